Background: an optimization exercise with open tools, aiming at small area, a short achievable clock period and few clock cycles. Do not read the settings as production practice. In this exercise RTL edits were held to simulation tests only and were not proved equivalent to the original. Order is by start time. A run may have started before the one above it ended, and the first run may already hold edits. Some runs may be left out. An edit can pass the tests and still lose a function that they never use. Power is estimated from default activity; no workload was simulated.

==> flow/design.v <==
`timescale 1ns / 1ps
module IFU(
        input [31:0] NPC,
        input clk,rst,
        output [31:0] INS,
        output [31:0] PC,
        output [31:0] ins_addr,
        input [31:0] ins_rd
    );
    reg [31:0] PC_reg;
    always @(posedge clk) begin
        if(rst) begin
            PC_reg = 32'h0000_3000;
        end else begin
            PC_reg <= NPC;
        end
    end
    assign PC = PC_reg;
    assign ins_addr = PC_reg;
    assign INS = ins_rd;
endmodule
`timescale 1ns / 1ps
module NPC(
    input [31:0] PC,
    input [31:0] C_PC, 
    input [15:0] IMM16,
    input [25:0] IMM26,
    input [31:0] IMM32,
    input [2:0] NPCOp,
    input EQ,LT,
    input [2:0] NPCCond,
    input stall,
    output [31:0] NPC
    );
    wire [31:0] _norm, _b, _j26, _j32;
    wire _cond, _uncond, _eq, _lt, _gt, _le, _ge, _ne;
    wire [31:0] _NPC, _NPC_temp;
    assign _norm = C_PC + 4,
           _b = PC + 4 + {{14{IMM16[15]}},IMM16,{2{1'b0}}},
           _j26 = {PC[31:28],IMM26,{2{1'b0}}},
           _j32 = IMM32;
    assign _uncond = 1'b1,
           _eq = EQ,
           _ne = !EQ,
           _lt = LT,
           _gt = !EQ & !LT,
           _le = LT | EQ,
           _ge = !LT;
    assign _cond = (NPCCond == 3'b101) ? _uncond : 
                   (NPCCond == 3'b110) ? _ne : 
                   (NPCCond == 3'b000) ? _eq : 
                   (NPCCond == 3'b001) ? _lt : 
                   (NPCCond == 3'b010) ? _gt : 
                   (NPCCond == 3'b011) ? _le : _ge;
    assign _NPC_temp = (NPCOp == 3'b000) ? _norm :
                 (NPCOp == 3'b001) ? _b :
                 (NPCOp == 3'b010) ? _j26 : _j32;
    assign _NPC = (_cond) ? _NPC_temp : _norm;
    assign NPC = (stall) ? C_PC : _NPC;
endmodule
`timescale 1ns / 1ps
module CMP(
    input [31:0] A1,A2,
    input CMPSigned,
    output EQ,
    output LT
    );
assign EQ = A1 == A2;
wire LT_signed = $signed(A1) < $signed(A2);
wire LT_unsigned = A1 < A2;
assign LT = (CMPSigned) ? LT_signed : LT_unsigned;
endmodule
`timescale 1ns / 1ps
module EXT(
    input [15:0] A,
    input EXTOp,  
    output [31:0] B
    );
    assign B = EXTOp ? {{16{A[15]}},A} : {{16{1'b0}},A};
endmodule
`timescale 1ns / 1ps
module GRF(
    input [4:0] A1,A2,A3,
    input [31:0] WD,
    input [31:0] PC,
    input GRFWe,
    input clk,rst,
    output [31:0] RD1,RD2
    );
    reg [31:0] GRF_REG [0:31]; 
    integer i;
    always @(posedge clk) begin
        if (rst) begin
            for (i = 0; i < 32; i = i + 1) begin
                GRF_REG[i] <= 32'd0;
            end
        end else if (GRFWe) begin
            GRF_REG[A3] <= (A3 == 5'b0) ? 32'b0 : WD;
        end
    end
    assign RD1 = GRF_REG[A1];
    assign RD2 = GRF_REG[A2];
endmodule
`timescale 1ns / 1ps
module ALU(
    input [31:0] A,B,
    input [4:0] SHAMT,
    input [3:0] ALUOp,
    output reg [31:0] C
    );
    always @(*) begin
        case(ALUOp) 
          4'b0000: C = A + B;
          4'b0001: C = A - B;
          4'b0010: C = A | B;
          4'b0011: C = B << SHAMT;
          4'b0100: C = A & B;
          default: C = A + B;
        endcase
    end
endmodule
`timescale 1ns / 1ps
module MD(
	input clk,rst,
	input start,
	output reg busy,
	input MDOp,
	input MDSigned,
	input MDOvrd,
	input MDOvrdDest,
	input [31:0] D1, D2,
	output [31:0] LO, HI,
	output ovrd_hi, ovrd_lo
    );
	reg [31:0] LO_reg, HI_reg;
	reg [3:0] timer;
	reg status;
	reg ovrd_hi_reg, ovrd_lo_reg;
	reg [63:0] calc_result_reg;
	wire [63:0] calc_result;
	wire [63:0] mul, div;
	wire [63:0] mul_signed, mul_unsigned;
	wire [63:0] div_signed, div_unsigned;
	wire [31:0] q_signed, q_unsigned, r_signed, r_unsigned;
	wire lo_ovrd, hi_ovrd;
	assign mul_signed = $signed(D1) * $signed(D2);
	assign mul_unsigned = D1 * D2;
	assign q_signed = $signed(D1) / $signed(D2);
	assign q_unsigned = D1 / D2;
	assign r_signed = $signed(D1) % $signed(D2);
	assign r_unsigned = D1 % D2;
	assign div_signed = {r_signed,q_signed};
	assign div_unsigned = {r_unsigned,q_unsigned};
	assign mul = (MDSigned) ? mul_signed : mul_unsigned;
	assign div = (MDSigned) ? div_signed : div_unsigned;
	assign calc_result = (MDOp) ? mul : div;
	assign lo_ovrd = MDOvrd & !MDOvrdDest,
		   hi_ovrd = MDOvrd & MDOvrdDest;
	always @(posedge clk) begin
		if(rst) begin
			LO_reg <= 32'b0;
			HI_reg <= 32'b0;
			timer <= 4'b0;
			status <= 1'b0;
			ovrd_hi_reg <= 1'b0;
			ovrd_lo_reg <= 1'b0;
			busy <= 1'b0;
			calc_result_reg <= 64'b0;
		end else begin
			if(lo_ovrd) begin
				LO_reg <= D1;
				ovrd_lo_reg <= 1'b1;
			end
			if(hi_ovrd) begin
				HI_reg <= D1;
				ovrd_hi_reg <= 1'b1;
			end
			if(start) begin
				timer <= (MDOp) ? 4'd4 : 4'd9;  
				status <= 1'b1;
				ovrd_hi_reg <= 1'b0;
				ovrd_lo_reg <= 1'b0;
				calc_result_reg <= calc_result;
				busy <= 1'b1;
			end else if(status) begin
				timer <= timer - 1;
				if(timer == 5'b0) begin
					busy <= 1'b0;
					status <= 1'b0;
					if(!hi_ovrd & !ovrd_hi_reg) HI_reg <= calc_result_reg[63:32];
					if(!lo_ovrd & !ovrd_lo_reg) LO_reg <= calc_result_reg[31:0];
				end
			end
		end
	end
	assign LO = LO_reg, 
		   HI = HI_reg;
	assign ovrd_hi = hi_ovrd | ovrd_hi_reg,
		   ovrd_lo = lo_ovrd | ovrd_lo_reg;
endmodule
`timescale 1ns / 1ps
module DM(
    input DMWe,
    input [1:0] DMOp,
    input DMEXTOp,
    input [31:0] ADDR,WD,
    input [31:0] PC,
    output [31:0] RD,
    output [31:0] data_addr,
    output [31:0] data_wd,
    output reg [3:0] data_byte_we,
    output [31:0] data_pc,
    input [31:0] data_rd
    );
assign data_addr = ADDR,
       data_wd = wd_temp,
       data_pc = PC;
always @(*) begin
    if (DMWe) begin
        case(DMOp)
            2'b00: begin
                data_byte_we = 4'b1111;
            end
            2'b01:begin
                case(ADDR[1])
                    1'b1: data_byte_we = 4'b1100;
                    1'b0: data_byte_we = 4'b0011;
                endcase
            end
            2'b10:begin
                case(ADDR[1:0])
                    2'b11: data_byte_we = 4'b1000;
                    2'b10: data_byte_we = 4'b0100;
                    2'b01: data_byte_we = 4'b0010;
                    2'b00: data_byte_we = 4'b0001;
                endcase
            end
            default: data_byte_we = 4'b0000;
        endcase
    end else begin
        data_byte_we = 4'b0000;
    end
end
wire [31:0] wd_temp;
wire [31:0] wd_half_temp;
wire [31:0] wd_byte_temp;
assign wd_half_temp = (ADDR[1] == 1'b1) ? {WD[15:0],{16{1'b0}}} :
                                          {{16{1'b0}},WD[15:0]};
assign wd_byte_temp = (ADDR[1:0] == 2'b11) ? {WD[7:0],{24{1'b0}}} : 
                      (ADDR[1:0] == 2'b10) ? {{8{1'b0}},WD[7:0],{16{1'b0}}} :
                      (ADDR[1:0] == 2'b01) ? {{16{1'b0}},WD[7:0],{8{1'b0}}} :
                      {{24{1'b0}},WD[7:0]};
assign wd_temp = (DMOp == 2'b00) ? WD :
                 (DMOp == 2'b01) ? wd_half_temp :
                 wd_byte_temp;
wire [15:0] data_rd_half_temp;
wire [7:0] data_rd_byte_temp;
wire [31:0] data_rd_half, data_rd_byte;
assign data_rd_half_temp = (ADDR[1] == 1'b1) ? data_rd[31:16] : 
                                               data_rd[15:0];
assign data_rd_byte_temp = (ADDR[1:0] == 2'b11) ? data_rd[31:24] :
                           (ADDR[1:0] == 2'b10) ? data_rd[23:16] :
                           (ADDR[1:0] == 2'b01) ? data_rd[15:8] :
                           data_rd[7:0];
assign data_rd_half = (DMEXTOp) ? {{16{data_rd_half_temp[15]}},data_rd_half_temp} : 
                                  {{16{1'b0}},data_rd_half_temp};
assign data_rd_byte = (DMEXTOp) ? {{24{data_rd_byte_temp[7]}},data_rd_byte_temp} :
                                  {{24{1'b0}},data_rd_byte_temp};
assign RD = (DMOp == 2'b00) ? data_rd : 
            (DMOp == 2'b01) ? data_rd_half :
                                 data_rd_byte ; 
endmodule
`timescale 1ns / 1ps
module CTRL(
    input [31:0] INS,
    output [4:0] rs,rt,rd,shamt,
    output [15:0] imm16,
    output [25:0] imm26,
    output [3:0] alu_op,
    output [2:0] npc_op,
                 npc_cond,
    output grf_we, 
           ext_signed,
           dm_we,
    output cmp_signed,
    output [1:0] dm_op,
    output dm_ext_signed,
    output [3:0] mgrfa3_c,
                 mgrfwd_c,
                 malub_c,
                 malusa_c,
    output [1:0] mcmpa2_c,
    output forward_e,
    output forward_m,
    output forward_w,
    output [4:0] target,
    output [2:0] forward_src_d,
    output [2:0] forward_src, 
    output [2:0] t_use_rd1, t_use_rd2, t_new,
    output [2:0] set_cond,
    output md_start, md_op, md_signed, md_ovrd, md_ovrd_dest,
    output read_hi, read_lo,
    output neo
    );
    wire [5:0] _opcode, _funct;
    wire [4:0] _rs, _rt, _rd, _shamt;
    wire [15:0] _imm16;
    wire [25:0] _imm26;
    assign _opcode = INS[31:26],  
           _rs = INS[25:21],
           _rt = INS[20:16],
           _rd = INS[15:11],
           _shamt = INS[10:6],
           _funct = INS[5:0];
    assign _imm16 = INS[15:0],  
           _imm26 = INS[25:0];  
       assign rs = _rs,
              rt = _rt,
              rd = _rd,
              shamt = _shamt,
              imm16 = _imm16,
              imm26 = _imm26;
    wire _special;
    wire _add, _sub, _jr, _sll;  
    wire _ori, _lw, _sw, _beq, _lui;  
    wire _jal;  
    wire _and, _andi, _addi, _or;
    wire _lb, _lh, _sb, _sh;
    wire _bne;
    wire _slt, _sltu;
    wire _mult, _multu, _div, _divu;
    wire _mfhi, _mflo, _mthi, _mtlo;
    wire _neo;  
    assign _special = !(|_opcode);
    assign _add = _special & (_funct == 6'b100000),
           _sub = _special & (_funct == 6'b100010),
           _jr = _special & (_funct == 6'b001000),
           _sll = _special & (_funct == 6'b000000);
    assign _ori = (_opcode == 6'b001101),
           _lw = (_opcode == 6'b100011),
           _sw = (_opcode == 6'b101011),
           _beq = (_opcode == 6'b000100),
           _lui = (_opcode == 6'b001111);
    assign _jal = (_opcode == 6'b000011);
    assign _and = _special & (_funct == 6'b100100);
    assign _andi = (_opcode == 6'b001100);
    assign _addi = (_opcode == 6'b001000);
    assign _or = _special & (_funct == 6'b100101);
    assign _lh = (_opcode == 6'b100001);
    assign _sh = (_opcode == 6'b101001);
    assign _lb = (_opcode == 6'b100000);
    assign _sb = (_opcode == 6'b101000);
    assign _slt = _special & (_funct == 6'b101010);
    assign _sltu = _special & (_funct == 6'b101011);
    assign _bne = (_opcode == 6'b000101);
    assign _mult = _special & (_funct == 6'b011000),
           _multu = _special & (_funct == 6'b011001),
           _div = _special & (_funct == 6'b011010),
           _divu = _special & (_funct == 6'b011011);
    assign _mfhi = _special & (_funct == 6'b010000),
           _mflo = _special & (_funct == 6'b010010),
           _mthi = _special & (_funct == 6'b010001),
           _mtlo = _special & (_funct == 6'b010011);
    assign _neo = (_opcode == 6'b111111) & (_funct == 6'b111111);
    assign neo = _neo;
              wire _no_reg_usage;
              assign _no_reg_usage = _lui | _md_read;
                     wire _branch;
                            assign _branch = _beq | _bne;
                     wire _jump;  
                            wire _jump_26, _jump_32;
                                   assign _jump = _jump_26 | _jump_32;
                                          assign _jump_26 = _jal,
                                                 _jump_32 = _jr;
                     wire _cond;
                            wire _cond_eq, _cond_lt, _cond_gt, _cond_le, _cond_ge, _cond_uncond, _cond_ne;
                                   assign _cond = _cond_uncond | _cond_eq | _cond_ne;
                                          assign _cond_uncond = _jal | _jr,
                                                 _cond_ne = _bne,
                                                 _cond_eq = _beq;
                     wire _link;
                            assign _link = _jal;
                     wire _cmp_signed;
                     assign _cmp_signed = _cond | (_set & !_set_unsigned);
                     assign cmp_signed = (_cmp_signed) ? 1'b1 : 1'b0;
                     wire _cmp_with_zero;
                            assign _cmp_with_zero = 1'b0;  
                     wire _cmp_with_signed_imm16;
                            assign _cmp_with_signed_imm16 = _set_imm16;
                     wire _set;
                            wire _set_lt;
                                   assign _set = _set_lt;
                                          assign _set_lt = _slt | _sltu;
                            wire _set_imm16;
                                   assign _set_imm16 = 1'b0;  
                            wire _set_unsigned;
                                   assign _set_unsigned = _sltu;
                     wire _calc;
                            wire _calc_and, _calc_add, _calc_sub, _calc_or, _calc_sll, _calc_imm16, _calc_shift;
                                   assign _calc = _calc_and | _calc_add | _calc_sub | _calc_or | _calc_sll;
                                          assign _calc_and = _and | _andi,
                                                 _calc_add = _add | _memory | _addi,
                                                 _calc_sub = _sub,
                                                 _calc_or = _or | _ori,
                                                 _calc_sll = _sll | _lui,
                                                 _calc_imm16 = _andi | _addi | _ori | _lui | _memory,
                                                 _calc_shift = _sll;
                            wire _calc_zero_ext, _calc_signed_ext;
                                   assign _calc_zero_ext = _andi | _ori,
                                          _calc_signed_ext = _addi;
                     wire _md;
                            assign _md = _md_mult | _md_div | _md_write | _md_read;
                                   wire _md_signed;
                                          assign _md_signed = _mult | _div;
                                   wire _md_mult, _md_div;
                                          assign _md_mult = _mult | _multu,
                                                 _md_div = _div | _divu;
                                   wire _md_write;
                                          wire _md_mthi, _md_mtlo;
                                          assign _md_write = _md_mthi | _md_mtlo;
                                                 assign _md_mthi = _mthi,
                                                        _md_mtlo = _mtlo;
                                   wire _md_read;
                                          wire _md_mfhi, _md_mflo;
                                          assign _md_read = _md_mfhi | _md_mflo;
                                                 assign _md_mfhi = _mfhi,
                                                        _md_mflo = _mflo;
                     wire _memory;
                            wire _memory_read, _memory_write;
                                   assign _memory = _memory_read | _memory_write;
                                          assign _memory_read = _lw | _lh | _lb,
                                                 _memory_write = _sw | _sh | _sb;
                            wire _memory_word, _memory_half, _memory_byte;
                                   assign _memory_word = _lw | _sw,
                                          _memory_half = _lh | _sh,
                                          _memory_byte = _lb | _sb;
                            wire _memory_ext_signed;
                                   assign _memory_ext_signed = _lb | _lh;
              assign forward_e = _set | _link;
              assign forward_m = (_calc & !_memory) | _link | _set | _md_read;
              assign forward_w = (_calc & !_memory_write) | _link | _set | _md_read;
              assign target = ( (_calc & !_calc_imm16) | (_set & !_set_imm16) | _md_read) ? _rd : 
                            ((_calc_imm16 & !_memory_write) | _set_imm16) ? _rt :
                            (_link) ? 5'd31 : 5'b0;
                     wire _src_d_set = _set;
                     wire _src_d_pc_8 = _link;
                     assign forward_src_d = (_src_d_set) ? 3'b000 :
                                            (_src_d_pc_8) ? 3'b001 :
                                            3'b000;
                     wire _src_alu;
                     wire _src_pc_8;
                     wire _src_set;
                     wire _src_hi, _src_lo;
                     assign _src_alu = (_calc & !_memory);
                     assign _src_pc_8 = _link;
                     assign _src_set = _set;
                     assign _src_hi = _md_mfhi;
                     assign _src_lo = _md_mflo;
                     assign forward_src = (_src_hi) ? 3'b011 :
                                          (_src_lo) ? 3'b100 :
                                          (_src_set) ? 3'b010 :
                                          (_src_alu) ? 3'b000 :
                                          (_src_pc_8) ? 3'b001 : 3'b000;  
              assign t_use_rd1 = (_no_reg_usage | _calc_shift) ? 3'd3 :     
                            ( (_calc & !_no_reg_usage & !_calc_shift) | _md_mult | _md_div | _md_write) ? 3'd1 :
                            (_set) ? 3'd0 :
                            3'd0;
              assign t_use_rd2 = (_memory_read | _no_reg_usage | _set_imm16 | _md_write) ? 3'd3 :         
                            (_memory_write) ? 3'd2 :
                            ((_calc & !_no_reg_usage & !_memory) | _md_mult | _md_div ) ? 3'd1 :
                            ((_set & !_set_imm16)) ? 3'd0 :
                            3'd0;
              assign t_new = (_memory_read) ? 3'd2 :
                            ((_calc & !_memory) | _md_read) ? 3'd1 : 
                            (_set) ? 3'd0 :
                            3'd0;
                     wire _npc_op_b, _npc_op_j26, _npc_op_j32;  
                     assign _npc_op_b = _branch,
                            _npc_op_j26 = _jump_26,
                            _npc_op_j32 = _jump_32;
                     wire _npc_cond_uncond, _npc_cond_eq, _npc_cond_lt, _npc_cond_gt, _npc_cond_le, _npc_cond_ge, _npc_cond_ne;
                     assign _npc_cond_uncond = _cond_uncond,
                            _npc_cond_ne = _cond_ne,
                            _npc_cond_eq = _cond_eq;
                            assign npc_op = (_npc_op_b) ? 3'b001 :
                                          (_npc_op_j26) ? 3'b010 :
                                          (_npc_op_j32) ? 3'b011 : 3'b000;
                            assign npc_cond = (_npc_cond_uncond) ? 3'b101 : 
                                              (_npc_cond_ne) ? 3'b110 : 
                                              (_npc_cond_eq) ? 3'b000 : 
                                                               3'b000;  
                     assign mcmpa2_c = (_cmp_with_zero) ? 2'b01 :
                                       (_cmp_with_signed_imm16) ? 2'b10 :
                                       2'b00;
                     wire _ext_signed; 
                     assign _ext_signed = _memory | _cmp_with_signed_imm16 | _calc_signed_ext;
                     assign ext_signed = (_ext_signed) ? 1'b1 : 1'b0;
                     assign set_cond = (_set_lt) ? 3'b00 :
                                       3'b00;
                     wire _alu_and, _alu_add, _alu_sub, _alu_or, _alu_sll;  
                     assign _alu_and = _calc_and,
                            _alu_add = _calc_add, 
                            _alu_sub = _calc_sub,
                            _alu_or = _calc_or,
                            _alu_sll = _calc_sll;
                     assign alu_op = (_alu_and) ? 4'b0100 : 
                                     (_alu_add) ? 4'b0000 :
                                     (_alu_sub) ? 4'b0001 :
                                     (_alu_or) ? 4'b0010 :
                                     (_alu_sll) ? 4'b0011 : 4'b0000;     
                            wire _malub_grf_a2, _malub_ext_b;  
                            assign _malub_grf_a2 = !_calc_imm16,
                                   _malub_ext_b = _calc_imm16;  
                            assign malub_c =  (_malub_grf_a2) ? 3'b000 :
                                              (_malub_ext_b) ? 3'b001 : 
                                              3'b000;
                            wire _malusa_5d16, _malusa_v;  
                            assign _malusa_5d16 = _lui;
                            assign malusa_c = (_malusa_5d16) ? 3'b001 : 3'b000; 
                     assign md_start = _md_mult | _md_div;
                     assign md_op = (_md_mult) ? 1'b1 : 1'b0;
                     assign md_signed = _md_signed;
                     assign md_ovrd = _md_write;
                     assign md_ovrd_dest = (_md_mthi) ? 1'b1 : 1'b0;
                     assign read_hi = _md_mfhi,
                            read_lo = _md_mflo;
                     wire _dm_we;
                     assign _dm_we = _memory_write;
                     assign dm_we = (_dm_we) ? 1'b1 : 1'b0;
                     wire _dm_op_word, _dm_op_half, _dm_op_byte;
                     assign _dm_op_word = _memory_word,
                            _dm_op_half = _memory_half,
                            _dm_op_byte = _memory_byte;
                     assign dm_op = (_dm_op_word) ? 2'b00 :
                                    (_dm_op_half) ? 2'b01 :
                                    2'b10;
                     wire _dm_ext_signed;
                     assign _dm_ext_signed = _memory_ext_signed;
                     assign dm_ext_signed = (_dm_ext_signed) ? 1'b1 : 1'b0;
                     wire _grf_we_n;
                     assign _grf_we_n = _memory_write | (_branch & !_link) | (_jump & !_link) | _md_mult | _md_div | _md_write;
                     assign grf_we = (!_grf_we_n) ? 1'b1 : 1'b0;
                            wire _mgrfa3_rd, _mgrfa3_rt, _mgrfa3_5d31;  
                            assign _mgrfa3_rd = (!_calc_imm16 & !_set_imm16) | _md_read,
                                   _mgrfa3_5d31 = _link,
                                   _mgrfa3_rt = _calc_imm16 | _set_imm16;  
                            assign mgrfa3_c = (_mgrfa3_5d31) ? 3'b010:  
                                          (_mgrfa3_rd) ? 3'b000 : 
                                          (_mgrfa3_rt) ? 3'b001 : 
                                          3'b000;
                            wire  _mgrfwd_dm_rd, _mgrfwd_pc_8, _mgrfwd_set;  
                            wire _mgrfwd_hi, _mgrfwd_lo;
                            assign _mgrfwd_dm_rd = _memory_read,
                                   _mgrfwd_pc_8 = _link,
                                   _mgrfwd_set = _set,
                                   _mgrfwd_hi = _md_mfhi,
                                   _mgrfwd_lo = _md_mflo;
                            assign mgrfwd_c = (_mgrfwd_hi) ? 3'b100 :
                                              (_mgrfwd_lo) ? 3'b101 :
                                              (_mgrfwd_dm_rd) ? 3'b001 :
                                              (_mgrfwd_pc_8) ? 3'b010 : 
                                              (_mgrfwd_set) ? 3'b011 :
                                              3'b000;
endmodule
`timescale 1ns / 1ps
module mips( 
    input clk,
    input reset,
    input [31:0] i_inst_rdata,
    output [31:0] i_inst_addr,
    input [31:0] m_data_rdata,
    output [31:0] m_data_addr, m_data_wdata, m_inst_addr,
    output [3:0] m_data_byteen,
    output w_grf_we,
    output [4:0] w_grf_addr,
    output [31:0] w_grf_wdata,
    output [31:0] w_inst_addr
    );
            wire [31:0] _IFU_NPC;
            wire [31:0] _IFU_INS, _IFU_PC;
        IFU Ifu (
            .NPC(_IFU_NPC),
            .clk(clk), .rst(reset),
            .INS(_IFU_INS),
            .PC(_IFU_PC),
            .ins_addr(i_inst_addr),
            .ins_rd(i_inst_rdata)
        );
            assign _IFU_NPC = _NPC_NPC;
        reg [31:0] C_IFU_INS, C_IFU_PC;
        reg [31:0] C_NPC_NPC;
        always @(posedge clk) begin
            if (reset | (_flush_CD & !_stall)) begin
                C_IFU_INS <= 32'b0;
                C_IFU_PC <= 32'b0;
                C_NPC_NPC <= 32'b0;
            end else begin
                if(!_stall) begin
                    C_IFU_INS <= _IFU_INS;
                    C_IFU_PC <= _IFU_PC;
                    C_NPC_NPC <= _NPC_NPC;
                end
            end
        end
            wire [31:0] _CTRL_D_INS;
            wire [4:0] _CTRL_D_RS, _CTRL_D_RT, _CTRL_D_RD, _CTRL_D_SHAMT; 
            wire [15:0] _CTRL_D_IMM16;
            wire [25:0] _CTRL_D_IMM26;
            wire [3:0] _CTRL_D_ALU_Op;
            wire [2:0] _CTRL_D_NPC_Op,_CTRL_D_NPC_Cond;
            wire _CTRL_D_GRF_We, _CTRL_D_EXT_Signed, _CTRL_D_DM_We;
            wire [3:0] _CTRL_D_MGRFA3_c, _CTRL_D_MGRFWD_c, _CTRL_D_MALUB_c, _CTRL_D_MALUSA_c;
            wire [2:0] _CTRL_D_t_use_rd1, _CTRL_D_t_use_rd2, _CTRL_D_t_new;
            wire _CTRL_D_neo;
            wire [1:0] _CTRL_D_MCMPA2_c;
            wire [2:0] _CTRL_D_SET_Cond;
            wire _CTRL_D_read_hi, _CTRL_D_read_lo;
            wire _CTRL_D_CMP_signed;
        CTRL Ctrl_D (
            .INS(_CTRL_D_INS),
            .rs(_CTRL_D_RS), .rt(_CTRL_D_RT), .rd(_CTRL_D_RD), .shamt(_CTRL_D_SHAMT),
            .imm16(_CTRL_D_IMM16), .imm26(_CTRL_D_IMM26),
            .alu_op(_CTRL_D_ALU_Op), .npc_op(_CTRL_D_NPC_Op), .npc_cond(_CTRL_D_NPC_Cond),
            .grf_we(_CTRL_D_GRF_We), .ext_signed(_CTRL_D_EXT_Signed), .dm_we(_CTRL_D_DM_We),
            .mgrfa3_c(_CTRL_D_MGRFA3_c), .mgrfwd_c(_CTRL_D_MGRFWD_c), .malub_c(_CTRL_D_MALUB_c), .malusa_c(_CTRL_D_MALUSA_c),
            .t_use_rd1(_CTRL_D_t_use_rd1), .t_use_rd2(_CTRL_D_t_use_rd2), .t_new(_CTRL_D_t_new),
            .neo(_CTRL_D_neo),
            .mcmpa2_c(_CTRL_D_MCMPA2_c),
            .set_cond(_CTRL_D_SET_Cond),
            .read_hi(_CTRL_D_read_hi), .read_lo(_CTRL_D_read_lo),
            .cmp_signed(_CTRL_D_CMP_signed)
        );
            assign _CTRL_D_INS = C_IFU_INS;
            wire [4:0] _GRF_A1, _GRF_A2;
            wire [4:0]  _GRF_A3;
            wire [31:0] _GRF_WD;
            wire _GRF_We;
            wire [31:0] _GRF_PC;
            wire [31:0] _GRF_RD1, _GRF_RD2;
        GRF Grf (
            .A1(_GRF_A1), .A2(_GRF_A2), .A3(_GRF_A3),
            .WD(_GRF_WD),
            .GRFWe(_GRF_We),
            .clk(clk), .rst(reset),
            .RD1(_GRF_RD1), .RD2(_GRF_RD2),
            .PC(_GRF_PC)
        );
            assign _GRF_A1 = _CTRL_D_RS,
                   _GRF_A2 = _CTRL_D_RT;
        wire _flush_CD;
        wire _flush_CD_cond;
        assign _flush_CD = 1'b0;  
        wire _stall;
        wire _stall_rd1, _stall_rd2;
        wire _stall_rd1_E, _stall_rd2_E;
        wire _stall_rd1_M, _stall_rd2_M;
        wire _stall_E_cond, _stall_M_cond;
        wire _stall_MD_HI, _stall_MD_LO;
        wire _stall_MD;
        assign _stall_rd1_E_cond = ( $signed(D_t_new) - $signed(_CTRL_D_t_use_rd1) > $signed(3'd0) );
        assign _stall_rd1_M_cond = ( $signed(E_t_new) - $signed(_CTRL_D_t_use_rd1) > $signed(3'd1) );
        assign _stall_rd2_E_cond = ( $signed(D_t_new) - $signed(_CTRL_D_t_use_rd2) > $signed(3'd0) );
        assign _stall_rd2_M_cond = ( $signed(E_t_new) - $signed(_CTRL_D_t_use_rd2) > $signed(3'd1) );
        assign _stall_rd1_E = (_target_E == _GRF_A1) & _stall_rd1_E_cond & (_GRF_A1 != 5'b0);
        assign _stall_rd2_E = (_target_E == _GRF_A2) & _stall_rd2_E_cond & (_GRF_A2 != 5'b0);
        assign _stall_rd1_M = (_target_M == _GRF_A1) & _stall_rd1_M_cond & (_GRF_A1 != 5'b0);
        assign _stall_rd2_M = (_target_M == _GRF_A2) & _stall_rd2_M_cond & (_GRF_A2 != 5'b0);
        assign _stall_rd1 = _stall_rd1_E | _stall_rd1_M;
        assign _stall_rd2 = _stall_rd2_E | _stall_rd2_M;
        assign _stall_MD_HI = (_CTRL_E_MD_Start | (_MD_Busy & !_MD_ovrd_hi)) & (_CTRL_D_read_hi);
        assign _stall_MD_LO = (_CTRL_E_MD_Start | (_MD_Busy & !_MD_ovrd_lo)) & (_CTRL_D_read_lo);
        assign _stall_MD = _stall_MD_HI | _stall_MD_LO;
        assign _stall = _stall_rd1 | _stall_rd2 | _stall_MD;
            wire [31:0] _GRF_RD1_F, _GRF_RD2_F;
            wire _forward_RD1_E_D = (_GRF_A1 == _target_E) & _forward_E & (_GRF_A1 != 5'b0);
            wire _forward_RD2_E_D = (_GRF_A2 == _target_E) & _forward_E & (_GRF_A2 != 5'b0);
            wire _forward_RD1_M_D = (_GRF_A1 == _target_M) & _forward_M & (_GRF_A1 != 5'b0);
            wire _forward_RD2_M_D = (_GRF_A2 == _target_M) & _forward_M & (_GRF_A2 != 5'b0);
            wire _forward_RD1_W_D = (_GRF_A1 == _target_W) & _forward_W & (_GRF_A1 != 5'b0);
            wire _forward_RD2_W_D = (_GRF_A2 == _target_W) & _forward_W & (_GRF_A2 != 5'b0);
            assign _GRF_RD1_F = (_forward_RD1_E_D) ? (_forward_data_E) :
                                (_forward_RD1_M_D) ? (_forward_data_M) :
                                (_forward_RD1_W_D) ? (_GRF_WD) :
                                _GRF_RD1;
            assign _GRF_RD2_F = (_forward_RD2_E_D) ? (_forward_data_E) :
                                (_forward_RD2_M_D) ? (_forward_data_M) :
                                (_forward_RD2_W_D) ? (_GRF_WD) :
                                _GRF_RD2;
            wire [31:0] _NPC_PC,_NPC_C_PC;
            wire [15:0] _NPC_IMM16;
            wire [25:0] _NPC_IMM26;
            wire [31:0] _NPC_IMM32;
            wire [2:0] _NPC_Op, _NPC_Cond;
            wire _NPC_EQ, _NPC_LT;
            wire [31:0] _NPC_NPC;
        NPC Npc (
            .PC(_NPC_PC), .C_PC(_NPC_C_PC),
            .IMM16(_NPC_IMM16), .IMM26(_NPC_IMM26), .IMM32(_NPC_IMM32),
            .NPCOp(_NPC_Op), .NPCCond(_NPC_Cond),
            .EQ(_NPC_EQ), .LT(_NPC_LT),
            .NPC(_NPC_NPC),
            .stall(_stall)
        );
            assign _NPC_PC = C_IFU_PC,
                _NPC_C_PC = _IFU_PC,
                _NPC_Op = _CTRL_D_NPC_Op,
                _NPC_Cond = _CTRL_D_NPC_Cond,
                _NPC_IMM16 = _CTRL_D_IMM16,
                _NPC_IMM26 = _CTRL_D_IMM26,
                _NPC_IMM32 = _GRF_RD1_F,  
                _NPC_EQ = _CMP_EQ,
                _NPC_LT = _CMP_LT;
            wire [15:0] _EXT_A;
            wire _EXT_Signed;
            wire [31:0] _EXT_B;
        EXT Ext (
            .A(_EXT_A),
            .EXTOp(_EXT_Signed),
            .B(_EXT_B)
        );
            assign _EXT_A = _CTRL_D_IMM16,
                _EXT_Signed = _CTRL_D_EXT_Signed;
            wire [31:0] _CMP_A1, _CMP_A2;
            wire _CMP_Signed;
            wire _CMP_EQ, _CMP_LT;
        CMP Cmp (
            .A1(_CMP_A1), .A2(_CMP_A2),
            .EQ(_CMP_EQ), .LT(_CMP_LT),
            .CMPSigned(_CMP_Signed)
        );
            wire [31:0] _MCMPA2;
            assign _MCMPA2 = (_CTRL_D_MCMPA2_c == 2'b01) ? 32'b0 : 
                             (_CTRL_D_MCMPA2_c == 2'b10) ? _EXT_B : 
                             (_CTRL_D_MCMPA2_c == 2'b00) ? _GRF_RD2_F :
                            _GRF_RD2_F;
            assign _CMP_A1 = _GRF_RD1_F,
                   _CMP_A2 = _MCMPA2,
                   _CMP_Signed = _CTRL_D_CMP_signed;
            wire _SET_CMP_EQ, _SET_CMP_LT;
            wire [31:0] _SET_RESULT;
            wire _SET_COND;
            wire _SET_LT;
            assign _SET_LT = _SET_CMP_LT;
            assign _SET_COND = (_CTRL_D_SET_Cond == 3'b00) ? _SET_LT : 
                                _SET_LT;
            assign _SET_RESULT = (_SET_COND) ? 32'd1 : 32'd0;
            assign _SET_CMP_LT = _CMP_LT,
                   _SET_CMP_EQ = _CMP_EQ;
        reg [31:0] D_IFU_INS, D_IFU_PC;
        reg [31:0] D_NPC_NPC;
        reg [31:0] D_EXT_B;
        reg [31:0] D_GRF_RD1, D_GRF_RD2;
        reg [4:0] D_GRF_A1, D_GRF_A2;
        reg D_CMP_EQ, D_CMP_LT;
        reg [2:0] D_t_new;
        reg [31:0] D_SET_RESULT;
        always @(posedge clk) begin
            if (reset | _stall) begin
                D_IFU_INS <= 32'b0;
                D_IFU_PC <= 32'b0;
                D_NPC_NPC <= 32'b0;
                D_EXT_B <= 32'b0;
                D_GRF_RD1 <= 32'b0;
                D_GRF_RD2 <= 32'b0;
                D_CMP_EQ <= 1'b0;
                D_CMP_LT <= 1'b0;
                D_GRF_A1 <= 5'b0;
                D_GRF_A2 <= 5'b0;
                D_t_new <= 3'b0;
                D_SET_RESULT <= 32'b0;
            end else begin
                D_IFU_INS <= C_IFU_INS;
                D_IFU_PC <= C_IFU_PC;
                D_NPC_NPC <= C_NPC_NPC;
                D_EXT_B <= _EXT_B;
                D_GRF_RD1 <= _GRF_RD1_F;
                D_GRF_RD2 <= _GRF_RD2_F;
                D_CMP_EQ <= _CMP_EQ;
                D_CMP_LT <= _CMP_LT;
                D_GRF_A1 <= _GRF_A1;
                D_GRF_A2 <= _GRF_A2;
                D_t_new <= _CTRL_D_t_new;
                D_SET_RESULT <= _SET_RESULT;
            end
        end
            wire [31:0] _CTRL_E_INS;
            wire [4:0] _CTRL_E_RS, _CTRL_E_RT, _CTRL_E_RD, _CTRL_E_SHAMT; 
            wire [15:0] _CTRL_E_IMM16;
            wire [25:0] _CTRL_E_IMM26;
            wire [3:0] _CTRL_E_ALU_Op;
            wire [2:0] _CTRL_E_NPC_Op,_CTRL_E_NPC_Cond;
            wire _CTRL_E_GRF_We, _CTRL_E_EXT_Signed, _CTRL_E_DM_We;
            wire [3:0] _CTRL_E_MGRFA3_c, _CTRL_E_MGRFWD_c, _CTRL_E_MALUB_c, _CTRL_E_MALUSA_c;
            wire [4:0] _target_E;
            wire _forward_E;
            wire [2:0] _forward_E_src;
            wire _CTRL_E_neo;
            wire _CTRL_E_forward_D;
            wire _CTRL_E_MD_Start, _CTRL_E_MD_Op, _CTRL_E_MD_Signed, _CTRL_E_MD_Ovrd, _CTRL_E_MD_Ovrd_Dest;
        CTRL Ctrl_E (
            .INS(_CTRL_E_INS),
            .rs(_CTRL_E_RS), .rt(_CTRL_E_RT), .rd(_CTRL_E_RD), .shamt(_CTRL_E_SHAMT),
            .imm16(_CTRL_E_IMM16), .imm26(_CTRL_E_IMM26),
            .alu_op(_CTRL_E_ALU_Op), 
            .npc_op(_CTRL_E_NPC_Op), .npc_cond(_CTRL_E_NPC_Cond),
            .grf_we(_CTRL_E_GRF_We), .ext_signed(_CTRL_E_EXT_Signed), .dm_we(_CTRL_E_DM_We),
            .mgrfa3_c(_CTRL_E_MGRFA3_c), .mgrfwd_c(_CTRL_E_MGRFWD_c), .malub_c(_CTRL_E_MALUB_c), .malusa_c(_CTRL_E_MALUSA_c),
            .target(_target_E), .forward_e(_forward_E), .forward_src_d(_forward_E_src),
            .neo(_CTRL_E_neo),
            .md_start(_CTRL_E_MD_Start), .md_op(_CTRL_E_MD_Op), .md_signed(_CTRL_E_MD_Signed), .md_ovrd(_CTRL_E_MD_Ovrd), .md_ovrd_dest(_CTRL_E_MD_Ovrd_Dest)
        );
            assign _CTRL_E_INS = D_IFU_INS;
            wire [31:0] _forward_data_E;
            assign _forward_data_E = (_forward_E_src == 3'b000) ? D_SET_RESULT : 
                                     (_forward_E_src == 3'b001) ? (D_IFU_PC + 8) :
                                     D_SET_RESULT; 
            wire [31:0] _D_GRF_RD1_F, _D_GRF_RD2_F;
            wire _forward_RD1_M_E = (D_GRF_A1 == _target_M) & _forward_M & (D_GRF_A1 != 5'b0); 
            wire _forward_RD2_M_E = (D_GRF_A2 == _target_M) & _forward_M & (D_GRF_A2 != 5'b0);
            wire _forward_RD1_W_E = (D_GRF_A1 == _target_W) & _forward_W & (D_GRF_A1 != 5'b0);
            wire _forward_RD2_W_E = (D_GRF_A2 == _target_W) & _forward_W & (D_GRF_A2 != 5'b0);
            assign _D_GRF_RD1_F = (_forward_RD1_M_E) ? (_forward_data_M) :
                                  (_forward_RD1_W_E) ? (_GRF_WD) :
                                  D_GRF_RD1;
            assign _D_GRF_RD2_F = (_forward_RD2_M_E) ? (_forward_data_M) :
                                  (_forward_RD2_W_E) ? (_GRF_WD) :
                                  D_GRF_RD2;
            wire [31:0] _ALU_A, _ALU_B;
            wire [4:0] _ALU_SHAMT;
            wire [3:0] _ALU_Op;
            wire [31:0] _ALU_C;
        ALU Alu (
            .A(_ALU_A), .B(_ALU_B),
            .SHAMT(_ALU_SHAMT),
            .ALUOp(_ALU_Op),
            .C(_ALU_C)
        );
            wire [31:0] _MALUB;
            wire [4:0] _MALUSA;
            assign _MALUB = (_CTRL_E_MALUB_c == 3'b000) ? _D_GRF_RD2_F : D_EXT_B;
            assign _MALUSA = (_CTRL_E_MALUSA_c == 3'b000) ? _CTRL_E_SHAMT : 5'd16;
            assign _ALU_A = _D_GRF_RD1_F,
                _ALU_B = _MALUB,
                _ALU_SHAMT = _MALUSA,
                _ALU_Op = _CTRL_E_ALU_Op;
            wire _MD_Start;
            wire _MD_Op;
            wire _MD_Signed;
            wire _MD_Ovrd, _MD_Ovrd_Dest;
            wire [31:0] _MD_D1, _MD_D2;
            wire _MD_Busy;
            wire [31:0] _MD_LO, _MD_HI;
            wire _MD_ovrd_hi, _MD_ovrd_lo;
        MD Md (
            .clk(clk), .rst(reset),
            .start(_MD_Start), 
            .MDOp(_MD_Op), .MDSigned(_MD_Signed),
            .MDOvrd(_MD_Ovrd), .MDOvrdDest(_MD_Ovrd_Dest),
            .D1(_MD_D1), .D2(_MD_D2),
            .busy(_MD_Busy),
            .LO(_MD_LO), .HI(_MD_HI),
            .ovrd_hi(_MD_ovrd_hi), .ovrd_lo(_MD_ovrd_lo)
        );
        assign _MD_D1 = _D_GRF_RD1_F,
               _MD_D2 = _D_GRF_RD2_F;
        assign _MD_Start = _CTRL_E_MD_Start,
               _MD_Op = _CTRL_E_MD_Op,
               _MD_Signed = _CTRL_E_MD_Signed,
               _MD_Ovrd = _CTRL_E_MD_Ovrd,
               _MD_Ovrd_Dest = _CTRL_E_MD_Ovrd_Dest;
        reg [31:0] E_IFU_INS, E_IFU_PC;
        reg [31:0] E_NPC_NPC;
        reg [31:0] E_EXT_B;
        reg [31:0] E_GRF_RD1, E_GRF_RD2;
        reg E_CMP_EQ, E_CMP_LT;
        reg [31:0] E_ALU_C;
        reg [4:0] E_GRF_A1, E_GRF_A2;
        reg [2:0] E_t_new;
        reg [31:0] E_SET_RESULT;
        reg [31:0] E_HI, E_LO;
        always @(posedge clk) begin
            if (reset) begin
                E_IFU_INS <= 32'b0;
                E_IFU_PC <= 32'b0;
                E_NPC_NPC <= 32'b0;
                E_EXT_B <= 32'b0;
                E_GRF_RD1 <= 32'b0;
                E_GRF_RD2 <= 32'b0;
                E_CMP_EQ <= 1'b0;
                E_CMP_LT <= 1'b0;
                E_ALU_C <= 32'b0;
                E_GRF_A1 <= 5'b0;
                E_GRF_A2 <= 5'b0;
                E_t_new <= 3'b0;
                E_SET_RESULT <= 32'b0;
                E_HI <= 32'b0;
                E_LO <= 32'b0;
            end else begin    
                E_IFU_INS <= D_IFU_INS;
                E_IFU_PC <= D_IFU_PC;
                E_NPC_NPC <= D_NPC_NPC;
                E_EXT_B <= D_EXT_B;
                E_GRF_RD1 <= _D_GRF_RD1_F;
                E_GRF_RD2 <= _D_GRF_RD2_F;
                E_CMP_EQ <= D_CMP_EQ;
                E_CMP_LT <= D_CMP_LT;
                E_ALU_C <= _ALU_C;
                E_GRF_A1 <= D_GRF_A1;
                E_GRF_A2 <= D_GRF_A2;
                E_t_new <= D_t_new;
                E_SET_RESULT <= D_SET_RESULT;
                E_HI <= _MD_HI;
                E_LO <= _MD_LO;
            end
        end
            wire [31:0] _CTRL_M_INS;
            wire [4:0] _CTRL_M_RS, _CTRL_M_RT, _CTRL_M_RD, _CTRL_M_SHAMT; 
            wire [15:0] _CTRL_M_IMM16;
            wire [25:0] _CTRL_M_IMM26;
            wire [3:0] _CTRL_M_ALU_Op;
            wire [2:0] _CTRL_M_NPC_Op,_CTRL_M_NPC_Cond;
            wire _CTRL_M_GRF_We, _CTRL_M_EXT_Signed, _CTRL_M_DM_We;
            wire [1:0] _CTRL_M_DM_Op;
            wire _CTRL_M_DM_EXT_Signed;
            wire [3:0] _CTRL_M_MGRFA3_c, _CTRL_M_MGRFWD_c, _CTRL_M_MALUB_c, _CTRL_M_MALUSA_c;
            wire _forward_M;
            wire [4:0] _target_M;
            wire [2:0] _forward_M_src;
            wire _CTRL_M_neo;
        CTRL Ctrl_M (
            .INS(_CTRL_M_INS),
            .rs(_CTRL_M_RS), .rt(_CTRL_M_RT), .rd(_CTRL_M_RD), .shamt(_CTRL_M_SHAMT),
            .imm16(_CTRL_M_IMM16), .imm26(_CTRL_M_IMM26),
            .alu_op(_CTRL_M_ALU_Op), .npc_op(_CTRL_M_NPC_Op), .npc_cond(_CTRL_M_NPC_Cond),
            .grf_we(_CTRL_M_GRF_We), .ext_signed(_CTRL_M_EXT_Signed), 
            .dm_we(_CTRL_M_DM_We), .dm_op(_CTRL_M_DM_Op), .dm_ext_signed(_CTRL_M_DM_EXT_Signed),
            .mgrfa3_c(_CTRL_M_MGRFA3_c), .mgrfwd_c(_CTRL_M_MGRFWD_c), .malub_c(_CTRL_M_MALUB_c), .malusa_c(_CTRL_M_MALUSA_c),
            .target(_target_M), .forward_m(_forward_M), .forward_src(_forward_M_src),
            .neo(_CTRL_M_neo)
        );
            assign _CTRL_M_INS = E_IFU_INS;
            wire [31:0] _forward_data_M;
            assign _forward_data_M = (_forward_M_src == 3'b011) ? E_HI :
                                     (_forward_M_src == 3'b100) ? E_LO :
                                     (_forward_M_src == 3'b010) ? E_SET_RESULT : 
                                     (_forward_M_src == 3'b000) ? E_ALU_C :
                                     (_forward_M_src == 3'b001) ? (E_IFU_PC + 8) :
                                     E_ALU_C;  
            wire [31:0] _E_GRF_RD1_F, _E_GRF_RD2_F;
            wire _forward_RD1_W_M = (E_GRF_A1 == _target_W) & _forward_W & (E_GRF_A1 != 5'b0);
            wire _forward_RD2_W_M = (E_GRF_A2 == _target_W) & _forward_W & (E_GRF_A2 != 5'b0);
            assign _E_GRF_RD1_F = (_forward_RD1_W_M) ? (_GRF_WD) :
                                E_GRF_RD1;
            assign _E_GRF_RD2_F =  (_forward_RD2_W_M) ? (_GRF_WD) :
                                E_GRF_RD2;
            wire _DM_We;
            wire [31:0] _DM_ADDR;
            wire [31:0] _DM_WD;
            wire [31:0] _DM_RD;
        DM Dm (
            .DMWe(_DM_We), .DMOp(_CTRL_M_DM_Op), .DMEXTOp(_CTRL_M_DM_EXT_Signed),
            .ADDR(_DM_ADDR), .WD(_DM_WD),
            .RD(_DM_RD),
            .PC(E_IFU_PC),
            .data_addr(m_data_addr), .data_wd(m_data_wdata), .data_byte_we(m_data_byteen), .data_pc(m_inst_addr),
            .data_rd(m_data_rdata)
        );
            assign _DM_ADDR = E_ALU_C,
                _DM_WD = _E_GRF_RD2_F,
                _DM_We = _CTRL_M_DM_We;
        reg [31:0] M_IFU_INS, M_IFU_PC;
        reg [31:0] M_NPC_NPC;
        reg [31:0] M_EXT_B;
        reg [31:0] M_GRF_RD1, M_GRF_RD2;
        reg M_CMP_EQ, M_CMP_LT;
        reg [31:0] M_ALU_C;
        reg [31:0] M_DM_RD;
        reg [31:0] M_SET_RESULT;
        reg [31:0] M_HI, M_LO;
        always @(posedge clk) begin
            if (reset) begin
                M_IFU_INS <= 32'b0;
                M_IFU_PC <= 32'b0;
                M_NPC_NPC <= 32'b0;
                M_EXT_B <= 32'b0;
                M_GRF_RD1 <= 32'b0;
                M_GRF_RD2 <= 32'b0;
                M_CMP_EQ <= 1'b0;
                M_CMP_LT <= 1'b0;
                M_ALU_C <= 32'b0;
                M_DM_RD <= 32'b0;
                M_SET_RESULT <= 32'b0;
                M_HI <= 32'b0;
                M_LO <= 32'b0;
            end else begin
                M_IFU_INS <= E_IFU_INS;
                M_IFU_PC <= E_IFU_PC;
                M_NPC_NPC <= E_NPC_NPC;
                M_EXT_B <= E_EXT_B;
                M_GRF_RD1 <= _E_GRF_RD1_F;
                M_GRF_RD2 <= _E_GRF_RD2_F;
                M_CMP_EQ <= E_CMP_EQ;
                M_CMP_LT <= E_CMP_LT;
                M_ALU_C <= E_ALU_C;
                M_DM_RD <= _DM_RD;
                M_SET_RESULT <= E_SET_RESULT;
                M_HI <= E_HI;
                M_LO <= E_LO;
            end
        end
            wire [31:0] _CTRL_W_INS;
            wire [4:0] _CTRL_W_RS, _CTRL_W_RT, _CTRL_W_RD, _CTRL_W_SHAMT; 
            wire [15:0] _CTRL_W_IMM16;
            wire [25:0] _CTRL_W_IMM26;
            wire [3:0] _CTRL_W_ALU_Op;
            wire [2:0] _CTRL_W_NPC_Op,_CTRL_W_NPC_Cond;
            wire _CTRL_W_GRF_We, _CTRL_W_EXT_Signed, _CTRL_W_DM_We;
            wire [3:0] _CTRL_W_MGRFA3_c, _CTRL_W_MGRFWD_c, _CTRL_W_MALUB_c, _CTRL_W_MALUSA_c;
            wire _forward_W;
            wire [4:0] _target_W;
            wire _CTRL_W_neo;
        CTRL Ctrl_W (
            .INS(_CTRL_W_INS),
            .rs(_CTRL_W_RS), .rt(_CTRL_W_RT), .rd(_CTRL_W_RD), .shamt(_CTRL_W_SHAMT),
            .imm16(_CTRL_W_IMM16), .imm26(_CTRL_W_IMM26),
            .alu_op(_CTRL_W_ALU_Op), .npc_op(_CTRL_W_NPC_Op), .npc_cond(_CTRL_W_NPC_Cond),
            .grf_we(_CTRL_W_GRF_We), .ext_signed(_CTRL_W_EXT_Signed), .dm_we(_CTRL_W_DM_We),
            .mgrfa3_c(_CTRL_W_MGRFA3_c), .mgrfwd_c(_CTRL_W_MGRFWD_c), .malub_c(_CTRL_W_MALUB_c), .malusa_c(_CTRL_W_MALUSA_c),
            .target(_target_W), .forward_w(_forward_W),
            .neo(_CTRL_W_neo)
        );
            assign _CTRL_W_INS = M_IFU_INS;
            wire [4:0] _MGRFA3;
            wire [31:0] _MGRFWD;
            assign _MGRFA3 = (_CTRL_W_MGRFA3_c == 3'b010) ? 5'd31 :
                             (_CTRL_W_MGRFA3_c == 3'b001) ? _CTRL_W_RT : _CTRL_W_RD;
            assign _MGRFWD = (_CTRL_W_MGRFWD_c == 3'b100) ? M_HI :
                             (_CTRL_W_MGRFWD_c == 3'b101) ? M_LO :
                             (_CTRL_W_MGRFWD_c == 3'b011) ? M_SET_RESULT :
                             (_CTRL_W_MGRFWD_c == 3'b000) ? M_ALU_C :
                             (_CTRL_W_MGRFWD_c == 3'b001) ? M_DM_RD : M_IFU_PC + 8;
            assign _GRF_A3 = _MGRFA3,
                   _GRF_We = _CTRL_W_GRF_We,
                   _GRF_WD = _MGRFWD,
                   _GRF_PC = M_IFU_PC;
            assign w_grf_addr = _GRF_A3,
                   w_grf_we = _GRF_We,
                   w_grf_wdata = _GRF_WD,
                   w_inst_addr = _GRF_PC;
endmodule
==> flow/run.sh <==
#!/bin/bash
# synth_recipe.tcl (not shown) runs the flow's synth.tcl, then flattens the netlist and writes it again
# the make line also repeats each setting of config.mk as NAME=value (left out here)
make -C /OpenROAD-flow-scripts/flow DESIGN_CONFIG=/design/flow/config.mk WORK_HOME=/design/flow/orfs CLKGATE_MAP_FILE= SYNTH_SCRIPT=/design/flow/synth_recipe.tcl finish
==> flow/config.mk <==
export PLATFORM = sky130hd
export DESIGN_NAME = mips
export DESIGN_NICKNAME = mips
export VERILOG_FILES = /design/flow/design.v
export SDC_FILE = /design/flow/constraint.sdc
export NUM_CORES = 4
export LEC_CHECK = 0
export CAP_MARGIN = 20
export CORE_MARGIN = 2
export CORE_UTILIZATION = 40
export SLEW_MARGIN = 20
==> flow/constraint.sdc <==
create_clock -name core_clock -period 100.0 [get_ports {clk}]
set_input_delay 20.0000 -clock core_clock [delete_from_list [all_inputs] [get_ports {clk}]]
set_output_delay 20.0000 -clock core_clock [all_outputs]
set_load 0.01 [all_outputs]
==> flow_metrics.tcl, run 1 <==
set metrics [dict create \
    slew_headroom 0.0928 \
    synth_edf_count 1024 \
    ys_dominant_reg_cell "edfxtp_1" \
    die_w_um 716 \
    first_global_vias 186000 \
    drt-vias-per-instance 6.17 \
    cpMaxStageDelayCell "xnor2_1" \
    ys_top_cells_by_area "edfxtp_1 15%, fa_1 15%, ha_1 9.8%" \
    multi_input_area_mm2 0.147 \
    cp_max_fo 30 \
    die_h_um 716 \
    die_area_mm2 0.513 \
    grt_pass1_wl_um 1370000 \
    synth_top_cell_area_share 0.152 \
    r2r-start "M_IFU_PC[3]$_SDFF_PP0_" \
    route.met2.wl_um 426000 \
    io_buffer_count 267 \
    hold_viol_final 0 \
    clock_sinks 1766 \
    drt_wl_total_um 982000 \
    hold_depth 2 \
    routedWlPerCell_um 31.6 \
    cts_hold_buf 0 \
    layout.cells.non_filler 31000 \
    cpMostUsedCell "o21a_1" \
    cap_violations 0 \
    syn_area_per_cell_um2 8.80 \
    tns_ns 0 \
    syn_inst 23000 \
    end_kind "flip-flop" \
    wl_met3_um 106000 \
    clk_path_buf_depth 4 \
    async_reset_ff_frac 0 \
    wl_met1_um 365000 \
    drive_above_1_share 0.155 \
    syn_area_mm2 0.203 \
    hpwl_um 748000 \
    clock_skew_ns 0.136 \
    crit_arrival_ns 95.42 \
    yosys_warnings 10 \
    placedCellCount 30500 \
    min_delay_worst_endpoint "C_IFU_PC[15]$_SDFFE_PP0N_" \
    final_common_cell "nor2_1" \
    r2r_setup_slack_ns 5.28 \
    hold_path_class "reg2reg" \
    seq_area_mm2 0.0457 \
    numCtsBuffers 204 \
    r2r_cells 465 \
    clk_pin_slew_worst_paths_ns 0.06 \
    worstMarginPinSlew_ns 1.35 \
    postPlaceCellArea_mm2 0.223 \
    synth_cell_types 124 \
    slew_viol_final 0 \
    start_util 0.401 \
    htree_levels 4 \
    cts_tree "done" \
    area_growth_pct 14.7 \
    design_area_mm2 0.233 \
    grt_max_degree 160 \
    antenna_left 0 \
    synth_seq_area_share 0.225 \
    layout_common_cells "2,934 x nor2_1, 2,489 x nand2_1, 2,025 x inv_1" \
    gp_congestion 1.07 \
    drc 0 \
    synth_top_cell_by_area "edfxtp_1" \
    cpPeakStageDelay_ns 1.07 \
    r2r-end "Md.calc_result_reg[19]$_SDFFE_PP0P_" \
    grt-ovfl-total 0 \
    crit_required_ns 100.69 \
    antenna_found_initial 135 \
    highest_layer "met5" \
    ys_seq_elements 1766 \
    n_fill_cell 48900 \
    fmax_mhz 10.6 \
    min_period_ns 94.72 \
    largest_reg_flops 1024 \
    layout.nets 27200 \
    worstHoldStart "Ifu.PC_reg[15]$_SDFFE_PP0N_" \
    num_vias 192000 \
    drtPass1Iterations 7 \
    core_area_mm2 0.505 \
    track_usage 0.374 \
    cts_root_buf "clkbuf_16" \
    drt_iter0_markers 22400 \
    setup_viol_count_final 0 \
    startpoint_type "flip-flop" \
    clock_latency_ns 0.98 \
    post-route-period-util 0.947 \
    fp-row-count 261 \
    io_pins 268 \
    status "timing/DRC/antenna clean" \
    path_class "reg2reg" \
]
[synth_stat cells (96+ instances only)]
master	number
a211oi_1	182
a21o_1	347
a21oi_1	1264
a31oi_1	193
and2_1	183
and3_1	135
buf_1	187
clkbuf_1	1031
dfxtp_1	742
edfxtp_1	1024
fa_1	1480
ha_1	1588
inv_1	2041
mux2_2	179
mux2i_1	310
mux4_2	661
nand2_1	2540
nand2b_1	191
nand3_1	342
nand4_1	169
nor2_1	2960
nor2b_1	414
nor3_1	615
nor4_1	97
o211ai_1	124
o21a_1	421
o21ai_0	894
o21bai_1	96
o31ai_1	97
or2_2	120
or3_1	171
xnor2_1	592
xor2_1	369
[worst max-delay path by stage]
| stage | startpoint | endpoint | slack (ns) | cells after the start |
|---|---|---|---|---|
| 2_1_floorplan | E_IFU_INS[28]$_SDFF_PP0_ | Md.calc_result_reg[30]$_SDFFE_PP0P_ | 0.12 | 513 |
| 3_3_place_gp | M_IFU_INS[30]$_SDFF_PP0_ | Md.calc_result_reg[36]$_SDFFE_PP0P_ | -0.73 | 489 |
| 3_5_place_dp | M_IFU_INS[30]$_SDFF_PP0_ | Md.calc_result_reg[36]$_SDFFE_PP0P_ | -0.91 | 491 |
| 5_1_grt | E_IFU_INS[5]$_SDFF_PP0_ | Md.calc_result_reg[58]$_SDFFE_PP0P_ | -0.40 | 485 |
| 6_report | M_IFU_PC[3]$_SDFF_PP0_ | Md.calc_result_reg[19]$_SDFFE_PP0P_ | 5.28 | 465 |
[cell families after synthesis]
logic type	Yosys count	synth area share
adder cells (fa/ha/maj)	3068	0.244
flip-flops	1766	0.225
XOR/XNOR	961	0.0415
buffers and inverters	3351	0.0627
AO/OA/AOI/OAI	4560	0.146
other	1	0.0000185
multiplexers	1157	0.0991
AND/OR/NAND/NOR	8174	0.181
[per-stage QoR]
stage	hold WS (ns)	setup slack [ns]	utilization
final	0.437	5.28	0.460
after global routing	0.459	-0.398	0.460
after CTS	0.426	0.00704	0.457
after detailed placement	0.446	-0.915	0.442
after global placement	0.444	-0.732	0.442
after floorplan	0.415	0.119	-
[what timing repair did]
action | in CTS | in global routing
endpoints found under the hold margin | 0 | 0
setup buffers | 6 | 53
resized for setup | 40 | 359
pin swaps | 2 | 53
setup endpoints to repair | 54 | 64
[per-layer routing]
metal | global-route usage | up-vias
met2 | 0.567 | 11200
met5 | 0 | -
met4 | 0.275 | 40
met1 | 0.460 | 94900
li1 | - | 82500
met3 | 0.0956 | 2889
[cell type report]
type | count | share of cell area
repair buffers | 2060 | 0.0706
well taps | 6706 | 0.0361
multi-input cells | 18000 | 0.633
flip-flops and latches | 1766 | 0.196
clock inverters | 126 | 0.00654
clock buffers | 249 | 0.0234
diodes | 105 | 0.00113
inverters | 2073 | 0.0335
[critical path: cells and delay by family (launching register included)]
kind | cells | cell delay (ns)
adder cells (fa/ha/maj) | 32 | 9.60
flip-flops | 1 | 0.52
buffers and inverters | 38 | 6.96
AND/OR/NAND/NOR | 120 | 22.13
XOR/XNOR | 1 | 1.07
multiplexers | 11 | 3.34
AO/OA/AOI/OAI | 263 | 50.69
Testbench counts, summed over its fixed seeds: cycles 33,208.
Power of run 1 is left out: the tool's default activity adds up to more than one toggle a clock period on the data nets, which glitch-free logic cannot reach.
==> inputs of run 2 (changes only) <==
==> flow/design.v (replaced) <==
`timescale 1ns / 1ps
module mips(
    input clk,
    input reset,
    input [31:0] i_inst_rdata,
    output [31:0] i_inst_addr,
    input [31:0] m_data_rdata,
    output [31:0] m_data_addr, m_data_wdata, m_inst_addr,
    output [3:0] m_data_byteen,
    output w_grf_we,
    output [4:0] w_grf_addr,
    output [31:0] w_grf_wdata,
    output [31:0] w_inst_addr
    );
    function [34:0] add34(input [33:0] a, input [33:0] b, input ci);
        integer n;
        reg c;
        begin
            c = ci;
            for (n = 0; n < 34; n = n + 1) begin
                add34[n] = a[n] ^ b[n] ^ c;
                c = (a[n] & b[n]) | ((a[n] ^ b[n]) & c);
            end
            add34[34] = c;
        end
    endfunction
    reg [14:2] pc;
    reg [31:0] ir;
    reg [14:2] ir_pc;
    reg ir_v;
    reg m_we;
    reg [4:0] m_wa;
    reg [31:0] m_res;
    reg [13:0] m_addr;   
    reg [14:2] m_pc;
    reg [3:0] m_be;
    reg [31:0] m_wd;
    reg m_ld;
    reg [1:0] m_sz;      
    reg [1:0] m_al;      
    reg w_we;
    reg [4:0] w_wa;
    reg [31:0] w_val;
    reg [31:0] w_out;    
    reg [14:2] w_pc;
    wire [5:0] op = ir[31:26];
    wire [5:0] fn = ir[5:0];
    wire [4:0] rs = ir[25:21];
    wire [4:0] rt = ir[20:16];
    wire [4:0] rd = ir[15:11];
    wire [4:0] sh = ir[10:6];
    wire [15:0] imm = ir[15:0];
    wire rtype  = (op == 6'b000000);
    wire f_alu  = rtype & fn[5];                   
    wire f_sll  = rtype & (fn[5:3] == 3'b000);
    wire f_jr   = rtype & (fn[5:3] == 3'b001);
    wire f_mf   = rtype & (fn[5:3] == 3'b010) & ~fn[0];
    wire f_mt   = rtype & (fn[5:3] == 3'b010) & fn[0];
    wire f_md   = rtype & (fn[5:3] == 3'b011);
    wire i_alu  = (op[5:3] == 3'b001);             
    wire i_lui  = i_alu & op[1];
    wire i_logic = i_alu & op[2] & ~op[1];         
    wire ld     = op[5] & ~op[3];
    wire st     = op[5] & op[3];
    wire br     = (op[5:1] == 5'b00010);
    wire jal    = (op[5:1] == 5'b00001);
    wire uses_rs = f_alu | f_jr | f_md | f_mt | (i_alu & ~i_lui) | op[5] | br;
    wire uses_rt = f_alu | f_sll | f_md | st | br;
    reg [31:0] gr [1:31];
    wire [31:0] dec_s = 32'd1 << rs;
    wire [31:0] dec_t = 32'd1 << rt;
    reg [31:0] gr_rs, gr_rt;
    integer k;
    always @(*) begin
        gr_rs = 32'd0;
        gr_rt = 32'd0;
        for (k = 1; k < 32; k = k + 1) begin
            gr_rs = gr_rs | ({32{dec_s[k]}} & gr[k]);
            gr_rt = gr_rt | ({32{dec_t[k]}} & gr[k]);
        end
    end
    always @(posedge clk) begin
        if (w_we) gr[w_wa] <= w_val;
    end
    wire fa_m = m_we & (m_wa == rs);
    wire fa_w = w_we & (w_wa == rs);
    wire fb_m = m_we & (m_wa == rt);
    wire fb_w = w_we & (w_wa == rt);
    wire [31:0] va = fa_m ? m_res : fa_w ? w_val : gr_rs;
    wire [31:0] vb = fb_m ? m_res : fb_w ? w_val : gr_rt;
    wire md_busy;
    wire ld_haz = m_we & m_ld & ((uses_rs & (m_wa == rs)) | (uses_rt & (m_wa == rt)));
    wire stall = ir_v & (ld_haz | ((f_mf | f_mt) & md_busy));
    wire go = ir_v & ~stall;
    wire [31:0] ext = {{16{imm[15] & ~op[2]}}, imm};
    wire [31:0] b = rtype ? vb : ext;
    wire subm = rtype & (fn[1] | fn[3]);
    wire [31:0] bx = b ^ {32{subm}};
    wire [34:0] sum_lo = add34({18'd0, va[15:0]}, {18'd0, bx[15:0]}, subm);
    wire [34:0] sum_h0 = add34({18'd0, va[31:16]}, {18'd0, bx[31:16]}, 1'b0);
    wire [34:0] sum_h1 = add34({18'd0, va[31:16]}, {18'd0, bx[31:16]}, 1'b1);
    wire [31:0] sum = {sum_lo[16] ? sum_h1[15:0] : sum_h0[15:0], sum_lo[15:0]};
    wire ult = (va[31] ^ b[31]) ? b[31] : sum[31];
    wire slt = (va[31] ^ b[31]) ? va[31] : sum[31];
    wire lt = fn[0] ? ult : slt;
    wire lor = rtype ? fn[0] : op[0];
    wire [31:0] logic_r = lor ? (va | b) : (va & b);
    wire [4:0] samt = rtype ? sh : 5'd16;
    wire [31:0] shl = b << samt;
    wire [34:0] pc_inc_f = add34({21'd0, pc}, 34'd0, 1'b1);
    wire [14:2] pc_inc = pc_inc_f[12:0];
    wire [31:0] md_hi, md_lo;
    wire s_lt = f_alu & fn[3];
    wire s_logic = (f_alu & ~fn[3] & fn[2]) | i_logic;
    wire s_shift = f_sll | i_lui;
    wire s_hi = f_mf & ~fn[1];
    wire s_lo = f_mf & fn[1];
    wire s_sum = ~(s_lt | s_logic | s_shift | f_mf | jal);
    wire [31:0] res = ({32{s_sum}} & sum)
                    | ({32{s_logic}} & logic_r)
                    | ({32{s_shift}} & shl)
                    | ({31'd0, s_lt & lt})
                    | ({32{jal}} & {17'd0, pc_inc, 2'b00})
                    | ({32{s_hi}} & md_hi)
                    | ({32{s_lo}} & md_lo);
    wire writes = f_alu | f_sll | f_mf | i_alu | ld | jal;
    wire [4:0] wa = jal ? 5'd31 : rtype ? rd : rt;
    wire eq = (va == vb);
    wire taken = br & (eq ^ op[0]);
    wire [34:0] pc_br_f = add34({21'd0, pc}, {21'd0, imm[12:0]}, 1'b0);
    wire [14:2] pc_br = pc_br_f[12:0];
    wire [14:2] npc = ~go ? (ir_v ? pc : pc_inc)
                    : taken ? pc_br
                    : jal ? ir[12:0]
                    : f_jr ? va[14:2]
                    : pc_inc;
    wire [1:0] al = sum[1:0];
    wire szw = op[1];             
    wire szh = ~op[1] & op[0];    
    wire szb = ~op[1] & ~op[0];   
    wire [3:0] be = szw ? 4'b1111
                  : szh ? (al[1] ? 4'b1100 : 4'b0011)
                  : (4'b0001 << al);
    wire [31:0] wd = szw ? vb : szh ? {2{vb[15:0]}} : {4{vb[7:0]}};
    wire md_start = go & f_md;
    wire md_div = fn[1];
    wire md_uns = fn[0];
    wire md_mt = go & f_mt;
    reg [32:0] H;       
    reg [31:0] L;       
    reg [31:0] Dr;      
    wire [32:0] Dv = {isdiv | (msg & Dr[31]), Dr};
    reg dcin;
    reg [4:0] cnt;
    reg run, isdiv, msg;
    reg nega, negq, negr;
    wire mlast = (cnt == 5'd0);
    wire [32:0] mr0 = {33{L[0]}} & Dv;
    wire [34:0] ms0 = add34({H[32], H}, {mr0[32], mr0}, 1'b0);
    wire [32:0] mr1 = {33{L[1]}} & Dv;
    wire [34:0] ms1 = add34({ms0[33], ms0[33:1]}, {mr1[32], mr1}, 1'b0);
    wire [32:0] mr2 = {33{L[2]}} & Dv;
    wire [34:0] ms2 = add34({ms1[33], ms1[33:1]}, {mr2[32], mr2}, 1'b0);
    wire msub = msg & mlast;
    wire [32:0] mr3 = {33{L[3]}} & (Dv ^ {33{msub}});
    wire [34:0] ms3 = add34({ms2[33], ms2[33:1]}, {mr3[32], mr3}, L[3] & msub);
    wire [32:0] mh = ms3[33:1];
    wire [31:0] ml = {ms3[0], ms2[0], ms1[0], ms0[0], L[31:4]};
    wire [32:0] dx = {H[31:0], L[31]};
    wire [34:0] ds = add34({1'b0, dx}, {Dv[32], Dv}, dcin);
    wire [31:0] dh = ds[33] ? dx[31:0] : ds[31:0];
    wire [31:0] dl = {L[30:0], ~ds[33]};
    wire neg_h = ~nega & ~negq;
    wire [34:0] nv_f = add34({2'b0, ~(neg_h ? H[31:0] : L)}, 34'd0, 1'b1);
    wire [31:0] nv = nv_f[31:0];
    wire nb = ~md_uns & vb[31];
    always @(posedge clk) begin
        if (reset) begin
            run <= 1'b0;
            nega <= 1'b0;
            negq <= 1'b0;
            negr <= 1'b0;
        end else if (md_start) begin
            run <= 1'b1;
            nega <= md_div & ~md_uns & va[31];
            negq <= md_div & ~md_uns & (va[31] ^ vb[31]);
            negr <= md_div & ~md_uns & va[31];
        end else if (run) begin
            if (nega) nega <= 1'b0;
            else if (mlast) run <= 1'b0;
        end else if (negq) begin
            negq <= 1'b0;
        end else if (negr) begin
            negr <= 1'b0;
        end
    end
    always @(posedge clk) begin
        if (md_start) begin
            isdiv <= md_div;
            msg <= ~md_uns;
            cnt <= md_div ? 5'd31 : 5'd7;
            H <= 33'd0;
            L <= va;
            Dr <= vb ^ {32{md_div & ~nb}};
            dcin <= ~nb;
        end else if (run) begin
            if (nega) begin
                L <= nv;
            end else begin
                if (isdiv) begin
                    H <= {1'b0, dh};
                    L <= dl;
                end else begin
                    H <= mh;
                    L <= ml;
                end
                cnt <= cnt - 5'd1;
            end
        end else if (negq) begin
            L <= nv;
        end else if (negr) begin
            H <= {1'b0, nv};
        end else if (md_mt) begin
            if (fn[1]) L <= va;
            else H <= {1'b0, va};
        end
    end
    assign md_hi = H[31:0];
    assign md_lo = L;
    assign md_busy = run | negq | negr;
    always @(posedge clk) begin
        if (reset) begin
            pc <= 13'h0c00;
            ir_v <= 1'b0;
            m_we <= 1'b0;
            m_be <= 4'b0;
            w_we <= 1'b0;
        end else begin
            pc <= npc;
            if (~stall) ir_v <= 1'b1;
            m_we <= go & writes & (wa != 5'd0);
            m_be <= (go & st) ? be : 4'b0;
            w_we <= m_we;
        end
    end
    always @(posedge clk) begin
        if (~stall) begin
            ir <= i_inst_rdata;
            ir_pc <= pc;
        end
        m_wa <= wa;
        m_res <= res;
        if (go & op[5]) m_addr <= res[13:0];
        m_pc <= ir_pc;
        m_wd <= wd;
        m_ld <= ld;
        m_sz <= op[1:0];
        m_al <= al;
        w_wa <= m_wa;
        w_pc <= m_pc;
        w_val <= wv;
        if (m_we) w_out <= wv;
    end
    wire m_szw = m_sz[1];
    wire m_szh = ~m_sz[1] & m_sz[0];
    wire m_szb = ~m_sz[1] & ~m_sz[0];
    wire m_nl = ~m_ld;
    wire m_w  = m_ld & m_szw;
    wire m_b0 = m_ld & (m_szw | (m_szh & ~m_al[1]) | (m_szb & m_al == 2'd0));
    wire m_b1 = m_ld & m_szb & (m_al == 2'd1);
    wire m_b2 = m_ld & ((m_szh & m_al[1]) | (m_szb & m_al == 2'd2));
    wire m_b3 = m_ld & m_szb & (m_al == 2'd3);
    wire m_h0 = m_ld & (m_szw | (m_szh & ~m_al[1]));
    wire m_h1 = m_ld & m_szh & m_al[1];
    wire m_bs = m_ld & m_szb;
    wire m_hs = m_ld & ~m_szw;
    wire [3:0] m_sg = {(m_szh & m_al[1]) | (m_szb & m_al == 2'd3), m_szb & m_al == 2'd2,
                       (m_szh & ~m_al[1]) | (m_szb & m_al == 2'd1), m_szb & m_al == 2'd0};
    wire [31:0] d = m_data_rdata;
    wire sgn = (m_sg[0] & d[7]) | (m_sg[1] & d[15]) | (m_sg[2] & d[23]) | (m_sg[3] & d[31]);
    wire [31:0] wv;
    assign wv[7:0] = ({8{m_nl}} & m_res[7:0]) | ({8{m_b0}} & d[7:0]) | ({8{m_b1}} & d[15:8])
                   | ({8{m_b2}} & d[23:16]) | ({8{m_b3}} & d[31:24]);
    assign wv[15:8] = ({8{m_nl}} & m_res[15:8]) | ({8{m_h0}} & d[15:8]) | ({8{m_h1}} & d[31:24])
                    | ({8{m_bs & sgn}});
    assign wv[31:16] = ({16{m_nl}} & m_res[31:16]) | ({16{m_w}} & d[31:16]) | ({16{m_hs & sgn}});
    assign i_inst_addr = {17'd0, pc, 2'b00};
    assign m_data_addr = {18'd0, m_addr};
    assign m_data_wdata = m_wd;
    assign m_data_byteen = m_be;
    assign m_inst_addr = {17'd0, m_pc, 2'b00};
    assign w_grf_we = w_we;
    assign w_grf_addr = w_wa;
    assign w_grf_wdata = w_out;
    assign w_inst_addr = {17'd0, w_pc, 2'b00};
endmodule
==> flow/flow/run.sh (new file) <==
#!/bin/bash
# The standard layout (standard.sh: standard synthesis, floorplan, place, CTS,
# route, finish) with two changes:
#  - ABC maps the combinational logic with an area-oriented script (flow/abc_map.script,
#    used in place of ORFS's abc_speed.script in a private copy of ORFS's scripts);
#    registers are mapped exactly as in the standard synthesis (dfflibmap runs before ABC,
#    and ABC does not touch flip-flops);
#  - the input and output port buffers are sky130_fd_sc_hd__buf_2 instead of the cell
#    buffer_ports picks by default. Every port still gets its own buffer.
# The make output goes to flow_make.log; ORFS keeps each step's full log under orfs/logs/.
set -euo pipefail
here=$(pwd)
rm -rf "$here/orfs_scripts"
cp -r "$FLOW_HOME/scripts" "$here/orfs_scripts"
cp "$here/flow/abc_map.script" "$here/orfs_scripts/abc_speed.script"
bash standard.sh "SCRIPTS_DIR=$here/orfs_scripts" "BUFFER_PORTS_ARGS=-buffer_cell sky130_fd_sc_hd__buf_2" finish > flow_make.log 2>&1
==> flow/flow/abc_map.script (new file) <==
&get -n
&st
&dch
&nf -R 1000 -p
&st
&dch
&nf -R 1000 -p
&put
==> flow/standard.sh (new file) <==
#!/bin/bash
# synth_recipe.tcl (not shown) runs the flow's synth.tcl, then flattens the netlist and writes it again
# the make line also repeats each setting of config.mk as NAME=value (left out here)
make -C /OpenROAD-flow-scripts/flow DESIGN_CONFIG=/design/flow/config.mk WORK_HOME=/design/flow/orfs CLKGATE_MAP_FILE= SYNTH_SCRIPT=/design/flow/synth_recipe.tcl "${@:-finish}"
--- a/flow/config.mk
+++ b/flow/config.mk
@@ -8,4 +8,6 @@
 export CAP_MARGIN = 20
-export CORE_MARGIN = 2
-export CORE_UTILIZATION = 40
+export CORE_MARGIN = 5
+export CORE_UTILIZATION = 50
+export CTS_CLUSTER_DIAMETER = 100
+export CTS_CLUSTER_SIZE = 20
 export SLEW_MARGIN = 20
removed: flow/run.sh
==> run 2 against run 1 <==
Net effect:
- synthesized cell count is 78% lower
- highest routed layer unchanged
- critical endpoint is now w_grf_wdata[10]
- first-iteration DRC count is 33% lower
- still clean
- cell count is 76% lower
- critical path type is now reg2out
- sequential share of layout area is 33 points higher
==> flow_metrics.tcl, run 2 <==
set metrics [dict create \
    status "timing/DRC/antenna clean" \
    synth_fa_ha_area_frac 0.0725 \
    grt_setup_unrepaired "false" \
    die_area_mm2 0.136 \
    min_period_ns 21.73 \
    clock_sinks 1349 \
    tns_ns 0 \
    synth_edf_count 1155 \
    worstHoldStart "m_pc[9]$_DFF_P_" \
    clock_skew_ns 0.0515 \
    grt_max_degree 69 \
    fmax_mhz 46.0 \
    max_flop_register "gr" \
    setup_viol_count_final 0 \
    hold_path_class "reg2reg" \
    r2r_setup_slack_ns 80.03 \
    seq_area_mm2 0.0386 \
    cts_tree "done" \
    clock_latency_ns 0.74 \
    drc 0 \
    powerDensity_mw_per_mm2 18.3 \
    crit_family "flip-flops" \
    place_ws_ns 78.14 \
    path_buf_inv 1 \
    die_h_um 369 \
    synth_top_family_by_area "compound AO/OA/AOI/OAI gates" \
    cap_violations 0 \
    die_w_um 369 \
    gp_congestion 1.03 \
    n_fill_cell 10600 \
    cpMaxStageDelayCell "edfxtp_1" \
    synth_cell_types 60 \
    cts_hold_buf 0 \
    htree_levels 3 \
    power_mw 1.34 \
    io_pins 268 \
    io_buffer_count 192 \
    layout.cells.non_filler 7399 \
    area_growth_pct 13.1 \
    ys_top_cells_by_area "edfxtp_1 54%, fa_1 6.2%, dfxtp_1 6.0%" \
    cpPeakStageDelay_ns 0.76 \
    hold_viol_final 0 \
    post-route-period-util 0.217 \
    ys_seq_elements 1349 \
    fp-row-count 131 \
    slew_viol_final 0 \
    routedWlPerCell_um 44.6 \
    post-synth-top-count-cell "edfxtp_1" \
    yosys_warnings 1 \
    track_usage 0.467 \
    drt_iter0_markers 15000 \
    clk_pin_slew_worst_paths_ns 0.09 \
    num_vias 58200 \
    synth_compound_area_frac 0.183 \
    end_kind "primary output" \
    worstMarginPinSlew_ns 1.28 \
    path_cells "buf_2" \
    layout.nets 5895 \
    largest_reg_flops 992 \
    final_common_cell "edfxtp_1" \
    start_util 0.505 \
    clk_path_buf_depth 3 \
    syn_inst 5003 \
    p_leak_nw 24.6 \
    post_cts_resized 0 \
    drtPass1Iterations 17 \
    core_area_mm2 0.128 \
    cts_root_buf "clkbuf_16" \
    cts_setup_buffers 0 \
    crit_required_ns 80.00 \
    synth_top_cell_area_share 0.537 \
    ys_dominant_reg_cell "edfxtp_1" \
    multi_input_area_mm2 0.0260 \
    slew_headroom 0.147 \
    grt_pass1_wl_um 441000 \
    antenna_found_initial 20 \
    drt-vias-per-instance 7.87 \
    r2r_cells 46 \
    hold_slack_ns 0.340 \
    drt_wl_total_um 330000 \
    yosys.area_share.simple 0.0934 \
    cp_max_fo 10 \
    syn_area_per_cell_um2 12.9 \
    syn_area_mm2 0.0646 \
    hpwl_um 203000 \
    drive_above_1_share 0.129 \
    utilization 0.571 \
    cp.depth 1 \
    design_area_mm2 0.0731 \
    postPlaceCellArea_mm2 0.0706 \
    vdd_drop_max_mv 0.0167 \
    crit_arrival_ns 1.73 \
    worst_slack_ns 78.27 \
    synth-xor-area-share 0.0149 \
    synth_top_cell_by_area "edfxtp_1" \
    synthMuxAreaShare 0.0203 \
    async_reset_ff_frac 0 \
    synth_common_cells "1,155 x edfxtp_1, 384 x nor2_1, 356 x a222oi_1" \
    first_global_vias 54200 \
    grt-ovfl-total 0 \
    path_class "reg2out" \
    r2r-end "m_addr[0]$_DFFE_PP_" \
    cp-startpoint "w_out[10]$_DFFE_PP_" \
    placedCellCount 7224 \
    numCtsBuffers 80 \
    endpoint "w_grf_wdata[10]" \
    layout_common_cells "1,155 x edfxtp_1, 356 x a222oi_1, 352 x a22oi_1" \
    startpoint_type "flip-flop" \
    r2r-start "ir[19]$_DFFE_PN_" \
    synth_seq_area_share 0.597 \
    antenna_left 0 \
]
-- run 2: changes by cell type in the layout (fill, tap and decap cells not counted), sizes merged, moves of 419 or more --
cell / delta
o21a: -419
nor3: -511
ha: -1537
fa: -1279
nor2: -2584
mux4: -661
buf: -1301
xnor2: -541
o21ai: -695
nand2: -2190
a21oi: -945
dfxtp: -548
inv: -2064
-- run 2: cell type report --
type,count,share of cell area
Clock buffer,127,0.0307
Clock inverter,12,0.00223
Sequential cell,1349,0.528
Inverter,176,0.00904
Timing Repair Buffer,493,0.0442
Antenna cell,36,0.00123
Multi-Input combinational cell,3477,0.355
Tap cell,1729,0.0296
-- run 2: layer usage --
layer | track usage | vias to the layer above | wire [um]
li1 | - | 21600 | -
met4 | 0.293 | 16 | 28600
met2 | 0.642 | 6655 | 130000
met3 | 0.228 | 1783 | 61400
met5 | 0.0210 | - | 484
met1 | 0.587 | 28200 | 109000
-- run 2: worst min path at each step --
stage                        to  slack [ns]  cells after the start
6_report        w_pc[9]$_DFF_P_        0.34                      0
5_1_grt        m_pc[11]$_DFF_P_        0.35                      0
4_1_cts        m_pc[11]$_DFF_P_        0.34                      0
3_5_place_dp    w_pc[8]$_DFF_P_        0.33                      0
3_3_place_gp   w_pc[14]$_DFF_P_        0.33                      0
2_1_floorplan  m_pc[10]$_DFF_P_        0.32                      0
-- run 2: cells by family after synthesis --
group / count (synthesis)
compound gates: 1612
xor+xnor: 110
fa+ha+maj: 254
buf+inv: 251
flops: 1349
mux: 131
other cells: 1
simple gates: 1295
-- run 2: power by group --
group | switching (mW) | internal (mW)
Sequential | 0.0350 | 0.670
Combinational | 0.190 | 0.0847
Clock | 0.200 | 0.158
Testbench counts for the RTL of run 2, summed over its fixed seeds: cycles 32,729.

==> what the ideal ports hide <==
In the flow no input, the clock included, has a driving cell. The finished layouts below were timed again as built, in two steps. Step 1 (the two cells are an assumption about what drives the block):
set clk [get_ports {clk}]
set_driving_cell -lib_cell sky130_fd_sc_hd__clkbuf_16 $clk
set_driving_cell -lib_cell sky130_fd_sc_hd__buf_2 [delete_from_list [all_inputs] $clk]
Step 2 moves the port delays by t, midway between the first and last clock arrival at a register: inputs arrive t later, outputs are due t later. That takes back most of the time a late clock gives input paths. a / b / c = ideal ports / drivers / drivers and shift; a / b = the first two.
run | t (ns) | setup WS [ns] | worst setup path at the end | worst register clock-pin slew, ns
run 1 | 1.006 | 5.277 / 5.277 / 5.277 | register to register | 0.09 / 0.09
run 2 | 0.796 | 78.266 / 78.182 / 78.216 | input to register | 0.10 / 0.10
After both steps setup and hold are still met in every run listed. For run 2, which loses most, drivers alone change the setup slack by -0.084 ns; drivers and shift together by -0.050 ns.
